This is an optimization exercise on Yosys and OpenROAD, whose aim is small area, not a production implementation.
RTL that was checked went through simulation tests only; none was proved equivalent to the original.
Order is by start time. A run may have started before the one above it ended, and the first run may already hold edits.
The series may have gaps, and a smaller design here may also do less where the tests do not look.
For runs 3 and 4, only the layout was checked, not whether the RTL still works.
No activity file was given, so power comes from the tool's default toggle rates.

## flow/run.sh

```bash
#!/bin/bash
# synth_recipe.tcl (not shown) runs the flow's synth.tcl, then flattens the netlist and writes it again
# the make line also repeats each setting of config.mk as NAME=value (left out here)
make -C /OpenROAD-flow-scripts/flow DESIGN_CONFIG=/design/flow/config.mk WORK_HOME=/design/flow/orfs CLKGATE_MAP_FILE= SYNTH_SCRIPT=/design/flow/synth_recipe.tcl finish
```

## flow/config.mk

```make
export PLATFORM = sky130hd
export DESIGN_NAME = PlotSignal
export DESIGN_NICKNAME = PlotSignal
export VERILOG_FILES = /design/flow/design.v
export SDC_FILE = /design/flow/constraint.sdc
export NUM_CORES = 4
export LEC_CHECK = 0
export CAP_MARGIN = 20
export CORE_MARGIN = 2
export CORE_UTILIZATION = 40
export PLACE_DENSITY = 0.6
export SLEW_MARGIN = 20
```

## flow/constraint.sdc

```tcl
create_clock -name core_clock -period 15.0 [get_ports {Clock}]
set_input_delay 3.0000 -clock core_clock [delete_from_list [all_inputs] [get_ports {Clock}]]
set_output_delay 3.0000 -clock core_clock [all_outputs]
set_load 0.01 [all_outputs]
```

## flow/design.v

```verilog
module PlotSignal (
  input  wire Clock,
  input  wire Reset_n,
  output wire [7:0]  X,
  output wire [7:0]  Y,
  output reg         WR,
  output reg  [11:0] RGB,
  input  wire [8:0]  DISP_VMRK1,
  input  wire [8:0]  DISP_VMRK2,
  input  wire [8:0]  DISP_HMRK1,
  input  wire [8:0]  DISP_HMRK2,
  input  wire [1:0]  INPUT_SELECT,
  output reg  [8:0]  ADC1_RDO_Add,     
  output reg         ADC1_RDO_Req,     
  input  wire        ADC1_RDO_Ack,     
  input  wire [13:0] ADC1_RDO_Q,       
  output reg         ADC1_RDO_Done,    
  input  wire [0:0]  ADC1_TDiv,        
  input  wire [1:0]  ADC1_VDiv,        
  input  wire [7:0]  ADC1_VShift,      
  input  wire [13:0] ADC1_TRG_LVL,     
  output reg  [8:0]  ADC2_RDO_Add,     
  output reg         ADC2_RDO_Req,     
  input  wire        ADC2_RDO_Ack,     
  input  wire [13:0] ADC2_RDO_Q,       
  output reg         ADC2_RDO_Done,    
  input  wire [0:0]  ADC2_TDiv,        
  input  wire [1:0]  ADC2_VDiv,        
  input  wire [7:0]  ADC2_VShift,      
  input  wire [13:0] ADC2_TRG_LVL,     
  output reg  [8:0]  DIG1_RDO_Add,     
  output reg         DIG1_RDO_Req,     
  input  wire        DIG1_RDO_Ack,     
  input  wire [0:0]  DIG1_RDO_Q,       
  output reg         DIG1_RDO_Done,    
  input  wire [0:0]  DIG1_TDiv,        
  input  wire [7:0]  DIG1_VShift,      
  output reg  [8:0]  DIG2_RDO_Add,     
  output reg         DIG2_RDO_Req,     
  input  wire        DIG2_RDO_Ack,     
  input  wire [0:0]  DIG2_RDO_Q,       
  output reg         DIG2_RDO_Done,    
  input  wire [0:0]  DIG2_TDiv,        
  input  wire [7:0]  DIG2_VShift,      
  output reg  [8:0]  DIG3_RDO_Add,     
  output reg         DIG3_RDO_Req,     
  input  wire        DIG3_RDO_Ack,     
  input  wire [0:0]  DIG3_RDO_Q,       
  output reg         DIG3_RDO_Done,    
  input  wire [0:0]  DIG3_TDiv,        
  input  wire [7:0]  DIG3_VShift,      
  output reg  [8:0]  DIG4_RDO_Add,     
  output reg         DIG4_RDO_Req,     
  input  wire        DIG4_RDO_Ack,     
  input  wire [0:0]  DIG4_RDO_Q,       
  output reg         DIG4_RDO_Done,    
  input  wire [0:0]  DIG4_TDiv,        
  input  wire [7:0]  DIG4_VShift       
);
  parameter COLOR_BLACK   = 12'b0000_0000_0000;  
  parameter COLOR_RED     = 12'b0000_0000_1111;  
  parameter COLOR_GREEN   = 12'b0000_1111_0000;  
  parameter COLOR_YELLOW  = 12'b0000_1111_1111;  
  parameter COLOR_BLUE    = 12'b1111_0000_0000;  
  parameter COLOR_FUCHSIA = 12'b1111_0000_1111;  
  parameter COLOR_AQUA    = 12'b1111_1111_0000;  
  parameter COLOR_WHITE   = 12'b1111_1111_1111;  
  parameter DISP_NCOL   = 160;
  parameter DISP_NROW   = 120;
  parameter GRID_SIDE   = 30;
  parameter GRID_COLOR  = COLOR_GREEN;
  parameter DSIG1_COLOR = COLOR_RED;
  parameter DSIG2_COLOR = COLOR_BLUE;
  parameter DSIG3_COLOR = COLOR_WHITE;
  parameter DSIG4_COLOR = COLOR_FUCHSIA;
  parameter ASIG1_COLOR = COLOR_RED;
  parameter ASIG2_COLOR = COLOR_BLUE;
  parameter TRG_COLOR   = COLOR_YELLOW;
  parameter MRK_COLOR   = COLOR_AQUA;
  parameter TDIV2 = 20;
  parameter TDIV3 = 50;
  parameter TDIV4 = 80;
  parameter TDIV5 = 110;
  parameter TDIV6 = 140;
  parameter ASCL2 = 1*GRID_SIDE;
  parameter ASCL3 = 2*GRID_SIDE;
  parameter ASCL4 = 3*GRID_SIDE;
  reg [8:0] ADC1_Sample;
  reg [8:0] ADC1_TRG_LVL_Cal;
  always @ (ADC1_RDO_Q, ADC1_VDiv, ADC1_VShift, ADC1_TRG_LVL) begin
    ADC1_Sample <= 'b0;
    ADC1_TRG_LVL_Cal <= 'b0;
    if (ADC1_RDO_Q > 'b0)
      case (ADC1_VDiv)
        0 : begin
          ADC1_Sample
            <= 120 - { 1'b0, ADC1_RDO_Q[13:6] }
             + 37 + ADC1_VShift - 120;
          ADC1_TRG_LVL_Cal
            <= 120 - { 1'b0, ADC1_TRG_LVL[13:6] }
             + 50 + ADC1_VShift - 120;
        end
        1 : begin
          ADC1_Sample
            <= 120 - { 2'b0, ADC1_RDO_Q[13:7] }
             - 27 + ADC1_VShift - 120;
          ADC1_TRG_LVL_Cal
            <= 120 - { 2'b0, ADC1_TRG_LVL[13:7] }
             - 20 + ADC1_VShift - 120;
        end
        2 : begin
          ADC1_Sample
            <= 120 - { 3'b0, ADC1_RDO_Q[13:8] }
             - 59 + ADC1_VShift - 120;
          ADC1_TRG_LVL_Cal
            <= 120 - { 3'b0, ADC1_TRG_LVL[13:8] }
             - 55 + ADC1_VShift - 120;
        end
        3 : begin
          ADC1_Sample
            <= 120 - { 4'b0, ADC1_RDO_Q[13:9] }
             - 75 + ADC1_VShift - 120;
          ADC1_TRG_LVL_Cal
            <= 120 - { 4'b0, ADC1_TRG_LVL[13:9] }
             - 73 + ADC1_VShift - 120;
        end
      endcase
  end
  reg [8:0] ADC2_Sample;
  reg [8:0] ADC2_TRG_LVL_Cal;
  always @ (ADC2_RDO_Q, ADC2_VDiv, ADC2_VShift, ADC2_TRG_LVL) begin
    ADC2_Sample <= 'b0;
    ADC2_TRG_LVL_Cal <= 'b0;
    if (ADC2_RDO_Q > 'b0)
      case (ADC2_VDiv)
        0 : begin
          ADC2_Sample
            <= 120 - { 1'b0, ADC2_RDO_Q[13:6] }
             + 98 + ADC2_VShift - 120;
          ADC2_TRG_LVL_Cal
            <= 120 - { 1'b0, ADC2_TRG_LVL[13:6] }
             + 111 + ADC2_VShift - 120;
        end
        1 : begin
          ADC2_Sample
            <= 120 - { 2'b0, ADC2_RDO_Q[13:7] }
             + 34 + ADC2_VShift - 120;
          ADC2_TRG_LVL_Cal
            <= 120 - { 2'b0, ADC2_TRG_LVL[13:7] }
             + 40 + ADC2_VShift - 120;
        end
        2 : begin
          ADC2_Sample
            <= 120 - { 3'b0, ADC2_RDO_Q[13:8] }
             + 2 + ADC2_VShift - 120;
          ADC2_TRG_LVL_Cal
            <= 120 - { 3'b0, ADC2_TRG_LVL[13:8] }
             + 5 + ADC2_VShift - 120;
        end
        3 : begin
          ADC2_Sample
            <= 120 - { 4'b0, ADC2_RDO_Q[13:9] }
             - 14 + ADC2_VShift - 120;
          ADC2_TRG_LVL_Cal
            <= 120 - { 4'b0, ADC2_TRG_LVL[13:9] }
             - 13 + ADC2_VShift - 120;
        end
      endcase
  end
  reg [7:0] ColCounter_q, RowCounter_q;
  reg [7:0] ColCounter_d, RowCounter_d;
  assign X = ColCounter_q,
         Y = RowCounter_q;
  (* syn_encoding = "user, safe" *) reg [2:0] State_q, State_d;
  parameter DRAW_ASIG_STATE = 3'b001,
            DRAW_DSIG_STATE = 3'b010,
            DRAW_MSIG_STATE = 3'b100;
  always @ (State_q, ColCounter_q, RowCounter_q,
            INPUT_SELECT,
            DISP_VMRK1, DISP_VMRK2, DISP_HMRK1, DISP_HMRK2,
            DIG1_RDO_Q,      DIG2_RDO_Q,    
            DIG1_TDiv,       DIG2_TDiv,   
            DIG1_VShift,     DIG2_VShift, 
            DIG1_RDO_Ack,    DIG2_RDO_Ack,
            DIG3_RDO_Q,      DIG4_RDO_Q,    
            DIG3_TDiv,       DIG4_TDiv,   
            DIG3_VShift,     DIG4_VShift, 
            DIG3_RDO_Ack,    DIG4_RDO_Ack,
            ADC1_Sample,      ADC2_Sample,
            ADC1_TDiv,        ADC2_TDiv,
            ADC1_VShift,      ADC2_VShift,
            ADC1_RDO_Ack,     ADC2_RDO_Ack,
            ADC1_TRG_LVL_Cal, ADC2_TRG_LVL_Cal ) begin
    ColCounter_d <= ColCounter_q;
    RowCounter_d <= RowCounter_q + 1;
    if ( RowCounter_q == DISP_NROW ) begin 
      RowCounter_d <= 'b0;
      ColCounter_d <= ColCounter_q + 1;
      if ( ColCounter_q == DISP_NCOL-1 )
        ColCounter_d <= 'b0;
    end
    WR <= 1'b1;
    RGB <= COLOR_BLACK;
    DIG1_RDO_Req  <= 1'b0;
    DIG1_RDO_Add  <= 1'b0;
    DIG1_RDO_Done <= 1'b0;
    DIG2_RDO_Req  <= 1'b0;
    DIG2_RDO_Add  <= 1'b0;
    DIG2_RDO_Done <= 1'b0;
    DIG3_RDO_Req  <= 1'b0;
    DIG3_RDO_Add  <= 1'b0;
    DIG3_RDO_Done <= 1'b0;
    DIG4_RDO_Req  <= 1'b0;
    DIG4_RDO_Add  <= 1'b0;
    DIG4_RDO_Done <= 1'b0;
    ADC1_RDO_Req  <= 1'b0;
    ADC1_RDO_Add  <= 1'b0;
    ADC1_RDO_Done <= 1'b0;
    ADC2_RDO_Req  <= 1'b0;
    ADC2_RDO_Add  <= 1'b0;
    ADC2_RDO_Done <= 1'b0;
    State_d <= State_q;
    case (State_q)
      DRAW_ASIG_STATE : begin
        if ( ColCounter_q == TDIV2  
          || ColCounter_q == TDIV3  
          || ColCounter_q == TDIV4 
          || ColCounter_q == TDIV5
          || ColCounter_q == TDIV6
          || RowCounter_q == ASCL2
          || RowCounter_q == ASCL3
          || RowCounter_q == ASCL4 )
          RGB <= GRID_COLOR;
        ADC1_RDO_Req <= 1'b1;
        ADC1_RDO_Add <= ColCounter_q;
        if ( ADC1_TDiv == 1'b1 )
          ADC1_RDO_Add <= { ColCounter_q[6:0], 1'b1 };
        if ( ADC1_RDO_Ack == 1'b1
          && {1'b0,RowCounter_q} == ADC1_Sample )
            RGB <= ASIG1_COLOR;
        ADC2_RDO_Req <= 1'b1;
        ADC2_RDO_Add <= ColCounter_q;
        if ( ADC2_TDiv == 1'b1 )
          ADC2_RDO_Add <= { ColCounter_q[6:0], 1'b1 };
        if ( ADC2_RDO_Ack == 1'b1
          && {1'b0,RowCounter_q} == ADC2_Sample )
            RGB <= ASIG2_COLOR;
        if ( ( ColCounter_q + 1 ) == DISP_VMRK1
          || ( ColCounter_q + 1 ) == DISP_VMRK2
          || ( RowCounter_q ) == 121 - DISP_HMRK1
          || ( RowCounter_q ) == 121 - DISP_HMRK2 )
          RGB <= MRK_COLOR;
        if ( ( ColCounter_q == 0 || ColCounter_q == 1 )
          && ( RowCounter_q == ( ADC1_TRG_LVL_Cal )
            || RowCounter_q == ( ADC2_TRG_LVL_Cal ) ) )
            RGB <= TRG_COLOR;
        if ( RowCounter_q == DISP_NROW
          || ColCounter_q == DISP_NCOL-1 ) begin
          ADC1_RDO_Done <= 1'b1;
          ADC2_RDO_Done <= 1'b1;
          if ( INPUT_SELECT == 1 )
            State_d <= DRAW_DSIG_STATE;
          if ( INPUT_SELECT == 2 )
            State_d <= DRAW_MSIG_STATE;
        end
      end
      DRAW_DSIG_STATE : begin
        if ( ColCounter_q == TDIV2  
          || ColCounter_q == TDIV3  
          || ColCounter_q == TDIV4 
          || ColCounter_q == TDIV5
          || ColCounter_q == TDIV6
          || RowCounter_q == ASCL2
          || RowCounter_q == ASCL3
          || RowCounter_q == ASCL4 )
          RGB <= GRID_COLOR;
        DIG1_RDO_Req <= 1'b1;
        DIG1_RDO_Add <= ColCounter_q;
        if ( DIG1_TDiv == 1'b1 )
          DIG1_RDO_Add <= { ColCounter_q[6:0], 1'b1 };
        if ( DIG1_RDO_Ack == 1'b1 ) begin
          if ( DIG1_RDO_Q[0:0] == 1'b1
            && RowCounter_q == 10 + DIG1_VShift - 120 )
              RGB <= DSIG1_COLOR;
          if ( DIG1_RDO_Q[0:0] == 1'b0
            && RowCounter_q == 20 + DIG1_VShift - 120 )
              RGB <= DSIG1_COLOR;
        end
        DIG2_RDO_Req <= 1'b1;
        DIG2_RDO_Add <= ColCounter_q;
        if ( DIG2_TDiv == 1'b1 )
          DIG2_RDO_Add <= { ColCounter_q[6:0], 1'b1 };
        if ( DIG2_RDO_Ack == 1'b1 ) begin
          if ( DIG2_RDO_Q[0:0] == 1'b1
            && RowCounter_q == 40 + DIG2_VShift - 120 )
              RGB <= DSIG2_COLOR;
          if ( DIG2_RDO_Q[0:0] == 1'b0
            && RowCounter_q == 50 + DIG2_VShift - 120 )
              RGB <= DSIG2_COLOR;
        end
        DIG3_RDO_Req <= 1'b1;
        DIG3_RDO_Add <= ColCounter_q;
        if ( DIG3_TDiv == 1'b1 )
          DIG3_RDO_Add <= { ColCounter_q[6:0], 1'b1 };
        if ( DIG3_RDO_Ack == 1'b1 ) begin
          if ( DIG3_RDO_Q[0:0] == 1'b1
            && RowCounter_q == 70 + DIG3_VShift - 120 )
              RGB <= DSIG3_COLOR;
          if ( DIG3_RDO_Q[0:0] == 1'b0
            && RowCounter_q == 80 + DIG3_VShift - 120 )
              RGB <= DSIG3_COLOR;
        end
        DIG4_RDO_Req <= 1'b1;
        DIG4_RDO_Add <= ColCounter_q;
        if ( DIG4_TDiv == 1'b1 )
          DIG4_RDO_Add <= { ColCounter_q[6:0], 1'b1 };
        if ( DIG4_RDO_Ack == 1'b1 ) begin
          if ( DIG4_RDO_Q[0:0] == 1'b1
            && RowCounter_q == 100 + DIG4_VShift - 120 )
              RGB <= DSIG4_COLOR;
          if ( DIG4_RDO_Q[0:0] == 1'b0
            && RowCounter_q == 110 + DIG4_VShift - 120 )
              RGB <= DSIG4_COLOR;
        end
        if ( ( ColCounter_q + 1 ) == DISP_VMRK1
          || ( ColCounter_q + 1 ) == DISP_VMRK2
          || ( RowCounter_q ) == 121 - DISP_HMRK1
          || ( RowCounter_q ) == 121 - DISP_HMRK2 )
          RGB <= MRK_COLOR;
        if ( RowCounter_q == DISP_NROW
          || ColCounter_q == DISP_NCOL-1 ) begin
          DIG1_RDO_Done <= 1'b1;
          DIG2_RDO_Done <= 1'b1;
          DIG3_RDO_Done <= 1'b1;
          DIG4_RDO_Done <= 1'b1;
          if ( INPUT_SELECT == 0 )
            State_d <= DRAW_ASIG_STATE;
          if ( INPUT_SELECT == 2 )
            State_d <= DRAW_MSIG_STATE;
        end
      end
      DRAW_MSIG_STATE : begin
        if ( ColCounter_q == TDIV2  
          || ColCounter_q == TDIV3  
          || ColCounter_q == TDIV4 
          || ColCounter_q == TDIV5
          || ColCounter_q == TDIV6
          || RowCounter_q == ASCL2
          || RowCounter_q == ASCL3
          || RowCounter_q == ASCL4 )
          RGB <= GRID_COLOR;
        ADC1_RDO_Req <= 1'b1;
        ADC1_RDO_Add <= ColCounter_q;
        if ( ADC1_TDiv == 1'b1 )
          ADC1_RDO_Add <= { ColCounter_q[6:0], 1'b1 };
        if ( ADC1_RDO_Ack == 1'b1
          && {1'b0,RowCounter_q} == ADC1_Sample - 15 )
            RGB <= ASIG1_COLOR;
        ADC2_RDO_Req <= 1'b1;
        ADC2_RDO_Add <= ColCounter_q;
        if ( ADC2_TDiv == 1'b1 )
          ADC2_RDO_Add <= { ColCounter_q[6:0], 1'b1 };
        if ( ADC2_RDO_Ack == 1'b1
          && {1'b0,RowCounter_q} == ADC2_Sample - 45 )
            RGB <= ASIG2_COLOR;
        DIG1_RDO_Req <= 1'b1;
        DIG1_RDO_Add <= ColCounter_q;
        if ( DIG1_TDiv == 1'b1 )
          DIG1_RDO_Add <= { ColCounter_q[6:0], 1'b1 };
        if ( DIG1_RDO_Ack == 1'b1 ) begin
          if ( DIG1_RDO_Q[0:0] == 1'b1
            && RowCounter_q == 70 + DIG1_VShift - 120 )
              RGB <= DSIG1_COLOR;
          if ( DIG1_RDO_Q[0:0] == 1'b0
            && RowCounter_q == 75 + DIG1_VShift - 120 )
              RGB <= DSIG1_COLOR;
        end
        DIG2_RDO_Req <= 1'b1;
        DIG2_RDO_Add <= ColCounter_q;
        if ( DIG2_TDiv == 1'b1 )
          DIG2_RDO_Add <= { ColCounter_q[6:0], 1'b1 };
        if ( DIG2_RDO_Ack == 1'b1 ) begin
          if ( DIG2_RDO_Q[0:0] == 1'b1
            && RowCounter_q == 80 + DIG2_VShift - 120 )
              RGB <= DSIG2_COLOR;
          if ( DIG2_RDO_Q[0:0] == 1'b0
            && RowCounter_q == 85 + DIG2_VShift - 120 )
              RGB <= DSIG2_COLOR;
        end
        DIG3_RDO_Req <= 1'b1;
        DIG3_RDO_Add <= ColCounter_q;
        if ( DIG3_TDiv == 1'b1 )
          DIG3_RDO_Add <= { ColCounter_q[6:0], 1'b1 };
        if ( DIG3_RDO_Ack == 1'b1 ) begin
          if ( DIG3_RDO_Q[0:0] == 1'b1
            && RowCounter_q == 95 + DIG3_VShift - 120 )
              RGB <= DSIG3_COLOR;
          if ( DIG3_RDO_Q[0:0] == 1'b0
            && RowCounter_q == 100 + DIG3_VShift - 120 )
              RGB <= DSIG3_COLOR;
        end
        DIG4_RDO_Req <= 1'b1;
        DIG4_RDO_Add <= ColCounter_q;
        if ( DIG4_TDiv == 1'b1 )
          DIG4_RDO_Add <= { ColCounter_q[6:0], 1'b1 };
        if ( DIG4_RDO_Ack == 1'b1 ) begin
          if ( DIG4_RDO_Q[0:0] == 1'b1
            && RowCounter_q == 105 + DIG4_VShift - 120 )
              RGB <= DSIG4_COLOR;
          if ( DIG4_RDO_Q[0:0] == 1'b0
            && RowCounter_q == 110 + DIG4_VShift - 120 )
              RGB <= DSIG4_COLOR;
        end
        if ( ( ColCounter_q + 1 ) == DISP_VMRK1
          || ( ColCounter_q + 1 ) == DISP_VMRK2
          || ( RowCounter_q ) == 121 - DISP_HMRK1
          || ( RowCounter_q ) == 121 - DISP_HMRK2 )
          RGB <= MRK_COLOR;
        if ( ( ColCounter_q == 0 || ColCounter_q == 1 )
          && ( RowCounter_q == ( ADC1_TRG_LVL_Cal - 15 )
            || RowCounter_q == ( ADC2_TRG_LVL_Cal - 45 ) ) )
            RGB <= TRG_COLOR;
        if ( RowCounter_q == DISP_NROW
          || ColCounter_q == DISP_NCOL-1 ) begin
          ADC1_RDO_Done <= 1'b1;
          ADC2_RDO_Done <= 1'b1;
          DIG1_RDO_Done <= 1'b1;
          DIG2_RDO_Done <= 1'b1;
          DIG3_RDO_Done <= 1'b1;
          DIG4_RDO_Done <= 1'b1;
          if ( INPUT_SELECT == 0 )
            State_d <= DRAW_ASIG_STATE;
          if ( INPUT_SELECT == 1 )
            State_d <= DRAW_DSIG_STATE;
        end
      end
    endcase
  end
  always @ (posedge Clock or negedge Reset_n) begin
    if ( Reset_n == 1'b0 ) begin
      State_q <= DRAW_ASIG_STATE;
      ColCounter_q <= 'b0;
      RowCounter_q <= 'b0;
    end
    else begin
      State_q <= State_d;
      ColCounter_q <= ColCounter_d;
      RowCounter_q <= RowCounter_d;
    end
  end
endmodule
```

==> impl_metrics.env, run 1 <==
export IMPL_h_tree_depth=1
export IMPL_drv_slew=0
export IMPL_cp_required_ps=12000
export IMPL_cts_tree="built"
export IMPL_hold_path_class="reg -> reg"
export IMPL_syn_to_final_growth_pct=16.10
export IMPL_clock_fmax_mhz=85.85
export IMPL_grt_max_degree=36
export IMPL_dieArea_mm2=0.04242
export IMPL_postCtsSetupRepairBufs=0
export IMPL_holdWs_ps=557.6
export IMPL_routedWlPerCell_um=18.17
export IMPL_yosys_register_bits=19
export IMPL_vias=16720
export IMPL_grt_overflow=0
export IMPL_period_share_pct=77.65
export IMPL_drt_vias_per_instance=5.738
export IMPL_cts_resized=0
export IMPL_io_pins=259
export IMPL_clk_latency_ps=250
export IMPL_layout_drive_gt1_share_pct=3.770
export IMPL_syn_avg_cell_area_um2=7.216
export IMPL_cts_root_buf="clkbuf_16"
export IMPL_cpPeakStageDelay_ps=610
export IMPL_min_period_ps=11650
export IMPL_routed_wl_mm=52.93
export IMPL_p_leak_nw=8.241
export IMPL_cts_reportedPaths_clkPinSlew_ps=60
export IMPL_initial_core_util_pct=40.78
export IMPL_outcome="complete, no violations"
export IMPL_fin_nets=2857
export IMPL_synth_cells=2261
export IMPL_cp_end_kind="output port"
export IMPL_cts_hold_buf=0
export IMPL_critPathArrivalTime_ps=8650
export IMPL_ir_drop_mv=0.04562
export IMPL_grt_usage_pct=24.28
export IMPL_p_total_uw=920.2
export IMPL_fin_skew_ps=3.358
export IMPL_grt_pass1_vias=15950
export IMPL_worstSetupPathType="in -> out"
export IMPL_critPathLaunchType="primary input"
export IMPL_syn_area_mm2=0.01632
export IMPL_dp_hpwl_mm=42.50
export IMPL_synth_edff_count=0
export IMPL_cts_buffers=3
export IMPL_cts_buffer_depth=2
export IMPL_synth_warnings=1
export IMPL_r2r_slack_ps=12180
export IMPL_async_flop_share_pct=100.0
export IMPL_ys_flop_type="dfrtp_1"
export IMPL_critPathMaxFanout=8
export IMPL_worst_pin_slew_ps=1018
export IMPL_std_cell_rows=73
export IMPL_slowest_stage="clkdlybuf4s50_1"
export IMPL_maxSlewHeadroom_pct=31.90
export IMPL_final_setup_tns_ps=0
export IMPL_grt_pass1_wl_mm=84.02
export IMPL_core_area_mm2=0.04001
export IMPL_ant_nets=0
export IMPL_fillCellCount=4095
export IMPL_die_w_um=206.0
export IMPL_ys_seq_area_share_pct=2.922
export IMPL_drc=0
export IMPL_fp_dieH_um=206.0
export IMPL_drt_initial_drc_count=1045
export IMPL_dr_pass1_iters=5
export IMPL_synth_cell_types=97
export IMPL_antenna_found_initial=0
export IMPL_power_density_mw_per_mm2=48.58
export IMPL_finalHoldViolations=0
export IMPL_cp_cell_sequence="clkdlybuf4s50_1, inv_1, ha_1, inv_1, nor2_1, nor2_1, xnor2_1, ha_1, ha_1, inv_1, a211oi_1, a41o_1, o21ai_0, a221o_1, nand2_1, a211oi_1, or4_1, o41a_1, a21boi_1, o221ai_2, clkdlybuf4s50_1"
export IMPL_final_setup_viol_count=0
export IMPL_port_buffers=239
export IMPL_drv_cap=0
export IMPL_rsz0062_at_grt="no"
export IMPL_globalplace_congestion=0.9201
export IMPL_cts_sinks=19
## cells in the final DEF, fill, tap and decap left out, types with 8 or more instances in the layout
cell and count:
ha_1 289, inv_1 243, clkdlybuf4s50_1 239, nor2_1 207, xnor2_1 179, nand2_1 122
o21ai_0 113, a21oi_1 106, xor2_1 94, nor3_1 66, mux2i_1 61, nand3_1 53
a211oi_1 36, nand2b_1 31, nor2b_1 29, nand4_1 27, nor4_1 24, nor3b_1 24
a31oi_1 18, dfrtp_1 17, o221ai_1 17, fa_1 16, a21o_1 15, o21ai_1 15
o22ai_1 15, o211ai_1 14, mux4_2 13, buf_4 13, and3_1 12, or3_1 12
or2_2 12, and2_1 11, o31ai_1 11, nor4b_1 11, o21a_1 11, a211o_1 10
o21bai_1 10, or4_1 9, o21ba_2 9, nand3b_1 8
## report_power, final
group	total [mW]	internal (mW)	switching, mW	leakage, nW
combinational	0.812	0.363	0.449	7.96
sequential	0.0513	0.0513	0	0.242
clock	0.0569	0.0358	0.0211	0.0409
total	0.920	0.450	0.470	8.24
## per-stage QoR
step | util (%) | worst slack, ps | instance area (µm²) | instances
floorplan | - | 4734 | 16330 | 2266
global placement | 47.11 | 3390 | 18850 | 2907
global route | 47.34 | 2909 | 18940 | 2912
detailed placement | 47.11 | 3361 | 18850 | 2907
CTS | 47.31 | 3360 | 18930 | 2911
finish | 47.35 | 3352 | 18940 | 2913
## final cells by class
type / count / area, µm² / area share [%]
Multi-Input combinational cell: 1859 / 14270 / 75.34
Timing Repair Buffer: 253 / 2505 / 13.22
Inverter: 252 / 948.4 / 5.007
Tap cell: 525 / 656.9 / 3.468
Sequential cell: 19 / 478.0 / 2.523
Clock buffer: 3 / 75.07 / 0.3963
Clock inverter: 1 / 5.005 / 0.02642
Antenna cell: 1 / 2.502 / 0.01321
## path summary, 6_finish.rpt
path / start / to / depth (start not counted)
setup / recovery: ADC2_TRG_LVL[10] / RGB[1] / 21
hold / removal: State_q[0] / State_q[0] / 2
setup reg to reg: ColCounter_q[0] / State_q[2] / 7
hold reg to reg: State_q[0] / State_q[0] / 2
max in group asynchronous: Reset_n / RowCounter_q[4] / 1
min in group asynchronous: Reset_n / ColCounter_q[0] / 1
## kinds of logic after synthesis
logic type      synth area share [%]
mux                            5.813
xor+xnor                       14.93
fa+ha+maj                      24.19
other cells                  0.04603
buf+inv                        9.755
simple gates                   21.06
compound gates                 21.29
flops                          2.922
## flip-flops by register name, indices dropped and copies added, names as in the netlist
name and cells:
ColCounter_q 8, RowCounter_q 8, State_q 3
## per-layer routing
layer  GRT usage, %  vias up  wire length, µm
li1               -     8247                -
met3          1.545       75             2468
met4          5.791        0             1274
met1          33.31     7936            24390
met5              0        -                0
met2          41.40      457            24800
## synthesized netlist by cell type (26+ instances only)
| cell type | number | share of area (%) |
|---|---|---|
| a211oi_1 | 36 | 1.7 |
| a21oi_1 | 106 | 3.3 |
| buf_2 | 28 | 0.86 |
| buf_4 | 26 | 1.2 |
| clkbuf_1 | 65 | 1.5 |
| ha_1 | 289 | 22 |
| inv_1 | 243 | 5.6 |
| mux2i_1 | 61 | 3.7 |
| nand2_1 | 122 | 2.8 |
| nand2b_1 | 31 | 1.2 |
| nand3_1 | 53 | 1.6 |
| nand4_1 | 27 | 1.0 |
| nor2_1 | 207 | 4.8 |
| nor2b_1 | 29 | 1.1 |
| nor3_1 | 66 | 2.0 |
| o21ai_0 | 113 | 3.5 |
| xnor2_1 | 179 | 9.6 |
| xor2_1 | 94 | 5.0 |
## worst max-delay path: cells and delay by family
| family | cells | cell delay, ps |
|---|---|---|
| AOI/OAI and AO/OA | 8 | 2130 |
| xor gates and xnor gates | 1 | 140 |
| adders and majority gates | 3 | 880 |
| buffers and inverters | 5 | 1530 |
| and+or+nand+nor | 4 | 950 |
==> run 2, diff against run 1 <==
==> flow/design.v (replaced) <==
module PlotSignal (
  input  wire Clock,
  input  wire Reset_n,
  output wire [7:0]  X,
  output wire [7:0]  Y,
  output wire        WR,
  output wire [11:0] RGB,
  input  wire [8:0]  DISP_VMRK1,
  input  wire [8:0]  DISP_VMRK2,
  input  wire [8:0]  DISP_HMRK1,
  input  wire [8:0]  DISP_HMRK2,
  input  wire [1:0]  INPUT_SELECT,
  output wire [8:0]  ADC1_RDO_Add,     
  output wire        ADC1_RDO_Req,     
  input  wire        ADC1_RDO_Ack,     
  input  wire [13:0] ADC1_RDO_Q,       
  output wire        ADC1_RDO_Done,    
  input  wire [0:0]  ADC1_TDiv,        
  input  wire [1:0]  ADC1_VDiv,        
  input  wire [7:0]  ADC1_VShift,      
  input  wire [13:0] ADC1_TRG_LVL,     
  output wire [8:0]  ADC2_RDO_Add,     
  output wire        ADC2_RDO_Req,     
  input  wire        ADC2_RDO_Ack,     
  input  wire [13:0] ADC2_RDO_Q,       
  output wire        ADC2_RDO_Done,    
  input  wire [0:0]  ADC2_TDiv,        
  input  wire [1:0]  ADC2_VDiv,        
  input  wire [7:0]  ADC2_VShift,      
  input  wire [13:0] ADC2_TRG_LVL,     
  output wire [8:0]  DIG1_RDO_Add,     
  output wire        DIG1_RDO_Req,     
  input  wire        DIG1_RDO_Ack,     
  input  wire [0:0]  DIG1_RDO_Q,       
  output wire        DIG1_RDO_Done,    
  input  wire [0:0]  DIG1_TDiv,        
  input  wire [7:0]  DIG1_VShift,      
  output wire [8:0]  DIG2_RDO_Add,     
  output wire        DIG2_RDO_Req,     
  input  wire        DIG2_RDO_Ack,     
  input  wire [0:0]  DIG2_RDO_Q,       
  output wire        DIG2_RDO_Done,    
  input  wire [0:0]  DIG2_TDiv,        
  input  wire [7:0]  DIG2_VShift,      
  output wire [8:0]  DIG3_RDO_Add,     
  output wire        DIG3_RDO_Req,     
  input  wire        DIG3_RDO_Ack,     
  input  wire [0:0]  DIG3_RDO_Q,       
  output wire        DIG3_RDO_Done,    
  input  wire [0:0]  DIG3_TDiv,        
  input  wire [7:0]  DIG3_VShift,      
  output wire [8:0]  DIG4_RDO_Add,     
  output wire        DIG4_RDO_Req,     
  input  wire        DIG4_RDO_Ack,     
  input  wire [0:0]  DIG4_RDO_Q,       
  output wire        DIG4_RDO_Done,    
  input  wire [0:0]  DIG4_TDiv,        
  input  wire [7:0]  DIG4_VShift       
);
  reg [7:0] col;
  reg [6:0] row;
  reg       adc, dig;
  wire row_end = &row[6:3];                
  wire col_end = col[7] & (&col[4:0]);     
  wire eoc     = row_end | col_end;
  wire [7:0] col_inc = col + 8'd1;
  always @(posedge Clock or negedge Reset_n) begin
    if (!Reset_n) begin
      col <= 8'd0;
      row <= 7'd0;
      adc <= 1'b1;
      dig <= 1'b0;
    end else begin
      row <= row_end ? 7'd0 : row + 7'd1;
      if (row_end)
        col <= col_end ? 8'd0 : col_inc;
      if (eoc && !(INPUT_SELECT[1] && INPUT_SELECT[0])) begin
        adc <= ~INPUT_SELECT[0];
        dig <= INPUT_SELECT[1] | INPUT_SELECT[0];
      end
    end
  end
  wire mix = adc & dig;
  assign X  = col;
  assign Y  = {1'b0, row};
  assign WR = 1'b1;
  wire [7:0] add0 = col;
  wire [7:0] add1 = {col[6:0], 1'b1};
  assign ADC1_RDO_Req  = adc;
  assign ADC2_RDO_Req  = adc;
  assign DIG1_RDO_Req  = dig;
  assign DIG2_RDO_Req  = dig;
  assign DIG3_RDO_Req  = dig;
  assign DIG4_RDO_Req  = dig;
  assign ADC1_RDO_Done = adc & eoc;
  assign ADC2_RDO_Done = adc & eoc;
  assign DIG1_RDO_Done = dig & eoc;
  assign DIG2_RDO_Done = dig & eoc;
  assign DIG3_RDO_Done = dig & eoc;
  assign DIG4_RDO_Done = dig & eoc;
  assign ADC1_RDO_Add  = {1'b0, {8{adc}} & (ADC1_TDiv ? add1 : add0)};
  assign ADC2_RDO_Add  = {1'b0, {8{adc}} & (ADC2_TDiv ? add1 : add0)};
  assign DIG1_RDO_Add  = {1'b0, {8{dig}} & (DIG1_TDiv ? add1 : add0)};
  assign DIG2_RDO_Add  = {1'b0, {8{dig}} & (DIG2_TDiv ? add1 : add0)};
  assign DIG3_RDO_Add  = {1'b0, {8{dig}} & (DIG3_TDiv ? add1 : add0)};
  assign DIG4_RDO_Add  = {1'b0, {8{dig}} & (DIG4_TDiv ? add1 : add0)};
  wire grid = col == 8'd20 || col == 8'd50 || col == 8'd80 || col == 8'd110
           || col == 8'd140 || row == 7'd30 || row == 7'd60 || row == 7'd90;
  wire [6:0] hrow = 7'd121 - row;           
  wire mrk = {1'b0, col_inc} == DISP_VMRK1 || {1'b0, col_inc} == DISP_VMRK2
          || {2'b0, hrow} == DISP_HMRK1 || {2'b0, hrow} == DISP_HMRK2;
  function [7:0] vsh(input [13:0] q, input [1:0] v);
    case (v)
      2'd0: vsh = q[13:6];
      2'd1: vsh = {1'b0, q[13:7]};
      2'd2: vsh = {2'b0, q[13:8]};
      default: vsh = {3'b0, q[13:9]};
    endcase
  endfunction
  function [8:0] kofs(input [1:0] v, input m, input [8:0] k0, input [8:0] k1,
                      input [8:0] k2, input [8:0] k3, input [8:0] off);
    case (v)
      2'd0: kofs = (m ? off : 9'd0) - k0;
      2'd1: kofs = (m ? off : 9'd0) - k1;
      2'd2: kofs = (m ? off : 9'd0) - k2;
      default: kofs = (m ? off : 9'd0) - k3;
    endcase
  endfunction
  wire [8:0] p1 = {1'b0, ADC1_VShift} - {2'b0, row};
  wire [8:0] p2 = {1'b0, ADC2_VShift} - {2'b0, row};
  wire [7:0] s1 = vsh(ADC1_RDO_Q,   ADC1_VDiv);
  wire [7:0] t1 = vsh(ADC1_TRG_LVL, ADC1_VDiv);
  wire [7:0] s2 = vsh(ADC2_RDO_Q,   ADC2_VDiv);
  wire [7:0] t2 = vsh(ADC2_TRG_LVL, ADC2_VDiv);
  wire zero_at_row = ~dig & (row == 7'd0);
  wire q1z = ADC1_RDO_Q == 14'd0;
  wire q2z = ADC2_RDO_Q == 14'd0;
  wire a1_hit = q1z ? zero_at_row : (p1 - {1'b0, s1}) ==
                kofs(ADC1_VDiv, dig, 9'd37, -9'd27, -9'd59, -9'd75, 9'd15);
  wire t1_hit = q1z ? zero_at_row : (p1 - {1'b0, t1}) ==
                kofs(ADC1_VDiv, dig, 9'd50, -9'd20, -9'd55, -9'd73, 9'd15);
  wire a2_hit = q2z ? zero_at_row : (p2 - {1'b0, s2}) ==
                kofs(ADC2_VDiv, dig, 9'd98, 9'd34, 9'd2, -9'd14, 9'd45);
  wire t2_hit = q2z ? zero_at_row : (p2 - {1'b0, t2}) ==
                kofs(ADC2_VDiv, dig, 9'd111, 9'd40, 9'd5, -9'd13, 9'd45);
  wire a1  = adc & ADC1_RDO_Ack & a1_hit;
  wire a2  = adc & ADC2_RDO_Ack & a2_hit;
  wire trg = adc & (col[7:1] == 7'd0) & (t1_hit | t2_hit);
  function dhit(input [7:0] vs, input [6:0] r, input [6:0] c);
    dhit = {1'b0, vs} == {2'b0, r} + {2'b0, c};
  endfunction
  wire d1 = dig & DIG1_RDO_Ack & dhit(DIG1_VShift, row,
              adc ? (DIG1_RDO_Q ? 7'd50 : 7'd45) : (DIG1_RDO_Q ? 7'd110 : 7'd100));
  wire d2 = dig & DIG2_RDO_Ack & dhit(DIG2_VShift, row,
              adc ? (DIG2_RDO_Q ? 7'd40 : 7'd35) : (DIG2_RDO_Q ? 7'd80 : 7'd70));
  wire d3 = dig & DIG3_RDO_Ack & dhit(DIG3_VShift, row,
              adc ? (DIG3_RDO_Q ? 7'd25 : 7'd20) : (DIG3_RDO_Q ? 7'd50 : 7'd40));
  wire d4 = dig & DIG4_RDO_Ack & dhit(DIG4_VShift, row,
              adc ? (DIG4_RDO_Q ? 7'd15 : 7'd10) : (DIG4_RDO_Q ? 7'd20 : 7'd10));
  reg [2:0] bgr;
  always @* begin
    if (trg)      bgr = 3'b011;
    else if (mrk) bgr = 3'b110;
    else if (d4)  bgr = 3'b101;
    else if (d3)  bgr = 3'b111;
    else if (d2)  bgr = 3'b100;
    else if (d1)  bgr = 3'b001;
    else if (a2)  bgr = 3'b100;
    else if (a1)  bgr = 3'b001;
    else if (grid) bgr = 3'b010;
    else          bgr = 3'b000;
  end
  assign RGB = {{4{bgr[2]}}, {4{bgr[1]}}, {4{bgr[0]}}};
endmodule
==> run 2 against run 1 <==
Against the previous run:
- still clean
- critical path depth decreased by 2
- utilization is 6.3 points higher
- fmax increased by 2.7%
- register-to-register slack better by 420 ps
- total power decreased by 56%
- clock skew is 1.0 ps lower
- die area fell by 52%
- combinational power is 63% lower
- sequential cell count fell by 2
- global-route usage down 0.94 points
- sequential share of layout area increased by 1.7 points
- critical path type unchanged
- critical endpoint is now RGB[10]
- largest cell class unchanged
==> impl_metrics.env, run 2 <==
export IMPL_outcome="complete, no violations"
export IMPL_cts_buffer_depth=2
export IMPL_p_leak_nw=4.207
export IMPL_cp_required_ps=12000
export IMPL_largest_register_ffs=8
export IMPL_synth_warnings=1
export IMPL_fin_nets=1487
export IMPL_dieArea_mm2=0.02027
export IMPL_crit_start="ADC2_VDiv[1]"
export IMPL_cpPeakStageDelay_ps=640
export IMPL_cts_hold_buf=0
export IMPL_drv_slew=0
export IMPL_period_share_pct=75.59
export IMPL_grt_util_met2_pct=41.72
export IMPL_synth_top_cell_by_area="ha_1"
export IMPL_top_register="col"
export IMPL_cp_depth=19
export IMPL_syn_area_mm2=0.007657
export IMPL_routedWlPerCell_um=16.92
export IMPL_netlist_area_leader_share_pct=14.71
export IMPL_final_setup_tns_ps=0
export IMPL_timing_rr_start="col[0]"
export IMPL_r2r_slack_ps=12600
export IMPL_dp_hpwl_mm=19.37
export IMPL_cts_tree="built"
export IMPL_multi_input_area_mm2=0.006645
export IMPL_clock_fmax_mhz=88.20
export IMPL_synth_cells=1049
export IMPL_cts_root_buf="clkbuf_16"
export IMPL_p_total_uw=405.3
export IMPL_critPathArrivalTime_ps=8340
export IMPL_io_pins=259
export IMPL_regArea_um2=426.7
export IMPL_final_cell_mix="238 x clkdlybuf4s50_1, 120 x nor2_1, 98 x xnor2_1, 90 x ha_1, 65 x nand2_1"
export IMPL_syn_to_final_growth_pct=31.50
export IMPL_cts_resized=0
export IMPL_synth_edff_count=0
export IMPL_async_flop_share_pct=100.0
export IMPL_ys_flop_type="dfrtp_1"
export IMPL_fin_util_pct=53.65
export IMPL_drt_vias_per_instance=5.540
export IMPL_grt_pass1_wl_mm=38.67
export IMPL_h_tree_depth=1
export IMPL_worstRegToRegCells=7
export IMPL_globalplace_congestion=0.8685
export IMPL_ant_nets=0
export IMPL_r2r_end="dig"
export IMPL_grt_usage_pct=23.34
export IMPL_dr_pass1_iters=8
export IMPL_die_w_um=142.4
export IMPL_core_area_mm2=0.01877
export IMPL_std_cell_rows=50
export IMPL_maxSlewHeadroom_pct=25.66
export IMPL_rsz0062_at_grt="no"
export IMPL_drv_cap=0
export IMPL_syn_avg_cell_area_um2=7.300
export IMPL_finalHoldViolations=0
export IMPL_ys_seq_area_share_pct=5.572
export IMPL_grt_pass1_vias=7539
export IMPL_ir_drop_mv=0.03600
export IMPL_holdWs_ps=741.7
export IMPL_endpoint="RGB[10]"
export IMPL_clk_latency_ps=240
export IMPL_timing_critical_path_mode_cell="nor2_1"
export IMPL_grt_use_met3_pct=3.062
export IMPL_layout_commonest_cell="clkdlybuf4s50_1"
export IMPL_drc=0
export IMPL_fp_dieH_um=142.4
export IMPL_cts_buffers=3
export IMPL_power_density_mw_per_mm2=40.25
export IMPL_crit_family="buffers and inverters"
export IMPL_antenna_found_initial=0
export IMPL_top_usage_layer="met2"
export IMPL_dp_cells=1452
export IMPL_hold_path_depth=2
export IMPL_synth_most_common_cell="nor2_1"
export IMPL_critical_path_buf_inv_count=3
export IMPL_routed_wl_mm=24.63
export IMPL_worstSetupPathType="in -> out"
export IMPL_hold_path_class="reg -> reg"
export IMPL_yosys_register_bits=17
export IMPL_ys_top_cells_by_count="120 x nor2_1, 98 x xnor2_1, 90 x ha_1"
export IMPL_critPathLaunchType="primary input"
export IMPL_worst_pin_slew_ps=1087
export IMPL_slowest_stage="clkdlybuf4s50_1"
export IMPL_cts_reportedPaths_clkPinSlew_ps=50
export IMPL_grt_max_degree=43
export IMPL_layout_drive_gt1_share_pct=2.946
export IMPL_min_period_ps=11340
export IMPL_port_buffers=238
export IMPL_largest_registers="col: 8 flops, row: 7 flops"
export IMPL_cp_end_kind="output port"
export IMPL_final_cells=1456
export IMPL_met1_usage_pct=31.12
export IMPL_antenna_diode_count=0
export IMPL_fin_skew_ps=2.355
export IMPL_critPathMaxFanout=22
export IMPL_grt_overflow=0
export IMPL_cp_cell_sequence="clkdlybuf4s50_1, ha_1, inv_1, nor2_1, a21oi_1, ha_1, fa_1, nor2b_1, o21a_1, o21ai_0, nor4_1, o311ai_1, mux2i_1, nor4_1, nor2_1, o21bai_1, nor2_1, nor3_1, clkdlybuf4s50_1"
export IMPL_netlist_top_cells_area="ha_1 15%, xnor2_1 11%, mux2i_1 6.5%"
export IMPL_drt_initial_drc_count=479
export IMPL_fillCellCount=1905
export IMPL_postCtsSetupRepairBufs=0
export IMPL_vias=8066
export IMPL_synth_cell_types=82
export IMPL_final_setup_viol_count=0
export IMPL_initial_core_util_pct=40.80
export IMPL_cts_sinks=17
==> run 2: cell types whose count changed in the layout (fill, tap and decap cells not counted), moves of 49 or more <==
cell,previous run,this run
xnor2_1,179,98
nand2_1,122,65
a21oi_1,106,54
ha_1,289,90
nor2_1,207,120
o21ai_0,113,47
xor2_1,94,45
inv_1,243,52
==> run 2: worst min path at each step <==
stage / startpoint / end / slack, ps
floorplan: col[1] / col[1] / 700
global placement: adc / adc / 730
detailed placement: adc / adc / 740
CTS: adc / adc / 750
global route: adc / adc / 790
finish: adc / adc / 740
==> run 2: logic make-up (layout without fill, tap and decap cells) <==
| kind of cell | count (synthesis) | after routing | share of synthesized area (%) |
|---|---|---|---|
| XOR/XNOR | 145 | 145 | 16.86 |
| other | 2 | 8 | 0.09808 |
| adder cells (fa/ha/maj) | 106 | 106 | 18.17 |
| flip-flops | 17 | 17 | 5.572 |
| multiplexers | 55 | 55 | 7.320 |
| buffers and inverters | 134 | 301 | 7.941 |
| AO/OA/AOI/OAI | 241 | 241 | 21.78 |
| AND/OR/NAND/NOR | 349 | 349 | 22.25 |
==> run 2: layer usage <==
metal | part of all wire, % | vias to the layer above
met2 | 47 | 231
li1 | - | 4081
met3 | 5.9 | 6
met5 | 0 | -
met1 | 47 | 3748
met4 | 0.46 | 0
==> run 2: area by class of cell <==
| cell class | instances | share of cell area, % |
|---|---|---|
| inverter | 53 | 1.976 |
| sequential | 17 | 4.237 |
| multi-input combinational | 904 | 65.99 |
| tap | 234 | 2.908 |
| clock buffer | 4 | 0.7828 |
| timing repair buffer | 244 | 24.11 |
==> run 2: through the flow <==
stage	setup slack [ps]	cell area, µm²
5_1_grt	3260	10070
4_1_cts	3674	10070
3_5_place_dp	3689	9991
6_report	3662	10070
3_3_place_gp	3774	9991
2_1_floorplan	5094	7680
==> run 2: power breakdown <==
part | total, mW | switching (mW) | internal (mW)
clock | 0.0527 | 0.0167 | 0.0360
sequential | 0.0490 | 0.00260 | 0.0464
combinational | 0.304 | 0.152 | 0.151
==> run 2: worst register-to-register path, stage by stage, from the launching register on <==
cell,delay [ps]
dfrtp_1,830
ha_1,350
and3_1,190
ha_1,160
and2_1,190
nor2_1,130
or3_1,320
o21a_1,110
==> run 3, diff against run 2 <==
--- a/flow/design.v
+++ b/flow/design.v
@@ -64,22 +64,11 @@
   wire col_end = col[7] & (&col[4:0]);     
   wire eoc     = row_end | col_end;
   wire [7:0] col_inc = col + 8'd1;
-  always @(posedge Clock or negedge Reset_n) begin
-    if (!Reset_n) begin
-      col <= 8'd0;
-      row <= 7'd0;
-      adc <= 1'b1;
-      dig <= 1'b0;
-    end else begin
-      row <= row_end ? 7'd0 : row + 7'd1;
-      if (row_end)
-        col <= col_end ? 8'd0 : col_inc;
-      if (eoc && !(INPUT_SELECT[1] && INPUT_SELECT[0])) begin
-        adc <= ~INPUT_SELECT[0];
-        dig <= INPUT_SELECT[1] | INPUT_SELECT[0];
-      end
-    end
-  end
+  wire       keep  = ~eoc | (INPUT_SELECT[1] & INPUT_SELECT[0]);
+  wire [6:0] row_n = row_end ? 7'd0 : row + 7'd1;
+  wire [7:0] col_n = ~row_end ? col : col_end ? 8'd0 : col_inc;
+  wire       adc_n = keep ? adc : ~INPUT_SELECT[0];
+  wire       dig_n = keep ? dig : INPUT_SELECT[1] | INPUT_SELECT[0];
   wire mix = adc & dig;
   assign X  = col;
   assign Y  = {1'b0, row};
@@ -171,4 +160,17 @@
     else          bgr = 3'b000;
   end
   assign RGB = {{4{bgr[2]}}, {4{bgr[1]}}, {4{bgr[0]}}};
+  always @(posedge Clock or negedge Reset_n) begin
+    if (!Reset_n) begin
+      col <= 8'd0;
+      row <= 7'd0;
+      adc <= 1'b1;
+      dig <= 1'b0;
+    end else begin
+      col <= col_n;
+      row <= row_n;
+      adc <= adc_n;
+      dig <= dig_n;
+    end
+  end
 endmodule
==> flow/flow/run.sh (new file) <==
#!/bin/bash
set -euo pipefail
export BUFFER_PORTS_ARGS="-buffer_cell sky130_fd_sc_hd__buf_1"
bash standard.sh > standard.log 2>&1
==> flow/standard.sh (new file) <==
#!/bin/bash
# synth_recipe.tcl (not shown) runs the flow's synth.tcl, then flattens the netlist and writes it again
# the make line also repeats each setting of config.mk as NAME=value (left out here)
make -C /OpenROAD-flow-scripts/flow DESIGN_CONFIG=/design/flow/config.mk WORK_HOME=/design/flow/orfs CLKGATE_MAP_FILE= SYNTH_SCRIPT=/design/flow/synth_recipe.tcl "${@:-finish}"
removed: flow/run.sh
==> run 3 against run 2 <==
Against the previous run:
- register-to-register slack better by 30 ps
- sequential power fell by 2%
- design area is 15% lower
- cell count is the same
- first-iteration DRC count decreased by 15%
- sequential cell count is the same
- utilization down 7.9 points
- global-route usage fell by 1.5 points
- critical path depth unchanged
- setup slack better by 860 ps
- clock power is essentially flat
- critical path type unchanged
- largest power group unchanged
==> impl_metrics.env, run 3 <==
export IMPL_layout_commonest_cell="buf_1"
export IMPL_layout_drive_gt1_share_pct=2.946
export IMPL_critPathMaxFanout=5
export IMPL_globalplace_congestion=0.9260
export IMPL_cts_buffers=3
export IMPL_multi_input_area_mm2=0.006645
export IMPL_rsz0062_at_grt="no"
export IMPL_outcome="complete, no violations"
export IMPL_grt_pass1_wl_mm=36.33
export IMPL_async_flop_share_pct=100.0
export IMPL_drv_cap=0
export IMPL_stdcell_area_mm2=0.008584
export IMPL_p_sw_uw=169.3
export IMPL_p_total_uw=373.5
export IMPL_p_seq_share_pct=12.9
export IMPL_dp_hpwl_mm=18.37
export IMPL_placed_area_mm2=0.008494
export IMPL_largest_register_ffs=8
export IMPL_routed_wl_mm=23.00
export IMPL_core_area_mm2=0.01877
export IMPL_final_cell_mix="238 x buf_1, 120 x nor2_1, 98 x xnor2_1, 90 x ha_1, 65 x nand2_1"
export IMPL_final_cells=1456
export IMPL_port_buffers=238
export IMPL_drc=0
export IMPL_die_w_um=142.4
export IMPL_netlist_top_cells_area="ha_1 15%, xnor2_1 11%, mux2i_1 6.5%"
export IMPL_antenna_diode_count=0
export IMPL_syn_area_mm2=0.007657
export IMPL_min_period_ps=10480
export IMPL_fin_skew_ps=3.906
export IMPL_drt_initial_drc_count=407
export IMPL_p_sw_share_pct=45.31
export IMPL_ys_seq_area_share_pct=5.572
export IMPL_worstSetupPathType="in -> out"
export IMPL_synth_most_common_cell="nor2_1"
export IMPL_dr_pass1_iters=7
export IMPL_drt_vias_per_instance=5.505
export IMPL_syn_avg_cell_area_um2=7.300
export IMPL_synth_warnings=1
export IMPL_syn_to_final_growth_pct=12.11
export IMPL_largest_registers="col: 8 flops, row: 7 flops"
export IMPL_comb_power_share_pct=73.0
export IMPL_finalHoldViolations=0
export IMPL_p_leak_nw=3.596
export IMPL_io_pins=259
export IMPL_hold_path_class="reg -> reg"
export IMPL_ir_drop_mv=0.03740
export IMPL_ys_top_cells_by_count="120 x nor2_1, 98 x xnor2_1, 90 x ha_1"
export IMPL_ys_flop_type="dfrtp_1"
export IMPL_clkPwrFrac_pct=14.2
export IMPL_worst_pin_slew_ps=1004
export IMPL_clock_fmax_mhz=95.42
export IMPL_ant_nets=0
export IMPL_synth_top_cell_by_area="ha_1"
export IMPL_critPathLaunchType="primary input"
export IMPL_synth_cell_types=82
export IMPL_maxSlewHeadroom_pct=31.37
export IMPL_drv_slew=0
export IMPL_cts_buffer_depth=2
export IMPL_cts_resized=0
export IMPL_routedWlPerCell_um=15.79
export IMPL_grt_pass1_vias=7310
export IMPL_yosys_register_bits=17
export IMPL_grt_max_degree=44
export IMPL_netlist_area_leader_share_pct=14.71
export IMPL_intPower_uw=204.3
export IMPL_clk_latency_ps=250
export IMPL_grt_overflow=0
export IMPL_cts_sinks=17
export IMPL_synth_cells=1049
export IMPL_initial_core_util_pct=40.80
export IMPL_dieArea_mm2=0.02027
export IMPL_cts_reportedPaths_clkPinSlew_ps=50
export IMPL_final_setup_viol_count=0
export IMPL_dp_cells=1451
export IMPL_grt_usage_pct=21.86
export IMPL_regArea_um2=426.7
export IMPL_top_register="col"
export IMPL_cts_tree="built"
export IMPL_final_setup_tns_ps=0
export IMPL_fin_nets=1487
export IMPL_synth_edff_count=0
export IMPL_cp_end_kind="output port"
export IMPL_holdWs_ps=717.9
export IMPL_cts_hold_buf=0
export IMPL_critPathArrivalTime_ps=7480
export IMPL_period_share_pct=69.86
export IMPL_cts_root_buf="clkbuf_16"
export IMPL_antenna_found_initial=0
export IMPL_cp_required_ps=12000
export IMPL_std_cell_rows=50
export IMPL_vias=8015
export IMPL_fp_dieH_um=142.4
export IMPL_h_tree_depth=1
export IMPL_power_density_mw_per_mm2=43.51
export IMPL_fillCellCount=1969
export IMPL_postCtsSetupRepairBufs=0
## run 3: cell types whose count changed in the layout (fill, tap and decap cells not counted)
cell and change:
clkdlybuf4s50_1 -238, o311ai_0 -1, buf_6 +1, o311ai_1 +1, buf_4 -1, buf_1 +238
## run 3: routing by layer
layer / vias up / share of wire [%] / global-route usage [%]
met1: 3684 / 45 / 28.76
met4: 0 / 1.8 / 4.013
li1: 4090 / - / -
met5: - / 0 / 0
met2: 214 / 48 / 38.88
met3: 27 / 4.8 / 2.423
## run 3: critical path, cell delays in order
cell and delay [ps]:
buf_1 70, inv_1 60, ha_1 210, fa_1 390, nand2b_1 200, a21o_1 200, a211oi_2 470, inv_1 90
ha_1 350, xnor2_1 350, a21bo_2 270, a211oi_1 290, o2111ai_1 150, nor4_1 320, nor2_1 110, o21bai_1 200
nor2_1 70, nor3_1 450, buf_1 210
## run 3: layout make-up
class                      instances  area share (%)
tap                              234           3.411
timing repair buffer             244           10.98
inverter                          53           2.317
sequential                        17           4.970
multi-input combinational        904           77.41
clock buffer                       4          0.9182
## run 3: through the flow
stage | util (%) | setup WS, ps
finish | 45.74 | 4521
global route | 45.74 | 3931
CTS | 45.68 | 4443
detailed placement | 45.26 | 4446
global placement | 45.26 | 4479
floorplan | - | 5094
## run 3: cells by family (layout without fill, tap and decap cells)
kind of cell | after synthesis | count (layout) | synth area share [%]
AOI/OAI and AO/OA | 241 | 241 | 21.78
other | 2 | 8 | 0.09808
and+or+nand+nor | 349 | 349 | 22.25
xor gates and xnor gates | 145 | 145 | 16.86
muxes | 55 | 55 | 7.320
adders and majority gates | 106 | 106 | 18.17
buffers and inverters | 134 | 301 | 7.941
DFF | 17 | 17 | 5.572
## run 3: path summary, 6_finish.rpt
| kind | from | end | slack [ps] | cells after the start |
|---|---|---|---|---|
| setup / recovery | ADC2_VShift[0] | RGB[10] | 4520 | 19 |
| hold / removal | adc | adc | 720 | 2 |
| setup reg to reg | col[0] | dig | 12630 | 7 |
| hold reg to reg | adc | adc | 720 | 2 |
| max in group asynchronous | Reset_n | col[1] | 11950 | 2 |
| min in group asynchronous | Reset_n | dig | 2620 | 1 |
## run 3: power groups by stage
stage               sequential, mW  clock, mW  combinational (mW)
detailed placement          0.0488          0               0.270
floorplan                   0.0480          0               0.213
finish                      0.0480     0.0529               0.273
global placement            0.0488          0               0.269
global route                0.0481     0.0562               0.306
CTS                         0.0480     0.0539               0.272
==> run 4, diff against run 3 <==
==> flow/flow/run.sh (replaced) <==
#!/bin/bash
# Layout flow: the standard synthesis, then the combinational logic of its netlist
# re-mapped for area (registers and tie cells kept as the standard synthesis made them),
# then the standard layout with the port buffers made of the smallest buffer cell.
set -euo pipefail
here=$(pwd)
res=$here/orfs/results/$FLOW_PLATFORM/PlotSignal/base
yosys_bin=$FLOW_HOME/../tools/install/yosys/bin/yosys
[[ -x $yosys_bin ]] || yosys_bin=$(command -v yosys)

# 1. standard synthesis (netlist only)
bash standard.sh "$res/1_2_yosys.v" > synth_std.log 2>&1
cp "$res/1_2_yosys.v" "$here/synth_std.v"

# 2. area re-mapping of the combinational logic
RESYN_LIB=$FLOW_HOME/platforms/$FLOW_PLATFORM/lib/sky130_fd_sc_hd__tt_025C_1v80.lib \
RESYN_IN=$here/synth_std.v RESYN_TOP=$FLOW_TOP RESYN_ABC=$here/flow/resyn.abc \
RESYN_STAT=$here/resynth_stat.txt RESYN_OUT=$here/synth_resyn.v \
  "$yosys_bin" -c "$here/flow/resynth.tcl" > resynth.log 2>&1
cp "$here/synth_resyn.v" "$res/1_2_yosys.v"
touch "$res/1_2_yosys.v"

# 3. standard layout from that netlist
export BUFFER_PORTS_ARGS="-buffer_cell sky130_fd_sc_hd__buf_1"
bash standard.sh > layout.log 2>&1
==> flow/flow/resyn.abc (new file) <==
strash; &get -n; &deepsyn -T 60; &put; &get -n; &dch -f; &nf -R 1000; &put
==> flow/flow/resynth.tcl (new file) <==
# Re-map the combinational logic of the standard synthesis netlist for area.
# Registers (and tie cells) are kept as they are: same instances, names and cell types.
yosys -import
set lib $::env(RESYN_LIB)
read_liberty -ignore_miss_func $lib
read_verilog $::env(RESYN_IN)
hierarchy -top $::env(RESYN_TOP)
setattr -mod -set keep_hierarchy 1 sky130_fd_sc_hd__df* sky130_fd_sc_hd__conb_*
flatten
delete t:\$scopeinfo
opt_clean -purge
abc -script $::env(RESYN_ABC) -liberty $lib -dont_use *lpflow* -dont_use *probe*
opt_clean -purge
setundef -zero
splitnets
opt_clean -purge
hilomap -singleton -hicell sky130_fd_sc_hd__conb_1 HI -locell sky130_fd_sc_hd__conb_1 LO
insbuf -buf sky130_fd_sc_hd__buf_4 A X
opt_clean -purge
select -module $::env(RESYN_TOP)
tee -o $::env(RESYN_STAT) stat -liberty $lib
select -clear
blackbox sky130_fd_sc_hd__*

write_verilog -noattr -nohex -nodec $::env(RESYN_OUT)
==> run 4 against run 3 <==
Against the previous run:
- clock-buffer cell count is 1 lower
- sequential share of layout area increased by 1.7 points
- fmax down 6.3%
- total power decreased by 29%
- synthesized cell count fell by 21%
- clock power fell by 1%
- global-route usage rose by 2.3 points
- non-clock buffer count down 1
- cell count fell by 16%
- combinational power shrank about 40%
- critical path depth is the same
- critical endpoint is now RGB[1]
- largest power group unchanged
- highest routed layer unchanged
==> impl_metrics.env, run 4 <==
export IMPL_multi_input_area_mm2=0.004667
export IMPL_min_period_ps=11180
export IMPL_stdcell_area_mm2=0.006397
export IMPL_fp_dieH_um=120.6
export IMPL_dieArea_mm2=0.01454
export IMPL_syn_area_mm2=0.005435
export IMPL_synth_warnings=1
export IMPL_drt_vias_per_instance=5.626
export IMPL_fin_util_pct=48.31
export IMPL_antenna_found_initial=0
export IMPL_top_register="col"
export IMPL_critPathLaunchType="primary input"
export IMPL_hold_path_depth=2
export IMPL_clk_latency_ps=240
export IMPL_maxSlewHeadroom_pct=39.01
export IMPL_drc=0
export IMPL_cts_buffer_depth=2
export IMPL_initial_core_util_pct=41.04
export IMPL_finalHoldViolations=0
export IMPL_hold_path_class="reg -> reg"
export IMPL_core_area_mm2=0.01324
export IMPL_fin_nets=1207
export IMPL_final_setup_tns_ps=0
export IMPL_grt_overflow=0
export IMPL_drt_initial_drc_count=563
export IMPL_p_leak_nw=2.128
export IMPL_syn_to_final_growth_pct=17.70
export IMPL_routed_wl_mm=19.01
export IMPL_holdWs_ps=775.8
export IMPL_critPathMaxFanout=20
export IMPL_grt_pass1_vias=5717
export IMPL_io_pins=259
export IMPL_rsz0062_at_grt="no"
export IMPL_antenna_diode_count=0
export IMPL_fin_skew_ps=2.104
export IMPL_final_cell_mix="238 x buf_1, 103 x nor2_1, 82 x o21ai_0, 76 x xnor2_1, 75 x nand2_1"
export IMPL_ant_nets=0
export IMPL_r2r_end="col[6]"
export IMPL_hold_start="row[0]"
export IMPL_cts_sinks=17
export IMPL_grt_usage_pct=24.18
export IMPL_dp_hpwl_mm=14.68
export IMPL_cpPeakStageDelay_ps=580
export IMPL_dr_pass1_iters=5
export IMPL_period_share_pct=74.52
export IMPL_cts_root_buf="clkbuf_16"
export IMPL_cts_resized=0
export IMPL_h_tree_depth=1
export IMPL_cts_buffers=3
export IMPL_cts_hold_buf=0
export IMPL_cp_end_kind="output port"
export IMPL_largest_registers="col: 8 flops, row: 7 flops"
export IMPL_outcome="complete, no violations"
export IMPL_port_buffers=238
export IMPL_dp_cells=1214
export IMPL_fillCellCount=1488
export IMPL_largest_register_ffs=8
export IMPL_timing_rr_start="row[6]"
export IMPL_postCtsSetupRepairBufs=0
export IMPL_crit_family="compound AO/OA/AOI/OAI gates"
export IMPL_syn_avg_cell_area_um2=6.564
export IMPL_cts_reportedPaths_clkPinSlew_ps=50
export IMPL_globalplace_congestion=0.9047
export IMPL_vias=6853
export IMPL_worst_pin_slew_ps=914.8
export IMPL_worstSetupPathType="in -> out"
export IMPL_routedWlPerCell_um=15.61
export IMPL_layout_drive_gt1_share_pct=1.248
export IMPL_critical_path_buf_inv_count=3
export IMPL_drv_slew=0
export IMPL_timing_critical_path_mode_cell="maj3_1"
export IMPL_drv_cap=0
export IMPL_p_total_uw=263.4
export IMPL_cts_tree="built"
export IMPL_cp_cell_sequence="buf_1, nor2b_1, a222oi_1, nand2_1, and2_0, maj3_1, maj3_1, nor2_1, a21oi_1, maj3_1, o21ai_0, clkinv_1, maj3_1, xor2_1, a2111oi_0, o221ai_1, o211ai_1, a211o_1, buf_1"
export IMPL_critPathArrivalTime_ps=8180
export IMPL_clock_fmax_mhz=89.46
export IMPL_slowest_stage="buf_1"
export IMPL_worstRegToRegCells=7
export IMPL_cp_required_ps=12000
export IMPL_std_cell_rows=42
export IMPL_grt_max_degree=73
export IMPL_layout_commonest_cell="buf_1"
export IMPL_min_to="row[0]"
export IMPL_fin_ws_ps=3821
export IMPL_grt_pass1_wl_mm=28.96
export IMPL_placed_area_mm2=0.006317
export IMPL_ir_drop_mv=0.05337
export IMPL_regArea_um2=427.9
export IMPL_r2r_slack_ps=12370
export IMPL_power_density_mw_per_mm2=41.17
export IMPL_synth_cells=828
export IMPL_die_w_um=120.6
export IMPL_final_cells=1218
export IMPL_post_place_ws_ps=3927
export IMPL_final_setup_viol_count=0
run 4: final cells by class:
| cell class | count | share of cell area (%) |
|---|---|---|
| well taps | 176 | 3.442 |
| multi-input cells | 759 | 72.95 |
| clock buffers | 3 | 1.173 |
| inverters | 19 | 1.115 |
| repair buffers | 243 | 14.55 |
| clock inverters | 1 | 0.07823 |
| flip-flops and latches | 17 | 6.689 |
run 4: metal layers:
metal | up-vias | share of wire, % | global-route usage [%]
met4 | 0 | 1.3 | 4.869
met2 | 259 | 46 | 38.70
met5 | - | 0 | 0
met3 | 21 | 6.0 | 2.075
li1 | 3451 | - | -
met1 | 3122 | 47 | 35.42
run 4: worst max path at each step:
stage	startpoint	endpoint	slack (ps)	cells past startpoint
6_report	ADC2_VDiv[1]	RGB[1]	3820	19
4_1_cts	ADC2_VDiv[1]	RGB[1]	3910	19
2_1_floorplan	ADC2_VShift[1]	RGB[5]	4890	15
3_3_place_gp	ADC2_VDiv[1]	RGB[7]	3950	19
3_5_place_dp	ADC2_VDiv[1]	RGB[1]	3930	19
5_1_grt	ADC2_VDiv[1]	RGB[0]	3350	19
run 4: power breakdown:
| group | internal, mW | leakage [nW] | switching [mW] | total [mW] |
|---|---|---|---|---|
| clock | 0.0356 | 0.0409 | 0.0167 | 0.0523 |
| combinational | 0.0663 | 1.87 | 0.0968 | 0.163 |
| sequential | 0.0465 | 0.216 | 0.00157 | 0.0480 |
run 4: tightest hold or removal path, stage by stage, from the launching register on:
cell     delay [ps]
dfrtp_1         340
buf_4           310
nor2_1           90
==> run 5, diff against run 4 <==
--- a/flow/design.v
+++ b/flow/design.v
@@ -57,15 +57,38 @@
   input  wire [0:0]  DIG4_TDiv,        
   input  wire [7:0]  DIG4_VShift       
 );
+  function [8:0] add9(input [8:0] a, input [8:0] b, input ci);
+    integer i;
+    reg c;
+    begin
+      c = ci;
+      for (i = 0; i < 9; i = i + 1) begin
+        add9[i] = a[i] ^ b[i] ^ c;
+        c = (a[i] & b[i]) | (c & (a[i] ^ b[i]));
+      end
+    end
+  endfunction
+  function [7:0] inc8(input [7:0] a);
+    integer i;
+    reg c;
+    begin
+      c = 1'b1;
+      for (i = 0; i < 8; i = i + 1) begin
+        inc8[i] = a[i] ^ c;
+        c = a[i] & c;
+      end
+    end
+  endfunction
   reg [7:0] col;
   reg [6:0] row;
   reg       adc, dig;
   wire row_end = &row[6:3];                
   wire col_end = col[7] & (&col[4:0]);     
   wire eoc     = row_end | col_end;
-  wire [7:0] col_inc = col + 8'd1;
+  wire [7:0] col_inc = inc8(col);
   wire       keep  = ~eoc | (INPUT_SELECT[1] & INPUT_SELECT[0]);
-  wire [6:0] row_n = row_end ? 7'd0 : row + 7'd1;
+  wire [7:0] row_inc = inc8({1'b0, row});
+  wire [6:0] row_n = row_end ? 7'd0 : row_inc[6:0];
   wire [7:0] col_n = ~row_end ? col : col_end ? 8'd0 : col_inc;
   wire       adc_n = keep ? adc : ~INPUT_SELECT[0];
   wire       dig_n = keep ? dig : INPUT_SELECT[1] | INPUT_SELECT[0];
@@ -95,7 +118,8 @@
   assign DIG4_RDO_Add  = {1'b0, {8{dig}} & (DIG4_TDiv ? add1 : add0)};
   wire grid = col == 8'd20 || col == 8'd50 || col == 8'd80 || col == 8'd110
            || col == 8'd140 || row == 7'd30 || row == 7'd60 || row == 7'd90;
-  wire [6:0] hrow = 7'd121 - row;           
+  wire [8:0] hrow9 = add9(9'd121, ~{2'b0, row}, 1'b1);
+  wire [6:0] hrow = hrow9[6:0];             
   wire mrk = {1'b0, col_inc} == DISP_VMRK1 || {1'b0, col_inc} == DISP_VMRK2
           || {2'b0, hrow} == DISP_HMRK1 || {2'b0, hrow} == DISP_HMRK2;
   function [7:0] vsh(input [13:0] q, input [1:0] v);
@@ -115,8 +139,8 @@
       default: kofs = (m ? off : 9'd0) - k3;
     endcase
   endfunction
-  wire [8:0] p1 = {1'b0, ADC1_VShift} - {2'b0, row};
-  wire [8:0] p2 = {1'b0, ADC2_VShift} - {2'b0, row};
+  wire [8:0] p1 = add9({1'b0, ADC1_VShift}, ~{2'b0, row}, 1'b1);
+  wire [8:0] p2 = add9({1'b0, ADC2_VShift}, ~{2'b0, row}, 1'b1);
   wire [7:0] s1 = vsh(ADC1_RDO_Q,   ADC1_VDiv);
   wire [7:0] t1 = vsh(ADC1_TRG_LVL, ADC1_VDiv);
   wire [7:0] s2 = vsh(ADC2_RDO_Q,   ADC2_VDiv);
@@ -124,19 +148,19 @@
   wire zero_at_row = ~dig & (row == 7'd0);
   wire q1z = ADC1_RDO_Q == 14'd0;
   wire q2z = ADC2_RDO_Q == 14'd0;
-  wire a1_hit = q1z ? zero_at_row : (p1 - {1'b0, s1}) ==
+  wire a1_hit = q1z ? zero_at_row : add9(p1, ~{1'b0, s1}, 1'b1) ==
                 kofs(ADC1_VDiv, dig, 9'd37, -9'd27, -9'd59, -9'd75, 9'd15);
-  wire t1_hit = q1z ? zero_at_row : (p1 - {1'b0, t1}) ==
+  wire t1_hit = q1z ? zero_at_row : add9(p1, ~{1'b0, t1}, 1'b1) ==
                 kofs(ADC1_VDiv, dig, 9'd50, -9'd20, -9'd55, -9'd73, 9'd15);
-  wire a2_hit = q2z ? zero_at_row : (p2 - {1'b0, s2}) ==
+  wire a2_hit = q2z ? zero_at_row : add9(p2, ~{1'b0, s2}, 1'b1) ==
                 kofs(ADC2_VDiv, dig, 9'd98, 9'd34, 9'd2, -9'd14, 9'd45);
-  wire t2_hit = q2z ? zero_at_row : (p2 - {1'b0, t2}) ==
+  wire t2_hit = q2z ? zero_at_row : add9(p2, ~{1'b0, t2}, 1'b1) ==
                 kofs(ADC2_VDiv, dig, 9'd111, 9'd40, 9'd5, -9'd13, 9'd45);
   wire a1  = adc & ADC1_RDO_Ack & a1_hit;
   wire a2  = adc & ADC2_RDO_Ack & a2_hit;
   wire trg = adc & (col[7:1] == 7'd0) & (t1_hit | t2_hit);
   function dhit(input [7:0] vs, input [6:0] r, input [6:0] c);
-    dhit = {1'b0, vs} == {2'b0, r} + {2'b0, c};
+    dhit = add9({1'b0, vs}, ~{2'b0, r}, 1'b1) == {2'b0, c};
   endfunction
   wire d1 = dig & DIG1_RDO_Ack & dhit(DIG1_VShift, row,
               adc ? (DIG1_RDO_Q ? 7'd50 : 7'd45) : (DIG1_RDO_Q ? 7'd110 : 7'd100));
--- a/flow/flow/resynth.tcl
+++ b/flow/flow/resynth.tcl
@@ -5,7 +5,7 @@
 read_liberty -ignore_miss_func $lib
 read_verilog $::env(RESYN_IN)
 hierarchy -top $::env(RESYN_TOP)
-setattr -mod -set keep_hierarchy 1 sky130_fd_sc_hd__df* sky130_fd_sc_hd__conb_*
+setattr -mod -set keep_hierarchy 1 sky130_fd_sc_hd__df* sky130_fd_sc_hd__conb_* sky130_fd_sc_hd__fa_*
 flatten
 delete t:\$scopeinfo
 opt_clean -purge
==> run 5 against run 4 <==
Against the previous run:
- total power increased by 7.4%
- sequential share of layout area increased by 0.17 points
- via count decreased by 17%
- critical endpoint is now RGB[4]
- die area decreased by 3.4%
- first-iteration DRC count decreased by 31%
- register-to-register slack got worse by 160 ps
- combinational power increased by 12%
- wire length decreased by 8.9%
- non-clock buffer count increased by 3
- still clean
==> impl_metrics.env, run 5 <==
export IMPL_outcome="complete, no violations"
export IMPL_syn_avg_cell_area_um2=7.780
export IMPL_finalHoldViolations=0
export IMPL_globalplace_congestion=0.8916
export IMPL_r2r_slack_ps=12210
export IMPL_syn_area_mm2=0.005244
export IMPL_cts_tree="built"
export IMPL_final_cell_mix="238 x buf_1, 69 x clkinv_1, 68 x nor2_1, 65 x o21ai_0, 64 x fa_1"
export IMPL_cts_resized=0
export IMPL_initial_core_util_pct=41.22
export IMPL_comb_power_share_pct=64.3
export IMPL_routed_wl_mm=17.32
export IMPL_min_period_ps=12540
export IMPL_critPathLaunchType="primary input"
export IMPL_cts_root_buf="clkbuf_16"
export IMPL_cts_buffer_depth=2
export IMPL_clock_fmax_mhz=79.76
export IMPL_core_area_mm2=0.01272
export IMPL_hold_path_class="reg -> reg"
export IMPL_final_cells=1063
export IMPL_grt_pass1_wl_mm=27.59
export IMPL_syn_to_final_growth_pct=18.66
export IMPL_cpPeakStageDelay_ps=730
export IMPL_dr_pass1_iters=4
export IMPL_intPower_uw=159.5
export IMPL_final_setup_viol_count=0
export IMPL_drv_cap=0
export IMPL_postCtsSetupRepairBufs=0
export IMPL_p_seq_share_pct=16.7
export IMPL_top_register="col"
export IMPL_cts_reportedPaths_clkPinSlew_ps=50
export IMPL_h_tree_depth=1
export IMPL_port_buffers=238
export IMPL_dp_hpwl_mm=14.07
export IMPL_cts_buffers=3
export IMPL_clk_latency_ps=250
export IMPL_critPathMaxFanout=28
export IMPL_drt_initial_drc_count=388
export IMPL_ant_nets=0
export IMPL_maxSlewHeadroom_pct=33.25
export IMPL_fp_dieH_um=118.5
export IMPL_grt_max_degree=43
export IMPL_dp_cells=1059
export IMPL_cp_required_ps=12000
export IMPL_worst_pin_slew_ps=1001
export IMPL_p_leak_nw=2.138
export IMPL_p_sw_share_pct=43.62
export IMPL_largest_register_ffs=8
export IMPL_largest_registers="col: 8 flops, row: 7 flops"
export IMPL_timing_critical_path_mode_cell="fa_1"
export IMPL_grt_overflow=0
export IMPL_antenna_found_initial=0
export IMPL_vias=5699
export IMPL_worstSetupPathType="in -> out"
export IMPL_grt_pass1_vias=5435
export IMPL_io_pins=259
export IMPL_critical_path_buf_inv_count=3
export IMPL_layout_drive_gt1_share_pct=1.908
export IMPL_p_sw_uw=123.4
export IMPL_synth_warnings=1
export IMPL_synth_cells=674
export IMPL_fin_nets=1120
export IMPL_slowest_stage="buf_1"
export IMPL_grt_usage_pct=24.18
export IMPL_critPathArrivalTime_ps=9540
export IMPL_dieArea_mm2=0.01404
export IMPL_ir_drop_mv=0.03472
export IMPL_std_cell_rows=41
export IMPL_cp_cell_sequence="buf_1, nor2_1, a221oi_1, nor2_1, fa_1, fa_1, fa_1, fa_1, fa_1, fa_1, fa_1, xnor2_1, a2111oi_0, a31oi_1, a2111oi_0, a41oi_1, o21ai_0, a21oi_1, nor3_1, clkinv_1, nand3_1, buf_1"
export IMPL_cp_end_kind="output port"
export IMPL_routedWlPerCell_um=16.29
export IMPL_placed_area_mm2=0.006142
export IMPL_cts_sinks=17
export IMPL_drv_slew=0
export IMPL_cts_hold_buf=0
export IMPL_antenna_diode_count=0
export IMPL_drt_vias_per_instance=5.361
export IMPL_drc=0
export IMPL_stdcell_area_mm2=0.006222
export IMPL_crit_family="adder cells"
export IMPL_rsz0062_at_grt="no"
export IMPL_die_w_um=118.5
export IMPL_fin_skew_ps=3.639
export IMPL_period_share_pct=83.58
export IMPL_layout_commonest_cell="buf_1"
export IMPL_power_density_mw_per_mm2=45.46
export IMPL_final_setup_tns_ps=0
export IMPL_clkPwrFrac_pct=19.0
-- run 5: changes by cell type in the layout (fill, tap and decap cells not counted), moves of 14 or more --
cell / delta
o21ai_0: -17
nand3_1: -26
nor3_1: -14
nor2_1: -35
maj3_1: -15
clkinv_1: +50
xor2_1: -22
o22ai_1: -21
xnor2_1: -48
nand2_1: -31
fa_1: +64
-- run 5: layout make-up --
type / count / area [µm²]
Clock buffer: 3 / 75.07
Clock inverter: 1 / 5.005
Fill cell: 1371 / 6500
Inverter: 69 / 259.0
Multi-Input combinational cell: 555 / 4288
Sequential cell: 17 / 426.7
Tap cell: 172 / 215.2
Timing Repair Buffer: 246 / 953.4
-- run 5: power groups by stage --
stage / Sequential [mW] / Combinational [mW] / Clock, mW
after CTS: 0.0472 / 0.183 / 0.0540
after detailed placement: 0.0480 / 0.182 / 0
after floorplan: 0.0487 / 0.128 / 0
after global placement: 0.0480 / 0.181 / 0
final: 0.0472 / 0.182 / 0.0537
after global routing: 0.0473 / 0.209 / 0.0554
-- run 5: final timing paths --
kind,start,endpoint,cells past startpoint
max,ADC2_VDiv[0],RGB[4],22
min,row[2],row[2],3
max reg2reg,col[0],dig,5
min reg2reg,row[2],row[2],3
max in group asynchronous,Reset_n,row[0],1
min in group asynchronous,Reset_n,dig,1
-- run 5: through the flow --
step	setup slack (ps)	hold slack [ps]	util (%)	power [mW]
after global routing	1628	841.0	48.91	0.3115
after global placement	2455	795.8	48.28	0.2292
after floorplan	3859	622.2	-	0.1772
after detailed placement	2440	806.7	48.28	0.2300
after CTS	2438	817.0	48.91	0.2842
final	2463	816.7	48.91	0.2829
-- run 5: per-layer routing --
layer / wire length [µm] / track usage (%) / up-vias / part of all wire, %
li1: - / - / 2778 / -
met1: 7349 / 30.88 / 2690 / 42
met2: 8782 / 45.05 / 223 / 51
met3: 1023 / 2.172 / 8 / 5.9
met4: 161 / 3.571 / 0 / 0.93
met5: 0 / 0 / - / 0
-- run 5: worst reg2reg max path, cell delays in order (launching register included) --
cell and delay, ps:
dfrtp_1 910, nand3_1 410, nor3_1 570, a21oi_1 260, nor2_1 190, mux2_1 330
==> run 6, diff against run 5 <==
==> flow/flow/run.sh (replaced) <==
#!/bin/bash
# Layout flow: the standard synthesis; then the combinational logic of its netlist
# re-mapped for area with a few ABC scripts, keeping the smallest result that is proven
# equivalent (registers, tie cells and full adders stay as the standard synthesis made
# them); then the standard layout, with the port buffers made of the smallest buffer.
set -euo pipefail
here=$(pwd)
res=$here/orfs/results/$FLOW_PLATFORM/PlotSignal/base
yosys_bin=$FLOW_HOME/../tools/install/yosys/bin/yosys
[[ -x $yosys_bin ]] || yosys_bin=$(command -v yosys)
export RESYN_LIB=$FLOW_HOME/platforms/$FLOW_PLATFORM/lib/sky130_fd_sc_hd__tt_025C_1v80.lib
export RESYN_TOP=$FLOW_TOP

# 1. standard synthesis (netlist only)
bash standard.sh "$res/1_2_yosys.v" > synth_std.log 2>&1
cp "$res/1_2_yosys.v" "$here/synth_std.v"

# 2. area re-mapping, one run per ABC script, in parallel
mkdir -p resyn
for scr in flow/*.abc; do
  k=$(basename "$scr" .abc)
  RESYN_IN=$here/synth_std.v RESYN_ABC=$here/$scr RESYN_STAT=$here/resyn/$k.stat \
  RESYN_OUT=$here/resyn/$k.v "$yosys_bin" -c "$here/flow/resynth.tcl" > "resyn_$k.log" 2>&1 &
done
wait || true

# 3. smallest first; keep the first one proven equivalent
best=$here/synth_std.v
for k in $(for f in resyn/*.stat; do
             a=$(awk '/Chip area/ {print $NF}' "$f"); [[ -n $a ]] && echo "$a $(basename "$f" .stat)"
           done | sort -g | awk '{print $2}'); do
  if EQ_GOLD=$here/synth_std.v EQ_GATE=$here/resyn/$k.v "$yosys_bin" -c "$here/flow/equiv.tcl" \
       > "equiv_$k.log" 2>&1; then
    best=$here/resyn/$k.v
    break
  fi
done
echo "netlist: $best" > chosen.txt
cp "$best" "$res/1_2_yosys.v"
touch "$res/1_2_yosys.v"

# 4. standard layout from that netlist
export BUFFER_PORTS_ARGS="-buffer_cell sky130_fd_sc_hd__buf_1"
bash standard.sh > layout.log 2>&1
==> flow/flow/a.abc (new file) <==
strash; &get -n; &deepsyn -T 60; &put; dch -f; amap
==> flow/flow/b.abc (new file) <==
strash; &get -n; &deepsyn -T 60 -S 1; &put; &get -n; &dch -f; &nf -R 1000; &put
==> flow/flow/c.abc (new file) <==
strash; dc2; dch -f; amap
==> flow/flow/d.abc (new file) <==
strash; &get -n; &deepsyn -T 60 -S 7; &put; dch -f; amap
==> flow/flow/equiv.tcl (new file) <==
# Prove that the re-mapped netlist does what the standard synthesis netlist does.
yosys -import
read_liberty -ignore_miss_func $::env(RESYN_LIB)
read_verilog $::env(EQ_GOLD)
yosys rename $::env(RESYN_TOP) gold
read_verilog $::env(EQ_GATE)
yosys rename $::env(RESYN_TOP) gate
flatten
delete t:\$scopeinfo
opt_clean
async2sync
equiv_make gold gate eq
hierarchy -top eq
equiv_simple -seq 2
equiv_induct
equiv_status -assert
--- a/flow/flow/resynth.tcl
+++ b/flow/flow/resynth.tcl
@@ -1,5 +1,6 @@
 # Re-map the combinational logic of the standard synthesis netlist for area.
-# Registers (and tie cells) are kept as they are: same instances, names and cell types.
+# Registers, tie cells and full adders are kept as the standard synthesis made them:
+# same instances, names and cell types.
 yosys -import
 set lib $::env(RESYN_LIB)
 read_liberty -ignore_miss_func $lib
@@ -17,9 +18,11 @@
 hilomap -singleton -hicell sky130_fd_sc_hd__conb_1 HI -locell sky130_fd_sc_hd__conb_1 LO
 insbuf -buf sky130_fd_sc_hd__buf_4 A X
 opt_clean -purge
+# every gate must be a library cell
+set unmapped "$::env(RESYN_TOP)/t:\$*"
+select -assert-none $unmapped
 select -module $::env(RESYN_TOP)
 tee -o $::env(RESYN_STAT) stat -liberty $lib
 select -clear
 blackbox sky130_fd_sc_hd__*
-
 write_verilog -noattr -nohex -nodec $::env(RESYN_OUT)
--- a/flow/config.mk
+++ b/flow/config.mk
@@ -8,5 +8,6 @@
 export CAP_MARGIN = 20
 export CORE_MARGIN = 2
 export CORE_UTILIZATION = 40
+export CTS_BUF_LIST = sky130_fd_sc_hd__clkbuf_4
 export PLACE_DENSITY = 0.6
 export SLEW_MARGIN = 20
removed: flow/flow/resyn.abc
==> run 6 against run 5 <==
Against the previous run:
- still clean
- design area is 4.9% lower
- global-route usage is 0.50 points higher
- total power is 9.5% lower
- utilization is 0.25 points lower
- register-to-register slack worse by 860 ps
- critical path depth is 2 higher
- first-iteration DRC count is 22% higher
- critical path type unchanged
- highest routed layer unchanged
==> impl_metrics.env, run 6 <==
export IMPL_ant_nets=0
export IMPL_port_buffers=238
export IMPL_period_share_pct=84.59
export IMPL_fillCellCount=1326
export IMPL_rsz0062_at_grt="no"
export IMPL_fin_nets=1159
export IMPL_power_density_mw_per_mm2=43.25
export IMPL_initial_core_util_pct=41.39
export IMPL_grt_usage_pct=24.68
export IMPL_cp_end_kind="output port"
export IMPL_grt_pass1_wl_mm=26.36
export IMPL_top_register="col"
export IMPL_critPathMaxFanout=16
export IMPL_final_cell_mix="237 x buf_1, 118 x clkinv_1, 110 x nor2_1, 85 x o22ai_1, 64 x fa_1"
export IMPL_p_leak_nw=1.981
export IMPL_min_period_ps=12690
export IMPL_cts_buffers=3
export IMPL_drc=0
export IMPL_grt_overflow=0
export IMPL_std_cell_rows=40
export IMPL_antenna_diode_count=0
export IMPL_clock_fmax_mhz=78.81
export IMPL_grt_pass1_vias=5220
export IMPL_hold_path_class="reg -> reg"
export IMPL_drv_slew=0
export IMPL_critPathLaunchType="primary input"
export IMPL_dr_pass1_iters=5
export IMPL_timing_rr_start="row[4]"
export IMPL_dp_hpwl_mm=14.25
export IMPL_cp_required_ps=12000
export IMPL_outcome="complete, no violations"
export IMPL_post_place_ws_ps=2424
export IMPL_holdWs_ps=648.3
export IMPL_final_setup_viol_count=0
export IMPL_endpoint="RGB[5]"
export IMPL_cts_buffer_depth=2
export IMPL_ir_drop_mv=0.03926
export IMPL_antenna_found_initial=0
export IMPL_layout_drive_gt1_share_pct=0.9677
export IMPL_worstRegToRegCells=16
export IMPL_drt_vias_per_instance=5.380
export IMPL_routed_wl_mm=16.99
export IMPL_drv_cap=0
export IMPL_core_area_mm2=0.01216
export IMPL_syn_area_mm2=0.005034
export IMPL_cts_root_buf="clkbuf_4"
export IMPL_routedWlPerCell_um=15.47
export IMPL_vias=5907
export IMPL_final_setup_tns_ps=0
export IMPL_globalplace_congestion=0.8777
export IMPL_placed_area_mm2=0.005889
export IMPL_layout_commonest_cell="buf_1"
export IMPL_r2r_end="col[6]"
export IMPL_dieArea_mm2=0.01350
export IMPL_fin_skew_ps=15.85
export IMPL_worstSetupPathType="in -> out"
export IMPL_fin_ws_ps=2312
export IMPL_p_total_uw=256.0
export IMPL_cts_reportedPaths_clkPinSlew_ps=100
export IMPL_maxSlewHeadroom_pct=48.10
export IMPL_clk_latency_ps=300
export IMPL_worst_pin_slew_ps=758.9
export IMPL_stdcell_area_mm2=0.005918
export IMPL_io_pins=259
export IMPL_drt_initial_drc_count=474
export IMPL_largest_register_ffs=8
export IMPL_die_w_um=116.2
export IMPL_cts_hold_buf=0
export IMPL_r2r_slack_ps=11350
export IMPL_cts_tree="built"
export IMPL_fp_dieH_um=116.2
export IMPL_synth_warnings=1
export IMPL_grt_max_degree=31
export IMPL_largest_registers="col: 8 flops, row: 7 flops"
export IMPL_h_tree_depth=1
export IMPL_postCtsSetupRepairBufs=0
export IMPL_syn_to_final_growth_pct=17.57
export IMPL_critPathArrivalTime_ps=9690
export IMPL_syn_avg_cell_area_um2=7.011
export IMPL_cts_resized=0
export IMPL_cts_sinks=17
export IMPL_synth_cells=718
export IMPL_crit_start="ADC2_VDiv[1]"
export IMPL_finalHoldViolations=0
==> run 6: final cells by class <==
| class | count | area, µm² | share of cell area, % |
|---|---|---|---|
| flip-flops and latches | 17 | 426.7 | 7.209 |
| well taps | 168 | 210.2 | 3.552 |
| clock inverters | 1 | 5.005 | 0.08457 |
| multi-input cells | 550 | 3894 | 65.79 |
| inverters | 118 | 442.9 | 7.484 |
| clock buffers | 3 | 22.52 | 0.3805 |
| repair buffers | 241 | 917.1 | 15.50 |
==> run 6: through the flow <==
step                      instances  util (%)
after floorplan                 724         -
after global placement         1094     48.43
after detailed placement       1094     48.43
after CTS                      1098     48.65
after global routing           1098     48.66
final                          1098     48.66
==> run 6: critical path, stage by stage <==
cell       delay (ps)
buf_1             500
clkinv_1          570
o22ai_1           370
o21ai_0           160
nand2_1           120
fa_1              180
fa_1              170
clkinv_1           70
fa_1              400
fa_1              390
fa_1              400
fa_1              400
fa_1              500
a211oi_1           50
or4b_1            500
a2111oi_0         320
o221ai_1          210
a221oi_1          310
o2111ai_1         130
o21ai_0           220
clkinv_1          170
a21oi_1           150
o21ai_0           180
buf_1             190
==> run 6: worst min path at each step <==
stage | startpoint | end | slack (ps) | cells past startpoint
after floorplan | col[6] | col[6] | 530 | 2
after global placement | col[6] | col[6] | 630 | 2
after detailed placement | col[6] | col[6] | 620 | 2
after CTS | col[6] | col[6] | 640 | 2
after global routing | col[6] | col[6] | 740 | 2
final | col[6] | col[6] | 650 | 2
==> run 6: power by group <==
part	leakage, nW	switching, mW	total, mW	internal (mW)
clock	0.0177	0.0160	0.0259	0.00994
combinational	1.75	0.108	0.183	0.0747
sequential	0.217	0.000762	0.0470	0.0463
==> run 6: metal layers <==
metal  wire, µm  global-route usage (%)  up-vias
li1           -                       -     2948
met1       7851                   36.32     2707
met2       7906                   40.16      236
met3       1044                   2.543       16
met4        189                   4.048        0
met5          0                       0        -
==> run 7, diff against run 6 <==
--- a/flow/config.mk
+++ b/flow/config.mk
@@ -8,6 +8,6 @@
 export CAP_MARGIN = 20
 export CORE_MARGIN = 2
 export CORE_UTILIZATION = 40
-export CTS_BUF_LIST = sky130_fd_sc_hd__clkbuf_4
+export CTS_BUF_LIST = sky130_fd_sc_hd__clkbuf_8
 export PLACE_DENSITY = 0.6
 export SLEW_MARGIN = 20
==> run 7 against run 6 <==
Against the previous run:
- clock skew down 9.3 ps
- combinational power is essentially flat
- utilization grew 0.15 points
- via count fell by 0.42%
- sequential share of layout area about the same
- synthesized cell count is the same
- area after synthesis unchanged
- critical endpoint unchanged
==> impl_metrics.env, run 7 <==
export IMPL_top_register="col"
export IMPL_holdWs_ps=624.6
export IMPL_cts_sinks=17
export IMPL_final_setup_viol_count=0
export IMPL_drv_slew=0
export IMPL_std_cell_rows=40
export IMPL_drv_cap=0
export IMPL_grt_pass1_wl_mm=26.35
export IMPL_ant_nets=0
export IMPL_critPathArrivalTime_ps=9700
export IMPL_clock_fmax_mhz=78.74
export IMPL_finalHoldViolations=0
export IMPL_drc=0
export IMPL_hold_start="col[6]"
export IMPL_port_buffers=238
export IMPL_grt_usage_pct=24.64
export IMPL_routedWlPerCell_um=15.46
export IMPL_antenna_diode_count=0
export IMPL_ir_drop_mv=0.02999
export IMPL_drt_vias_per_instance=5.357
export IMPL_largest_registers="col: 8 flops, row: 7 flops"
export IMPL_cts_reportedPaths_clkPinSlew_ps=60
export IMPL_critPathMaxFanout=16
export IMPL_critPathLaunchType="primary input"
export IMPL_rsz0062_at_grt="no"
export IMPL_syn_avg_cell_area_um2=7.011
export IMPL_fin_nets=1159
export IMPL_cp_end_kind="output port"
export IMPL_largest_register_ffs=8
export IMPL_power_density_mw_per_mm2=44.55
export IMPL_layout_drive_gt1_share_pct=0.9677
export IMPL_globalplace_congestion=0.8777
export IMPL_post_place_ws_ps=2424
export IMPL_outcome="complete, no violations"
export IMPL_grt_max_degree=31
export IMPL_p_leak_nw=1.988
export IMPL_postCtsSetupRepairBufs=0
export IMPL_synth_warnings=1
export IMPL_final_setup_tns_ps=0
export IMPL_r2r_end="col[6]"
export IMPL_cts_root_buf="clkbuf_8"
export IMPL_fin_skew_ps=6.577
export IMPL_syn_to_final_growth_pct=17.95
export IMPL_synth_cells=718
export IMPL_die_w_um=116.2
export IMPL_hold_path_depth=2
export IMPL_antenna_found_initial=0
export IMPL_cts_resized=0
export IMPL_routed_wl_mm=16.97
export IMPL_worstRegToRegCells=16
export IMPL_clk_latency_ps=250
export IMPL_dr_pass1_iters=5
export IMPL_min_to="col[6]"
export IMPL_initial_core_util_pct=41.39
export IMPL_grt_overflow=0
export IMPL_period_share_pct=84.67
export IMPL_cts_buffers=3
export IMPL_core_area_mm2=0.01216
export IMPL_dp_hpwl_mm=14.25
export IMPL_worst_pin_slew_ps=799.3
export IMPL_h_tree_depth=1
export IMPL_crit_start="ADC2_VDiv[1]"
export IMPL_drt_initial_drc_count=420
export IMPL_timing_rr_start="row[4]"
export IMPL_cp_required_ps=12000
export IMPL_worstSetupPathType="in -> out"
export IMPL_final_cell_mix="237 x buf_1, 118 x clkinv_1, 110 x nor2_1, 85 x o22ai_1, 64 x fa_1"
export IMPL_fin_ws_ps=2300
export IMPL_io_pins=259
export IMPL_layout_commonest_cell="buf_1"
export IMPL_fp_dieH_um=116.2
export IMPL_maxSlewHeadroom_pct=45.33
export IMPL_grt_pass1_vias=5219
export IMPL_cts_hold_buf=0
export IMPL_vias=5882
export IMPL_dieArea_mm2=0.01350
export IMPL_r2r_slack_ps=11360
export IMPL_fillCellCount=1320
export IMPL_cts_tree="built"
export IMPL_hold_path_class="reg -> reg"
export IMPL_cts_buffer_depth=2
export IMPL_min_period_ps=12700
export IMPL_fin_util_pct=48.82
export IMPL_syn_area_mm2=0.005034
==> run 7: metrics by stage <==
stage | std cells | cell area, µm² | power (mW)
4_1_cts | 1098 | 5936 | 0.2648
6_report | 1098 | 5937 | 0.2645
3_3_place_gp | 1094 | 5889 | 0.2278
5_1_grt | 1098 | 5937 | 0.2921
2_1_floorplan | 724 | 5056 | 0.1777
3_5_place_dp | 1094 | 5889 | 0.2294
==> run 7: power by group <==
group | total [mW] | internal [mW] | switching, mW
Sequential | 0.0471 | 0.0463 | 0.000761
Combinational | 0.183 | 0.0747 | 0.108
Clock | 0.0343 | 0.0184 | 0.0159
==> run 7: layer usage <==
layer  track usage, %  share of wire [%]  up-vias
met5                0                  0        -
met3            2.543                6.6       16
met1            36.32                 46     2663
met4            3.810                1.0        0
li1                 -                  -     2947
met2            40.12                 46      256
==> run 7: cell type report <==
type | count | area (µm²) | area share, %
Clock inverter | 1 | 5.005 | 0.08430
Sequential cell | 17 | 426.7 | 7.187
Tap cell | 168 | 210.2 | 3.541
Inverter | 118 | 442.9 | 7.460
Multi-Input combinational cell | 550 | 3894 | 65.58
Clock buffer | 3 | 41.29 | 0.6955
Timing Repair Buffer | 241 | 917.1 | 15.45
==> run 7: worst max path at each step <==
stage	end	cells past startpoint	slack (ps)
3_5_place_dp	RGB[6]	24	2420
3_3_place_gp	RGB[3]	24	2480
2_1_floorplan	RGB[5]	20	3560
5_1_grt	RGB[5]	24	1870
6_report	RGB[5]	24	2300
4_1_cts	RGB[6]	24	2410
==> run 7: critical path: stages <==
cell and delay, ps:
buf_1 500, clkinv_1 570, o22ai_1 370, o21ai_0 160, nand2_1 120, fa_1 180, fa_1 170, clkinv_1 70
fa_1 400, fa_1 390, fa_1 400, fa_1 400, fa_1 500, a211oi_1 50, or4b_1 500, a2111oi_0 320
o221ai_1 210, a221oi_1 310, o2111ai_1 130, o21ai_0 220, clkinv_1 170, a21oi_1 150, o21ai_0 180, buf_1 190
==> run 8, diff against run 7 <==
==> flow/flow/run.sh (replaced) <==
#!/bin/bash
# Layout flow: the standard synthesis; then the combinational logic of its netlist
# re-mapped for area, keeping the smallest result that is proven equivalent (registers,
# tie cells and full adders stay as the standard synthesis made them; full adders may be
# used in inverted form); then the standard layout, with the port buffers made of the
# smallest buffer cell.
set -euo pipefail
here=$(pwd)
res=$here/orfs/results/$FLOW_PLATFORM/PlotSignal/base
yosys_bin=$FLOW_HOME/../tools/install/yosys/bin/yosys
[[ -x $yosys_bin ]] || yosys_bin=$(command -v yosys)
export RESYN_LIB=$FLOW_HOME/platforms/$FLOW_PLATFORM/lib/sky130_fd_sc_hd__tt_025C_1v80.lib
export RESYN_TOP=$FLOW_TOP
export yosys_bin here

# 1. standard synthesis (netlist only)
bash standard.sh "$res/1_2_yosys.v" > synth_std.log 2>&1
cp "$res/1_2_yosys.v" "$here/synth_std.v"

# 2. a second starting point: full adders flipped where that saves inverters
python3 flow/flipfa.py synth_std.v synth_flip.v > flipfa.log 2>&1 || cp synth_std.v synth_flip.v

# 3. area re-mapping, one run per starting point and ABC script
mkdir -p resyn
one() {
  local start=$1 scr=$2 k=$1_$(basename "$2" .abc)
  RESYN_IN=$here/synth_$start.v RESYN_ABC=$here/$scr RESYN_STAT=$here/resyn/$k.stat \
  RESYN_OUT=$here/resyn/$k.v "$yosys_bin" -c "$here/flow/resynth.tcl" > "resyn_$k.log" 2>&1 || true
}
export -f one
for s in std flip; do for scr in flow/*.abc; do echo "$s $scr"; done; done \
  | xargs -P "${NUM_CORES:-4}" -L 1 bash -c 'one "$0" "$1"'

# 4. smallest first; keep the first one proven equivalent to the standard netlist
best=$here/synth_std.v
for k in $(for f in resyn/*.stat; do
             a=$(awk '/Chip area/ {print $NF}' "$f"); [[ -n $a && -s resyn/$(basename "$f" .stat).v ]] \
               && echo "$a $(basename "$f" .stat)"
           done | sort -g | awk '{print $2}'); do
  if EQ_GOLD=$here/synth_std.v EQ_GATE=$here/resyn/$k.v "$yosys_bin" -c "$here/flow/equiv.tcl" \
       > "equiv_$k.log" 2>&1; then
    best=$here/resyn/$k.v
    break
  fi
done
echo "netlist: $best" > chosen.txt
cp "$best" "$res/1_2_yosys.v"
touch "$res/1_2_yosys.v"

# 5. standard layout from that netlist
export BUFFER_PORTS_ARGS="-buffer_cell sky130_fd_sc_hd__buf_1"
bash standard.sh > layout.log 2>&1
==> flow/flow/e.abc (new file) <==
strash; dc2; dch -f; amap; strash; dc2; dch -f; amap
==> flow/flow/equiv.tcl (replaced) <==
# Prove that the re-mapped netlist does what the standard synthesis netlist does,
# matching the ports and the registers by name (other nets are hidden first).
yosys -import
read_liberty -ignore_miss_func $::env(RESYN_LIB)
read_verilog $::env(EQ_GOLD)
yosys rename $::env(RESYN_TOP) gold
read_verilog $::env(EQ_GATE)
yosys rename $::env(RESYN_TOP) gate
flatten
delete t:\$scopeinfo
opt_clean
async2sync
yosys rename -hide w:_*
opt_clean
equiv_make gold gate eq
hierarchy -top eq
equiv_simple -seq 2
equiv_induct
equiv_status -assert
==> flow/flow/flipfa.py (new file) <==
#!/usr/bin/env python3
"""Choose which full adders of a gate-level netlist to use in inverted form.

A full adder is self-dual: fa(~a, ~b, ~c) = (~sum, ~cout).  Where a full adder pin is
joined to another full adder, a register, or a port only through inverters, the
inversion cannot be absorbed into other logic and costs an inverter cell.  This
picks, per full adder, whether to flip it (inverters on all its pins, which the
following logic optimisation cancels or absorbs) so that as few such hard
connections as possible are inverted.

usage: flipfa.py in.v out.v
"""
import re, sys, random

src = open(sys.argv[1]).read()
cell_re = re.compile(r'^(\s*)(sky130_fd_sc_hd__\w+)\s+(\S+)\s*\((.*?)\);', re.S | re.M)
pin_re = re.compile(r'\.(\w+)\(\s*([^()]*?)\s*\)')
OUTP = {'X', 'Y', 'Q', 'Q_N', 'SUM', 'COUT', 'HI', 'LO'}

cells = []
for m in cell_re.finditer(src):
    typ, name, body = m.group(2), m.group(3), m.group(4)
    pins = dict(pin_re.findall(body))
    cells.append((typ, name, pins, m.start(), m.end()))

drv = {}
for i, (typ, name, pins, a, b) in enumerate(cells):
    for p, n in pins.items():
        if p in OUTP:
            drv[n] = (i, p)

def kind(typ):
    t = typ.split('__')[1]
    if t.startswith('fa_'): return 'fa'
    if t.startswith(('inv_', 'clkinv_')): return 'inv'
    if t.startswith(('buf_', 'clkbuf_')): return 'buf'
    if t.startswith('df'): return 'ff'
    return 'logic'

def source(net):
    """Follow inverters and buffers back from net: (source, parity); source is
    ('fa', index) for a full adder output, 'hard' for a port, register or constant,
    None for other logic."""
    par = 0
    for _ in range(100):
        d = drv.get(net)
        if d is None:
            return 'hard', par          # input port or constant
        i, p = d
        k = kind(cells[i][0])
        if k == 'inv':
            par ^= 1; net = cells[i][2]['A']; continue
        if k == 'buf':
            net = cells[i][2]['A']; continue
        if k == 'fa':
            return ('fa', i), par
        if k == 'ff':
            return 'hard', par
        return None, par
    return None, par

fas = [i for i, c in enumerate(cells) if kind(c[0]) == 'fa']
# edges: (u, v, parity); u/v are fa indices or -1 for fixed polarity
edges = []
for i in fas:
    for p in ('A', 'B', 'CIN'):
        s, par = source(cells[i][2][p])
        if s is None:
            continue
        u = s[1] if isinstance(s, tuple) else -1
        edges.append((u, i, par))
# full adder outputs that reach registers or output ports through inverters only
outs = set(re.findall(r'^\s*output\s+(?:\[[^\]]*\]\s*)?([^;]+);', src, re.M))
outnets = []
for o in outs:
    for n in o.split(','):
        outnets.append(n.strip())
sinks = []
for i, (typ, name, pins, a, b) in enumerate(cells):
    if kind(typ) in ('ff',):
        for p, n in pins.items():
            if p == 'D':
                sinks.append(n)
for n in sinks:
    s, par = source(n)
    if isinstance(s, tuple):
        edges.append((s[1], -1, par))

flip = {i: 0 for i in fas}
def cost():
    return sum(par ^ flip.get(u, 0) ^ flip.get(v, 0) for u, v, par in edges)
adj = {i: [] for i in fas}
for e in edges:
    for x in e[:2]:
        if x in adj: adj[x].append(e)
before = cost()
changed = True
while changed:
    changed = False
    for i in fas:
        cur = sum(par ^ flip.get(u, 0) ^ flip.get(v, 0) for u, v, par in adj[i])
        flip[i] ^= 1
        new = sum(par ^ flip.get(u, 0) ^ flip.get(v, 0) for u, v, par in adj[i])
        if new < cur:
            changed = True
        else:
            flip[i] ^= 1
after = cost()

# rewrite: a flipped full adder gets inverters on every pin
out = []
last = 0
k = 0
for i, (typ, name, pins, a, b) in enumerate(cells):
    if not flip.get(i):
        continue
    out.append(src[last:a]); last = b
    newpins = {}
    extra = []
    for p, n in pins.items():
        w = 'flipfa_%d' % k; k += 1
        newpins[p] = w
        if p in OUTP:
            extra.append('  sky130_fd_sc_hd__inv_1 flipfa_inv_%d (.A(%s), .Y(%s));' % (k, w, n))
        else:
            extra.append('  sky130_fd_sc_hd__inv_1 flipfa_inv_%d (.A(%s), .Y(%s));' % (k, n, w))
    out.append('\n  %s %s (%s);\n%s' % (typ, name, ', '.join('.%s(%s)' % kv for kv in newpins.items()), '\n'.join(extra)))
out.append(src[last:])
res = ''.join(out)
wires = ''.join('  wire flipfa_%d;\n' % j for j in range(k))
res = re.sub(r'(module\s+\w+\s*\([^;]*\);\n)', lambda m: m.group(1) + wires, res, count=1)
open(sys.argv[2], 'w').write(res)
print('full adders %d, flipped %d, inverted hard connections %d -> %d'
      % (len(fas), sum(flip.values()), before, after))
removed: flow/flow/b.abc
==> run 8 against run 7 <==
Against the previous run:
- sequential share of layout area is the same
- die area stayed put
- setup slack did not move
- via count unchanged
- critical path depth is the same
- clock skew unchanged
- critical path type unchanged
- largest cell class unchanged
- highest routed layer unchanged
==> impl_metrics.env, run 8 <==
export IMPL_outcome="complete, no violations"
export IMPL_drv_slew=0
export IMPL_cp_end_kind="output port"
export IMPL_routed_wl_mm=16.97
export IMPL_syn_area_mm2=0.005034
export IMPL_hold_path_class="reg -> reg"
export IMPL_clkPwrFrac_pct=13.0
export IMPL_dp_cells=1094
export IMPL_antenna_found_initial=0
export IMPL_cts_buffers=3
export IMPL_cp_required_ps=12000
export IMPL_initial_core_util_pct=41.39
export IMPL_io_pins=259
export IMPL_final_cell_mix="237 x buf_1, 118 x clkinv_1, 110 x nor2_1, 85 x o22ai_1, 64 x fa_1"
export IMPL_final_setup_tns_ps=0
export IMPL_routedWlPerCell_um=15.46
export IMPL_grt_pass1_wl_mm=26.35
export IMPL_cp_depth=24
export IMPL_clock_fmax_mhz=78.74
export IMPL_crit_family="adder cells"
export IMPL_postCtsSetupRepairBufs=0
export IMPL_finalHoldViolations=0
export IMPL_grt_usage_pct=24.64
export IMPL_cts_resized=0
export IMPL_final_setup_viol_count=0
export IMPL_crit_start="ADC2_VDiv[1]"
export IMPL_timing_critical_path_mode_cell="fa_1"
export IMPL_r2r_slack_ps=11360
export IMPL_worstRegToRegCells=16
export IMPL_timing_rr_start="row[4]"
export IMPL_p_leak_nw=1.988
export IMPL_ant_nets=0
export IMPL_cpPeakStageDelay_ps=570
export IMPL_largest_register_ffs=8
export IMPL_ir_drop_mv=0.02999
export IMPL_critical_path_buf_inv_count=5
export IMPL_power_density_mw_per_mm2=44.55
export IMPL_slowest_stage="clkinv_1"
export IMPL_core_area_mm2=0.01216
export IMPL_port_buffers=238
export IMPL_dp_hpwl_mm=14.25
export IMPL_grt_pass1_vias=5219
export IMPL_layout_commonest_cell="buf_1"
export IMPL_final_cells=1098
export IMPL_cts_sinks=17
export IMPL_drv_cap=0
export IMPL_dieArea_mm2=0.01350
export IMPL_cts_buffer_depth=2
export IMPL_worstSetupPathType="in -> out"
export IMPL_endpoint="RGB[5]"
export IMPL_p_seq_share_pct=17.8
export IMPL_p_sw_share_pct=47.27
export IMPL_cts_reportedPaths_clkPinSlew_ps=60
export IMPL_antenna_diode_count=0
export IMPL_top_register="col"
export IMPL_layout_drive_gt1_share_pct=0.9677
export IMPL_synth_warnings=1
export IMPL_min_period_ps=12700
export IMPL_critPathLaunchType="primary input"
export IMPL_p_sw_uw=125.0
export IMPL_worst_pin_slew_ps=799.3
export IMPL_clk_latency_ps=250
export IMPL_syn_avg_cell_area_um2=7.011
export IMPL_p_total_uw=264.5
export IMPL_fin_skew_ps=6.577
export IMPL_drc=0
export IMPL_grt_max_degree=31
export IMPL_std_cell_rows=40
export IMPL_vias=5882
export IMPL_die_w_um=116.2
export IMPL_critPathMaxFanout=16
export IMPL_fillCellCount=1320
export IMPL_r2r_end="col[6]"
export IMPL_maxSlewHeadroom_pct=45.33
export IMPL_dr_pass1_iters=5
export IMPL_cts_root_buf="clkbuf_8"
export IMPL_cts_hold_buf=0
export IMPL_rsz0062_at_grt="no"
export IMPL_post_place_ws_ps=2424
export IMPL_drt_initial_drc_count=420
export IMPL_cts_tree="built"
export IMPL_synth_cells=718
export IMPL_drt_vias_per_instance=5.357
export IMPL_critPathArrivalTime_ps=9700
export IMPL_fin_ws_ps=2300
export IMPL_largest_registers="col: 8 flops, row: 7 flops"
export IMPL_globalplace_congestion=0.8777
export IMPL_hold_start="col[6]"
export IMPL_intPower_uw=139.4
export IMPL_h_tree_depth=1
export IMPL_grt_overflow=0
export IMPL_cp_cell_sequence="buf_1, clkinv_1, o22ai_1, o21ai_0, nand2_1, fa_1, fa_1, clkinv_1, fa_1, fa_1, fa_1, fa_1, fa_1, a211oi_1, or4b_1, a2111oi_0, o221ai_1, a221oi_1, o2111ai_1, o21ai_0, clkinv_1, a21oi_1, o21ai_0, buf_1"
export IMPL_fin_nets=1159
export IMPL_fp_dieH_um=116.2
export IMPL_syn_to_final_growth_pct=17.95
export IMPL_period_share_pct=84.67
export IMPL_comb_power_share_pct=69.2
run 8: per-stage QoR:
step / utilization, % / hold WS (ps) / cell area, µm²
2_1_floorplan: - / 534.0 / 5056
3_3_place_gp: 48.43 / 626.8 / 5889
3_5_place_dp: 48.43 / 615.9 / 5889
4_1_cts: 48.81 / 630.1 / 5936
5_1_grt: 48.82 / 731.4 / 5937
6_report: 48.82 / 624.6 / 5937
run 8: how the worst min path moves through the flow:
stage,end,slack (ps),cells past startpoint
after floorplan,col[6],530,2
after global placement,col[6],630,2
after detailed placement,col[6],620,2
after CTS,col[6],630,2
after global routing,col[6],730,2
final,col[6],620,2
run 8: metal layers:
layer	vias to the layer above	global-route usage, %	part of all wire, %
met3	16	2.543	6.6
li1	2947	-	-
met2	256	40.12	46
met1	2663	36.32	46
met5	-	0	0
met4	0	3.810	1.0
run 8: cell type report:
class	instances	area, µm²	area share, %
Clock buffer	3	41.29	0.6955
Clock inverter	1	5.005	0.08430
Inverter	118	442.9	7.460
Multi-Input combinational cell	550	3894	65.58
Sequential cell	17	426.7	7.187
Tap cell	168	210.2	3.541
Timing Repair Buffer	241	917.1	15.45
run 8: power by group through the flow:
stage	Combinational, mW	Clock (mW)	Sequential (mW)
5_1_grt	0.207	0.0385	0.0471
6_report	0.183	0.0343	0.0471
4_1_cts	0.182	0.0356	0.0470
2_1_floorplan	0.129	0	0.0489
3_3_place_gp	0.180	0	0.0479
3_5_place_dp	0.181	0	0.0479
run 8: worst register-to-register path, stage by stage (launching register included):
cell	delay, ps
dfrtp_1	840
clkinv_1	390
nor4_1	260
buf_4	210
clkinv_1	140
nor2_1	170
clkinv_1	100
nor2_1	140
clkinv_1	100
nor2_1	140
clkinv_1	100
nor2_1	170
clkinv_1	110
nor2_1	250
o21ai_0	210
nand2_1	100
o21ai_0	70
==> run 9, diff against run 8 <==
==> flow/flow/run.sh (replaced) <==
#!/bin/bash
# Layout flow: the standard synthesis; then the combinational logic of its netlist
# re-mapped for area, keeping the smallest result that is proven equivalent (registers,
# tie cells and full adders stay as the standard synthesis made them); then the standard layout, with the port buffers made of the
# smallest buffer cell.
set -euo pipefail
here=$(pwd)
res=$here/orfs/results/$FLOW_PLATFORM/PlotSignal/base
yosys_bin=$FLOW_HOME/../tools/install/yosys/bin/yosys
[[ -x $yosys_bin ]] || yosys_bin=$(command -v yosys)
export RESYN_LIB=$FLOW_HOME/platforms/$FLOW_PLATFORM/lib/sky130_fd_sc_hd__tt_025C_1v80.lib
export RESYN_TOP=$FLOW_TOP
export yosys_bin here

# 1. standard synthesis (netlist only)
bash standard.sh "$res/1_2_yosys.v" > synth_std.log 2>&1
cp "$res/1_2_yosys.v" "$here/synth_std.v"

# 2. area re-mapping, one run per ABC script
mkdir -p resyn
one() {
  local start=$1 scr=$2 k=$1_$(basename "$2" .abc)
  RESYN_IN=$here/synth_$start.v RESYN_ABC=$here/$scr RESYN_STAT=$here/resyn/$k.stat \
  RESYN_OUT=$here/resyn/$k.v "$yosys_bin" -c "$here/flow/resynth.tcl" > "resyn_$k.log" 2>&1 || true
}
export -f one
for s in std; do for scr in flow/*.abc; do echo "$s $scr"; done; done \
  | xargs -P "${NUM_CORES:-4}" -L 1 bash -c 'one "$0" "$1"'

# 3. smallest first; keep the first one proven equivalent to the standard netlist
best=$here/synth_std.v
for k in $(for f in resyn/*.stat; do
             a=$(awk '/Chip area/ {print $NF}' "$f"); [[ -n $a && -s resyn/$(basename "$f" .stat).v ]] \
               && echo "$a $(basename "$f" .stat)"
           done | sort -g | awk '{print $2}'); do
  if EQ_GOLD=$here/synth_std.v EQ_GATE=$here/resyn/$k.v "$yosys_bin" -c "$here/flow/equiv.tcl" \
       > "equiv_$k.log" 2>&1; then
    best=$here/resyn/$k.v
    break
  fi
done
echo "netlist: $best" > chosen.txt
cp "$best" "$res/1_2_yosys.v"
touch "$res/1_2_yosys.v"

# 4. standard layout from that netlist
export BUFFER_PORTS_ARGS="-buffer_cell sky130_fd_sc_hd__buf_1"
bash standard.sh > layout.log 2>&1
==> flow/flow/m11.abc (new file) <==
strash; &get -n; &deepsyn -T 60; &put; dch -f; amap -m -F 20 -A 50
==> flow/flow/m12.abc (new file) <==
strash; &get -n; &deepsyn -T 60; &put; dch -f; amap -F 50 -A 200 -C 2000
==> flow/flow/m16.abc (new file) <==
strash; &get -n; &deepsyn -T 60; &put; dch -f; amap -F 20 -A 50 -E 0.01
removed: flow/flow/c.abc
removed: flow/flow/d.abc
removed: flow/flow/e.abc
removed: flow/flow/flipfa.py
==> run 9 against run 8 <==
Against the previous run:
- wire length grew 3.0%
- critical path depth shrank 3
- clock skew is essentially flat
- non-clock buffer count is the same
- register-to-register slack gained 440 ps
- first-iteration DRC count shrank 14%
- fmax shrank 2.0%
- cell count shrank 2.3%
- utilization shrank 0.18 points
- critical path type unchanged
- highest routed layer unchanged
==> impl_metrics.env, run 9 <==
export IMPL_critPathMaxFanout=19
export IMPL_clock_fmax_mhz=77.13
export IMPL_drv_slew=0
export IMPL_cts_resized=0
export IMPL_drv_cap=0
export IMPL_initial_core_util_pct=41.16
export IMPL_power_density_mw_per_mm2=45.20
export IMPL_r2r_end="col[6]"
export IMPL_postCtsSetupRepairBufs=0
export IMPL_dp_cells=1068
export IMPL_r2r_slack_ps=11800
export IMPL_largest_registers="col: 8 flops, row: 7 flops"
export IMPL_syn_avg_cell_area_um2=7.193
export IMPL_largest_register_ffs=8
export IMPL_rsz0062_at_grt="no"
export IMPL_std_cell_rows=40
export IMPL_grt_overflow=0
export IMPL_layout_commonest_cell="buf_1"
export IMPL_regArea_um2=426.7
export IMPL_final_cells=1073
export IMPL_drt_vias_per_instance=5.520
export IMPL_hold_path_class="reg -> reg"
export IMPL_hold_start="col[1]"
export IMPL_final_cell_mix="238 x buf_1, 127 x clkinv_1, 90 x o22ai_1, 75 x nor2_1, 64 x fa_1"
export IMPL_clk_latency_ps=260
export IMPL_cts_buffer_depth=2
export IMPL_grt_max_degree=28
export IMPL_ir_drop_mv=0.02262
export IMPL_worstRegToRegCells=12
export IMPL_antenna_found_initial=0
export IMPL_cts_buffers=3
export IMPL_critPathArrivalTime_ps=9970
export IMPL_p_leak_nw=1.903
export IMPL_vias=5923
export IMPL_top_register="col"
export IMPL_globalplace_congestion=0.8645
export IMPL_routed_wl_mm=17.47
export IMPL_syn_area_mm2=0.004985
export IMPL_slowest_stage="clkinv_1"
export IMPL_worst_pin_slew_ps=917.0
export IMPL_grt_pass1_vias=5361
export IMPL_finalHoldViolations=0
export IMPL_maxSlewHeadroom_pct=37.28
export IMPL_final_setup_tns_ps=0
export IMPL_die_w_um=115.6
export IMPL_min_period_ps=12970
export IMPL_hold_path_depth=1
export IMPL_cpPeakStageDelay_ps=640
export IMPL_cts_tree="built"
export IMPL_outcome="complete, no violations"
export IMPL_port_buffers=238
export IMPL_cts_root_buf="clkbuf_8"
export IMPL_worstSetupPathType="in -> out"
export IMPL_routedWlPerCell_um=16.29
export IMPL_antenna_diode_count=0
export IMPL_fillCellCount=1316
export IMPL_critPathLaunchType="primary input"
export IMPL_min_to="col[1]"
export IMPL_ant_nets=0
export IMPL_period_share_pct=86.43
export IMPL_fp_dieH_um=115.6
export IMPL_syn_to_final_growth_pct=18.17
export IMPL_cp_required_ps=12000
export IMPL_timing_rr_start="row[4]"
export IMPL_grt_usage_pct=25.70
export IMPL_cts_reportedPaths_clkPinSlew_ps=70
export IMPL_drt_initial_drc_count=361
export IMPL_io_pins=259
export IMPL_timing_critical_path_mode_cell="fa_1"
export IMPL_grt_pass1_wl_mm=27.21
export IMPL_fin_nets=1134
export IMPL_fin_skew_ps=6.871
export IMPL_core_area_mm2=0.01211
export IMPL_layout_drive_gt1_share_pct=0.8840
export IMPL_cts_hold_buf=0
export IMPL_drc=0
export IMPL_synth_warnings=1
export IMPL_final_setup_viol_count=0
export IMPL_dieArea_mm2=0.01337
export IMPL_dr_pass1_iters=5
export IMPL_synth_cells=693
export IMPL_cts_sinks=17
export IMPL_cp_cell_sequence="buf_1, clkinv_1, o22ai_1, nor2_1, a221oi_1, nor2_1, fa_1, fa_1, fa_1, fa_1, fa_1, fa_1, fa_1, a2111oi_0, o211ai_1, a2111oi_0, or2_0, a31oi_1, o21a_1, o21ai_0, buf_1"
export IMPL_multi_input_area_mm2=0.003811
export IMPL_dp_hpwl_mm=14.46
export IMPL_cp_end_kind="output port"
export IMPL_h_tree_depth=1
-- run 9: final cells by class --
type / count / share of cell area (%)
inverters: 127 / 8.093
flip-flops and latches: 17 / 7.243
repair buffers: 241 / 15.61
clock buffers: 3 / 0.7009
well taps: 168 / 3.568
multi-input cells: 516 / 64.70
clock inverters: 1 / 0.08496
-- run 9: power breakdown --
| group | internal (mW) | leakage (nW) | switching [mW] |
|---|---|---|---|
| registers | 0.0463 | 0.217 | 0.000919 |
| logic | 0.0748 | 1.66 | 0.109 |
| clock network | 0.0184 | 0.0255 | 0.0167 |
| total | 0.140 | 1.90 | 0.127 |
-- run 9: layer usage --
metal	track usage, %	part of all wire, %	vias up
met1	35.65	46	2681
li1	-	-	2928
met5	0	0	-
met4	5.635	1.9	0
met3	2.929	6.9	22
met2	43.51	45	292
-- run 9: worst max-delay path: cells and delay by family --
kind,cells,cell delay [ps]
adders and majority gates,7,2810
buffers and inverters,3,1320
AOI/OAI and AO/OA,8,2470
and+or+nand+nor,3,350
-- run 9: metrics by stage --
step | setup WS (ps) | power [mW] | hold slack (ps) | util [%] | cell area (µm²)
after floorplan | 3472 | 0.1791 | 554.2 | - | 5007
after detailed placement | 2129 | 0.2305 | 682.6 | 48.16 | 5833
after global placement | 2218 | 0.2292 | 675.4 | 48.16 | 5833
after CTS | 2121 | 0.2662 | 699.4 | 48.54 | 5879
final | 2035 | 0.2662 | 698.1 | 48.64 | 5891
after global routing | 1462 | 0.2941 | 743.2 | 48.64 | 5891
-- run 9: worst max-delay path by stage --
| stage | from | endpoint | slack [ps] | cells after the start |
|---|---|---|---|---|
| after floorplan | ADC1_VDiv[1] | RGB[1] | 3470 | 20 |
| after global placement | ADC1_VDiv[1] | RGB[0] | 2220 | 21 |
| after detailed placement | ADC1_VDiv[1] | RGB[2] | 2130 | 21 |
| after CTS | ADC1_VDiv[1] | RGB[2] | 2120 | 21 |
| after global routing | ADC1_VDiv[1] | RGB[2] | 1460 | 21 |
| final | ADC1_VDiv[1] | RGB[2] | 2030 | 21 |
==> run 10, diff against run 9 <==
--- a/flow/config.mk
+++ b/flow/config.mk
@@ -9,5 +9,7 @@
 export CORE_MARGIN = 2
 export CORE_UTILIZATION = 40
 export CTS_BUF_LIST = sky130_fd_sc_hd__clkbuf_8
+export CTS_CLUSTER_DIAMETER = 300
+export CTS_CLUSTER_SIZE = 30
 export PLACE_DENSITY = 0.6
 export SLEW_MARGIN = 20
==> run 10 against run 9 <==
Against the previous run:
- area after synthesis unchanged
- via count unchanged
- combinational power about the same
- clock power about the same
- clock skew unchanged
- die area unchanged
- sequential power about the same
- hold slack unchanged
- non-clock buffer count unchanged
- sequential cell count unchanged
- utilization unchanged
- critical path type unchanged
- critical endpoint unchanged
- largest power group unchanged
==> impl_metrics.env, run 10 <==
export IMPL_outcome="complete, no violations"
export IMPL_cp_end_kind="output port"
export IMPL_clkPwrFrac_pct=13.2
export IMPL_layout_commonest_cell="buf_1"
export IMPL_grt_pass1_wl_mm=27.21
export IMPL_syn_avg_cell_area_um2=7.193
export IMPL_synth_cells=693
export IMPL_dr_pass1_iters=5
export IMPL_dieArea_mm2=0.01337
export IMPL_fin_nets=1134
export IMPL_critPathMaxFanout=19
export IMPL_worstSetupPathType="in -> out"
export IMPL_clock_fmax_mhz=77.13
export IMPL_final_setup_viol_count=0
export IMPL_worst_pin_slew_ps=917.0
export IMPL_placed_area_mm2=0.005833
export IMPL_postCtsSetupRepairBufs=0
export IMPL_final_cells=1073
export IMPL_cts_resized=0
export IMPL_finalHoldViolations=0
export IMPL_p_sw_uw=126.7
export IMPL_vias=5923
export IMPL_fin_ws_ps=2035
export IMPL_hold_start="col[1]"
export IMPL_timing_rr_start="row[4]"
export IMPL_holdWs_ps=698.1
export IMPL_drc=0
export IMPL_critPathLaunchType="primary input"
export IMPL_initial_core_util_pct=41.16
export IMPL_grt_usage_pct=25.70
export IMPL_p_seq_share_pct=17.7
export IMPL_dp_cells=1068
export IMPL_routedWlPerCell_um=16.29
export IMPL_intPower_uw=139.6
export IMPL_antenna_diode_count=0
export IMPL_grt_pass1_vias=5361
export IMPL_period_share_pct=86.43
export IMPL_grt_overflow=0
export IMPL_cp_required_ps=12000
export IMPL_cts_reportedPaths_clkPinSlew_ps=70
export IMPL_cts_root_buf="clkbuf_8"
export IMPL_largest_register_ffs=8
export IMPL_critical_path_buf_inv_count=3
export IMPL_port_buffers=238
export IMPL_ant_nets=0
export IMPL_fin_util_pct=48.64
export IMPL_layout_drive_gt1_share_pct=0.8840
export IMPL_top_register="col"
export IMPL_cpPeakStageDelay_ps=640
export IMPL_grt_max_degree=28
export IMPL_slowest_stage="clkinv_1"
export IMPL_h_tree_depth=1
export IMPL_ir_drop_mv=0.02262
export IMPL_syn_area_mm2=0.004985
export IMPL_clk_latency_ps=260
export IMPL_fin_skew_ps=6.871
export IMPL_routed_wl_mm=17.47
export IMPL_drt_vias_per_instance=5.520
export IMPL_drv_slew=0
export IMPL_crit_family="adder cells"
export IMPL_critPathArrivalTime_ps=9970
export IMPL_hold_path_class="reg -> reg"
export IMPL_cts_buffer_depth=2
export IMPL_p_sw_share_pct=47.58
export IMPL_cts_sinks=17
export IMPL_final_setup_tns_ps=0
export IMPL_largest_registers="col: 8 flops, row: 7 flops"
export IMPL_drt_initial_drc_count=361
export IMPL_post_place_ws_ps=2129
export IMPL_antenna_found_initial=0
export IMPL_maxSlewHeadroom_pct=37.28
export IMPL_core_area_mm2=0.01211
export IMPL_fp_dieH_um=115.6
export IMPL_timing_critical_path_mode_cell="fa_1"
export IMPL_cts_hold_buf=0
export IMPL_comb_power_share_pct=69.1
export IMPL_syn_to_final_growth_pct=18.17
export IMPL_final_cell_mix="238 x buf_1, 127 x clkinv_1, 90 x o22ai_1, 75 x nor2_1, 64 x fa_1"
export IMPL_power_density_mw_per_mm2=45.20
export IMPL_drv_cap=0
export IMPL_p_leak_nw=1.903
export IMPL_crit_start="ADC1_VDiv[1]"
export IMPL_stdcell_area_mm2=0.005891
export IMPL_io_pins=259
export IMPL_die_w_um=115.6
export IMPL_cts_buffers=3
export IMPL_cts_tree="built"
export IMPL_cp_cell_sequence="buf_1, clkinv_1, o22ai_1, nor2_1, a221oi_1, nor2_1, fa_1, fa_1, fa_1, fa_1, fa_1, fa_1, fa_1, a2111oi_0, o211ai_1, a2111oi_0, or2_0, a31oi_1, o21a_1, o21ai_0, buf_1"
export IMPL_globalplace_congestion=0.8645
export IMPL_rsz0062_at_grt="no"
export IMPL_min_period_ps=12970
export IMPL_p_total_uw=266.2
export IMPL_dp_hpwl_mm=14.46
export IMPL_std_cell_rows=40
export IMPL_synth_warnings=1
run 10: path summary, 6_finish.rpt:
path                       endpoint  slack, ps  cells after the start
setup reg to reg             col[6]      11800                     12
max in group asynchronous    row[6]      11840                      2
hold reg to reg              col[1]        700                      1
setup / recovery             RGB[2]       2030                     21
min in group asynchronous    col[7]       2670                      1
hold / removal               col[1]        700                      1
run 10: layer usage:
metal	track usage, %	wire, µm
met1	35.65	7991
met2	43.51	7941
met3	2.929	1214
met4	5.635	327
met5	0	0
run 10: final cells by class:
cell class                 count  area (µm²)
fill                        1316        6221
multi-input combinational    516        3811
timing repair buffer         241       919.6
inverter                     127       476.7
sequential                    17       426.7
tap                          168       210.2
clock buffer                   3       41.29
clock inverter                 1       5.005
run 10: power groups by stage:
stage | clock network [mW] | logic, mW | registers, mW
2_1_floorplan | 0 | 0.130 | 0.0488
3_3_place_gp | 0 | 0.181 | 0.0481
3_5_place_dp | 0 | 0.182 | 0.0480
4_1_cts | 0.0358 | 0.183 | 0.0472
5_1_grt | 0.0378 | 0.209 | 0.0472
6_report | 0.0352 | 0.184 | 0.0472

## port drivers added, routing unchanged
How much do the figures lean on ideal ports? The routed layouts below were timed once more, with nothing changed but the port constraints. Step 1 assumes that a clkbuf_16 drives the clock port and a buf_2 every other input. Step 2 moves the port delays by t, midway between the first and last clock arrival at a register: inputs arrive t later, outputs are due t later. That takes back most of the time a late clock gives input paths. a / b / c = ideal ports / drivers / drivers and shift; a / b = the first two.
run	shift t [ns]	slack for setup (ns)	worst hold slack (ns)	worst setup path after step 2	slew at the worst register clock pin (ns)
run 1	0.287	3.352 / 3.329 / 3.329	0.558 / 0.558 / 0.558	input to output	0.06 / 0.06
run 2	0.278	3.662 / 3.635 / 3.635	0.742 / 0.742 / 0.742	input to output	0.05 / 0.05
run 3	0.278	4.521 / 4.491 / 4.491	0.718 / 0.718 / 0.718	input to output	0.05 / 0.05
run 4	0.275	3.821 / 3.791 / 3.791	0.776 / 0.776 / 0.776	input to output	0.05 / 0.05
run 5	0.280	2.463 / 2.433 / 2.433	0.817 / 0.817 / 0.817	input to output	0.05 / 0.05
run 6	0.325	2.312 / 2.287 / 2.287	0.648 / 0.648 / 0.648	input to output	0.12 / 0.12
run 7	0.280	2.300 / 2.275 / 2.275	0.625 / 0.625 / 0.625	input to output	0.07 / 0.07
run 8	0.280	2.300 / 2.275 / 2.275	0.625 / 0.625 / 0.625	input to output	0.07 / 0.07
run 9	0.289	2.035 / 2.010 / 2.010	0.698 / 0.698 / 0.698	input to output	0.07 / 0.07
run 10	0.289	2.035 / 2.010 / 2.010	0.698 / 0.698 / 0.698	input to output	0.07 / 0.07
After both steps setup and hold are still met in every run listed.
